What follows belongs to an exercise in optimizing a design on an open flow for small area; a production flow would make more cautious choices. RTL that was checked went through simulation tests only; none was proved equivalent to the original. Order is by start time. A run may have started before the one above it ended, and the first run may already hold edits. Not every run is shown, and edits may drop behaviour that the tests do not exercise. Function not checked in runs 5 and 13: the RTL went through the layout flow alone. The clock port is modelled as an ideal driver, which makes a skipped or thinned clock tree look cheaper than it is; a real chip needs a root buffer or a tree. Power figures rest on the tool's default switching activity, not on a simulated workload.

==> flow/design.v <==
module vending_machine (
	clk,							 
	reset_n,						 
	i_input_coin,				 
	i_select_item,				 
	i_trigger_return,			 
	o_available_item,			 
	o_output_item,			 
	o_return_coin				 
);
	input clk;
	input reset_n;
	input [3-1:0] i_input_coin;
	input [4-1:0] i_select_item;
	input i_trigger_return;
	output reg [4-1:0] o_available_item;
	output reg [4-1:0] o_output_item;
	output reg [3-1:0] o_return_coin;
	wire [31:0] kkItemPrice [4-1:0];	 
	wire [31:0] kkCoinValue [3-1:0];	 
	assign kkItemPrice[0] = 400;
	assign kkItemPrice[1] = 500;
	assign kkItemPrice[2] = 1000;
	assign kkItemPrice[3] = 2000;
	assign kkCoinValue[0] = 100;
	assign kkCoinValue[1] = 500;
	assign kkCoinValue[2] = 1000;
	reg [31-1:0] current_total;
	reg [3:0] stopwatch;                         
	reg returning;                               
	reg [31-1:0] current_total_nxt;
	reg [4-1:0] withdrawl_items_nxt;
	reg [3:0] stopwatch_nxt;
	reg returning_nxt;
	reg action;                                  
	always @(*) begin
		current_total_nxt = current_total;
		withdrawl_items_nxt = 0;
		stopwatch_nxt = stopwatch;
		returning_nxt = returning;
		action = 0;
		if (returning) begin
			stopwatch_nxt = 10;
			if (current_total >= kkCoinValue[2][31-1:0])
				current_total_nxt = current_total - kkCoinValue[2][31-1:0];
			else if (current_total >= kkCoinValue[1][31-1:0])
				current_total_nxt = current_total - kkCoinValue[1][31-1:0];
			else if (current_total >= kkCoinValue[0][31-1:0])
				current_total_nxt = current_total - kkCoinValue[0][31-1:0];
			else
				returning_nxt = 0;
		end
		else if (i_trigger_return) begin
			returning_nxt = 1;
			stopwatch_nxt = 10;
		end
		else begin
			action = 1;
			if (i_input_coin[0])
				current_total_nxt = current_total + kkCoinValue[0][31-1:0];
			else if (i_input_coin[1])
				current_total_nxt = current_total + kkCoinValue[1][31-1:0];
			else if (i_input_coin[2])
				current_total_nxt = current_total + kkCoinValue[2][31-1:0];
			else if (i_select_item[0]) begin
				if (current_total >= kkItemPrice[0][31-1:0]) begin
					current_total_nxt = current_total - kkItemPrice[0][31-1:0];
					withdrawl_items_nxt[0] = 1;
				end
			end
			else if (i_select_item[1]) begin
				if (current_total >= kkItemPrice[1][31-1:0]) begin
					current_total_nxt = current_total - kkItemPrice[1][31-1:0];
					withdrawl_items_nxt[1] = 1;
				end
			end
			else if (i_select_item[2]) begin
				if (current_total >= kkItemPrice[2][31-1:0]) begin
					current_total_nxt = current_total - kkItemPrice[2][31-1:0];
					withdrawl_items_nxt[2] = 1;
				end
			end
			else if (i_select_item[3]) begin
				if (current_total >= kkItemPrice[3][31-1:0]) begin
					current_total_nxt = current_total - kkItemPrice[3][31-1:0];
					withdrawl_items_nxt[3] = 1;
				end
			end
			else
				action = 0;
			if (action || current_total == 0)
				stopwatch_nxt = 10;
			else if (stopwatch == 0) begin
				returning_nxt = 1;
				stopwatch_nxt = 10;
			end
			else
				stopwatch_nxt = stopwatch - 4'd1;
		end
	end
	always @(*) begin
		o_available_item[0] = current_total >= kkItemPrice[0][31-1:0];
		o_available_item[1] = current_total >= kkItemPrice[1][31-1:0];
		o_available_item[2] = current_total >= kkItemPrice[2][31-1:0];
		o_available_item[3] = current_total >= kkItemPrice[3][31-1:0];
		o_return_coin = 0;
		if (returning) begin
			if (current_total >= kkCoinValue[2][31-1:0]) o_return_coin[2] = 1;
			else if (current_total >= kkCoinValue[1][31-1:0]) o_return_coin[1] = 1;
			else if (current_total >= kkCoinValue[0][31-1:0]) o_return_coin[0] = 1;
		end
	end
	always @(posedge clk) begin
		if (!reset_n) begin
			current_total <= 0;
			o_output_item <= 0;
			stopwatch <= 10;
			returning <= 0;
		end
		else begin
			current_total <= current_total_nxt;
			o_output_item <= withdrawl_items_nxt;
			stopwatch <= stopwatch_nxt;
			returning <= returning_nxt;
		end
	end
endmodule
==> flow/run.sh <==
#!/bin/bash
# synth_recipe.tcl (not shown) runs the flow's synth.tcl, then flattens the netlist and writes it again
# the make line also repeats each setting of config.mk as NAME=value (left out here)
make -C /OpenROAD-flow-scripts/flow DESIGN_CONFIG=/design/flow/config.mk WORK_HOME=/design/flow/orfs CLKGATE_MAP_FILE= SYNTH_SCRIPT=/design/flow/synth_recipe.tcl finish
==> flow/config.mk <==
export PLATFORM = sky130hd
export DESIGN_NAME = vending_machine
export DESIGN_NICKNAME = vending_machine
export VERILOG_FILES = /design/flow/design.v
export SDC_FILE = /design/flow/constraint.sdc
export NUM_CORES = 4
export LEC_CHECK = 0
export CAP_MARGIN = 20
export CORE_MARGIN = 2
export CORE_UTILIZATION = 40
export SLEW_MARGIN = 20
==> flow/constraint.sdc <==
create_clock -name core_clock -period 7.0 [get_ports {clk}]
set_input_delay 1.4000 -clock core_clock [delete_from_list [all_inputs] [get_ports {clk}]]
set_output_delay 1.4000 -clock core_clock [all_outputs]
set_load 0.01 [all_outputs]
==> out/qor.yml, run 1 <==
synth:
  synth_seq_area_share: 0.0997
  synth_ff_type: "dfxtp_1"
  yosysWarnings: 1
  synth_area_sq_mm: 0.00763
  syn_area_per_cell_sq_um: 6.72
  synth_seq_cells: 38
  synth.distinct_cells: 86
  synth_edf_count: 0
  async_flop_share: 0
  synth_cells: 1135
global_routing:
  grt_pass1_vias: 8944
  grt_max_degree: 42
  grt_pass1_wl_um: 56000
  grt_use_total: 0.365
  antenna_found_initial: 1
  overflow: 0
die:
  die_y_um: 142
  die_x_um: 142
  coreArea_sq_mm: 0.0187
  start_util: 0.408
  row_count: 50
  num_io_pins: 21
  dieArea_sq_mm: 0.0202
timing:
  clock_skew_ns: 0.00858
  hold_violations: 0
  rsz0062_at_grt: "no"
  tns_ns: 0
  min_period_over_period: 0.846
  max_freq_mhz: 169
  drv_slew: 0
  setup_viol: 0
  tightestPinTransition_ns: 1.15
  period_needed_ns: 5.92
  relSlewSlack: 0.233
routing:
  vias: 9994
  wl_met1_um: 14600
  drtIter0Drc: 1949
  ant_nets: 0
  routed_wl_um: 37600
  vias_per_cell: 7.59
  drtPass1Iterations: 6
  wl_met3_um: 5210
  drc: 0
  post_drt_wl_per_cell_um: 28.6
  dr_wl_met2_um: 15400
  highest_layer: "met4"
cts:
  cts_root_buffer: "clkbuf_16"
  post_cts_resized: 0
  clk-insertion-delay-late_ns: 0.31
  clock_sinks: 38
  tritoncts: "built"
  clock_path_buffers: 2
  cts_made_buffers: 5
  htree_num_levels: 2
  cts_setup_buffers: 0
  cts_hold_buf: 0
  path_clk_slew_ns: 0.07
pwr:
  max-vdd-ir-drop_v: 0.0000940
  powerDensity_mw_per_mm2: 193
  power_leakage_uw: 0.00252
worst_hold_path:
  holdCritPathClass: "flip-flop to flip-flop"
cells_and_area:
  area_growth_pct: 6.30
  antenna_cells: 0
  nNetsFinal: 1106
  drive_above_1_share: 0.0869
  n_fill_cell: 1949
  finish.utilization: 0.434
placement:
  dp_hpwl_um: 25900
  gp_congestion: 1.05
  numPortBuffers: 20
setup_path:
  r2r_end: "current_total[19]"
  path_max_fanout: 18
  worstSetupStartpoint: "current_total[4]"
  reg2reg_from: "current_total[4]"
  worstPathRequired_ns: 5.60
  r2r_cells: 11
  worst-endpoint-arrival_ns: 4.52
  reg2reg_slack_ns: 2.33
  critical_path_class: "flip-flop to primary output"
  cp-endpoint: "o_return_coin[2]"
  critPathLaunchType: "flip-flop"
  critPathCaptureType: "primary output"
job:
  maxCapViolCount: 0
run_status:
  status: "finished clean"
-- cell usage after synthesis (all sizes together) (8+ instances only) --
cell | count | area (sq um)
o221ai | 10 | 87.6
a21o | 12 | 90.1
nor3 | 56 | 285
buf | 30 | 145
or4 | 18 | 139
or3 | 19 | 119
or2 | 11 | 68.8
a221o | 13 | 130
xor2 | 20 | 175
xnor2 | 54 | 473
and4 | 10 | 87.6
a211o | 13 | 114
nor4 | 28 | 245
nand2 | 78 | 295
nand3 | 38 | 190
dfxtp | 38 | 761
inv | 29 | 109
o21ai | 80 | 400
o31ai | 13 | 103
mux2i | 9 | 90.1
and3 | 10 | 62.6
o22ai | 8 | 50.1
nor2 | 78 | 293
a31oi | 21 | 131
ha | 15 | 188
a21oi | 84 | 420
nor2b | 11 | 68.8
nand4 | 37 | 231
a211oi | 29 | 248
clkbuf | 91 | 342
a2111oi | 12 | 138
a221oi | 13 | 114
o211ai | 29 | 218
-- sequential cells by signal, summed over array words and instances, names as in the netlist --
signal,count
current_total,29
o_output_item,4
returning,1
stopwatch,4
-- where the power goes --
part | switching, uW | leakage [uW] | total (uW) | internal [uW]
logic | 628 | 0.00213 | 947 | 320
registers | 83.7 | 0.000313 | 322 | 238
clock network | 124 | 0.0000760 | 292 | 169
total | 835 | 0.00252 | 1560 | 726
-- cell type report --
class,count,area [sq um],share of cell area
Inverter,33,124,0.0153
Clock inverter,3,45.0,0.00555
Timing Repair Buffer,60,495,0.0611
Clock buffer,5,125,0.0154
Tap cell,234,293,0.0361
Sequential cell,38,761,0.0938
Multi-Input combinational cell,943,6270,0.773
-- worst min path at each step --
stage	start	to	slack, ns	cells after the start
2_1_floorplan	stopwatch[0]	stopwatch[0]	0.41	1
3_3_place_gp	stopwatch[0]	stopwatch[0]	0.43	1
3_5_place_dp	stopwatch[0]	stopwatch[0]	0.44	1
4_1_cts	stopwatch[0]	stopwatch[0]	0.46	1
5_1_grt	stopwatch[0]	stopwatch[0]	0.47	1
6_report	stopwatch[0]	stopwatch[0]	0.44	1
-- placed cells by master, fill, tap and decap left out, types with 7 or more instances in the layout --
cell type        instances
xor2_1                  20
and3_1                  10
nand2_1                 77
or4_1                   17
a221oi_1                13
a2111oi_0                8
o31ai_1                 12
or3_1                   19
nor3_1                  55
o22ai_1                  8
buf_4                   40
o221ai_1                10
a21oi_1                 84
a31oi_1                 21
a221o_1                 13
o211ai_1                29
o32ai_1                  7
nor2b_1                 11
a21o_1                  12
or2_2                   11
nor4_1                  21
nand3_1                 38
a211o_1                 13
and4_1                  10
ha_1                    15
a211oi_1                26
mux2i_1                  9
xnor2_1                 54
dfxtp_1                 38
nor2_1                  78
nand4_1                 37
clkdlybuf4s50_1         19
o21ai_0                 75
inv_1                   27
-- routing by layer --
layer,vias up,global-route usage
li1,4289,-
met1,4680,0.508
met2,833,0.524
met3,192,0.0723
met4,0,0.198
met5,-,0
-- critical path, stage by stage (launching register included) --
cell             delay [ns]
dfxtp_1                0.78
inv_1                  0.30
ha_1                   0.39
nor2b_1                0.55
a211oi_4               0.22
and4_1                 0.41
buf_4                  0.28
inv_2                  0.32
nand2_1                0.22
inv_2                  0.19
clkdlybuf4s50_1        0.55
-- logic make-up after synthesis --
| group | Yosys count | synth area share |
|---|---|---|
| flops | 38 | 0.0997 |
| mux | 13 | 0.0177 |
| xor+xnor | 74 | 0.0849 |
| buf+inv | 154 | 0.0800 |
| simple gates | 419 | 0.299 |
| fa+ha+maj | 15 | 0.0246 |
| compound gates | 422 | 0.394 |
-- through the flow --
step	instance area [sq um]	worst slack [ns]	total power [uW]	hold WS [ns]	std cells
floorplan	7630	3.02	945	0.413	1135
global route	8110	0.963	1620	0.474	1316
detailed placement	7930	1.56	1220	0.439	1308
global placement	7930	1.76	1220	0.432	1308
finish	8110	1.08	1560	0.445	1316
CTS	8100	1.19	1520	0.456	1316
==> run 2, diff against run 1 <==
==> flow/design.v (replaced) <==
module vending_machine (
	clk,
	reset_n,
	i_input_coin,
	i_select_item,
	i_trigger_return,
	o_available_item,
	o_output_item,
	o_return_coin
);
	input clk;
	input reset_n;
	input [3-1:0] i_input_coin;
	input [4-1:0] i_select_item;
	input i_trigger_return;
	output [4-1:0] o_available_item;
	output [4-1:0] o_output_item;
	output [3-1:0] o_return_coin;
	localparam [3:0] S_T0  = 4'd0;
	localparam [3:0] S_T10 = 4'd10;
	localparam [3:0] S_O0  = 4'd11;
	localparam [3:0] S_O1  = 4'd12;
	localparam [3:0] S_O2  = 4'd13;
	localparam [3:0] S_O3  = 4'd14;
	localparam [3:0] S_RET = 4'd15;
	localparam HB = 25 - 6;            
	reg [25-1:0] credit;               
	reg [3:0] state;
	wire [5:0] lo = credit[5:0];
	wire [HB-1:0] hi = credit[25-1:6];
	wire hi_nz = |hi;
	wire ge1  = hi_nz | (|lo);
	wire ge4  = hi_nz | (|lo[5:2]);
	wire ge5  = hi_nz | (|lo[5:3]) | (lo[2] & (lo[1] | lo[0]));
	wire ge10 = hi_nz | (|lo[5:4]) | (lo[3] & (lo[2] | lo[1]));
	wire ge20 = hi_nz | lo[5] | (lo[4] & (lo[3] | lo[2]));
	wire returning = (state == S_RET);
	reg [5:0] delta;
	reg [3:0] state_nxt;
	reg [3:0] s_dec;
	always @(*) begin
		case (state)
			4'd1: s_dec = 4'd0;
			4'd2: s_dec = 4'd1;
			4'd3: s_dec = 4'd2;
			4'd4: s_dec = 4'd3;
			4'd5: s_dec = 4'd4;
			4'd6: s_dec = 4'd5;
			4'd7: s_dec = 4'd6;
			4'd8: s_dec = 4'd7;
			4'd9: s_dec = 4'd8;
			4'd10: s_dec = 4'd9;
			4'd11: s_dec = 4'd9;
			4'd12: s_dec = 4'd9;
			4'd13: s_dec = 4'd9;
			4'd14: s_dec = 4'd9;
			default: s_dec = 4'd9;
		endcase
	end
	always @(*) begin
		delta = 6'd0;
		if (returning) begin
			if (ge10) delta = -6'sd10;
			else if (ge5) delta = -6'sd5;
			else if (ge1) delta = -6'sd1;
			state_nxt = ge1 ? S_RET : S_T10;
		end
		else if (i_trigger_return)
			state_nxt = S_RET;
		else if (i_input_coin[0]) begin
			delta = 6'd1;
			state_nxt = S_T10;
		end
		else if (i_input_coin[1]) begin
			delta = 6'd5;
			state_nxt = S_T10;
		end
		else if (i_input_coin[2]) begin
			delta = 6'd10;
			state_nxt = S_T10;
		end
		else if (i_select_item[0]) begin
			if (ge4) delta = -6'sd4;
			state_nxt = ge4 ? S_O0 : S_T10;
		end
		else if (i_select_item[1]) begin
			if (ge5) delta = -6'sd5;
			state_nxt = ge5 ? S_O1 : S_T10;
		end
		else if (i_select_item[2]) begin
			if (ge10) delta = -6'sd10;
			state_nxt = ge10 ? S_O2 : S_T10;
		end
		else if (i_select_item[3]) begin
			if (ge20) delta = -6'sd20;
			state_nxt = ge20 ? S_O3 : S_T10;
		end
		else if (!ge1)
			state_nxt = S_T10;
		else if (state == S_T0)
			state_nxt = S_RET;
		else
			state_nxt = s_dec;
	end
	wire [6:0] lo_sum = {1'b0, lo} + {1'b0, delta};
	wire neg = delta[5];
	wire up = lo_sum[6] & ~neg;
	wire dn = ~lo_sum[6] & neg;
	wire [HB:0] tog;
	assign tog[0] = up | dn;
	genvar i;
	generate
		for (i = 0; i < HB; i = i + 1) begin : g_cnt
			assign tog[i+1] = tog[i] & (hi[i] ^ dn);
		end
	endgenerate
	wire [HB-1:0] hi_nxt = hi ^ tog[HB-1:0];
	always @(posedge clk) begin
		if (!reset_n) begin
			credit <= 0;
			state <= S_T10;
		end
		else begin
			credit <= {hi_nxt, lo_sum[5:0]};
			state <= state_nxt;
		end
	end
	assign o_available_item = {ge20, ge10, ge5, ge4};
	assign o_output_item = {state == S_O3, state == S_O2, state == S_O1, state == S_O0};
	assign o_return_coin = returning ? {ge10, ~ge10 & ge5, ~ge5 & ge1} : 3'b000;
endmodule
==> out/qor.yml, run 2 <==
routing:
  vias_per_cell: 5.37
  drc: 0
  vias: 1924
  ant_nets: 0
  post_drt_wl_per_cell_um: 13.2
  routed_wl_um: 4720
  drtIter0Drc: 113
  drtPass1Iterations: 4
synth:
  synth_top_area_share: 0.262
  synth.distinct_cells: 54
  synth_area_sq_mm: 0.00222
  synth_simple_gate_area_frac: 0.320
  synth_compound_gate_area_share: 0.175
  synth_cells: 276
  synth_ff_type: "dfxtp_1"
  synth_seq_cells: 29
  async_flop_share: 0
  yosysWarnings: 1
  synthAdderAreaFrac: 0.0711
  synth_xor_area_frac: 0.107
  yosysTopAreaCell: "dfxtp_1"
  synth_edf_count: 0
  synthMuxAreaShare: 0.00451
  syn_area_per_cell_sq_um: 8.04
  synth.most_common_cell: "dfxtp_1"
  synth_area_leaders: "dfxtp_1 26%, and2_1 6.5%, ha_1 6.2%"
  synth_seq_area_share: 0.262
  synthTopCellsByCount: "29 x dfxtp_1, 23 x and2_1, 19 x nor2_1"
  synth_top_family_by_area: "simple AND/OR/NAND/NOR gates"
pwr:
  max-vdd-ir-drop_v: 0.000128
  powerDensity_mw_per_mm2: 186
  power_leakage_uw: 0.00111
cts:
  clock_sinks: 29
  clock_path_buffers: 2
  cts_hold_buf: 0
  path_clk_slew_ns: 0.06
  cts_setup_buffers: 0
  htree_num_levels: 2
  cts_root_buffer: "clkbuf_8"
  clk-insertion-delay-late_ns: 0.28
  cts_made_buffers: 5
  tritoncts: "built"
  post_cts_resized: 0
setup_path:
  critical_path_class: "flip-flop to flip-flop"
  slowest_stage: "or4_1"
  path_max_fanout: 9
  critPathLaunchType: "flip-flop"
  critPathCaptureType: "flip-flop"
  worstPathRequired_ns: 7.21
  worst-endpoint-arrival_ns: 6.00
  slowest_delay_ns: 0.74
  crit_chain: "nor4_1 -> nand4_1 -> or4_1 -> and2_1 -> nand2_1 -> o221ai_1 -> ha_1 -> fa_1 -> a21oi_1 -> o21bai_1 -> a21o_1 -> a21oi_1 -> ha_1 -> or4b_4 -> a221oi_4 -> and3_1 -> nand2_4 -> or3_1 -> a21boi_1"
  cpLargestDelayFamily: "simple AND/OR/NAND/NOR gates"
  cp_num_buf_inv: 0
timing:
  period_needed_ns: 5.79
  tns_ns: 0
  hold_violations: 0
  rsz0062_at_grt: "no"
  max_freq_mhz: 173
  min_period_over_period: 0.828
  drv_slew: 0
  hold-worst-slack_ns: 0.482
  clock_skew_ns: 0.00374
  relSlewSlack: 0.485
  setup_viol: 0
  tightestPinTransition_ns: 0.770
placement:
  dp_hpwl_um: 3490
  numPortBuffers: 20
  gp_congestion: 0.915
global_routing:
  top_usage_layer: "met1"
  overflow: 0
  globalRouteMet3Util: 0.0345
  grt_util_met1: 0.244
  use_met2: 0.242
  grt_use_total: 0.166
  grt_max_degree: 28
  grt_pass1_vias: 1776
  grt_pass1_wl_um: 8290
  antenna_found_initial: 0
cells_and_area:
  nNetsFinal: 308
  layout_commonest_cell: "dfxtp_1"
  final_cell_mix: "29 x dfxtp_1, 23 x and2_1, 20 x clkdlybuf4s50_1, 19 x nor2_1, 17 x nand2_1"
  reg_top3: "credit x25, state x4"
  n_fill_cell: 535
  antenna_cells: 0
  multiInputGateArea_sq_mm: 0.00150
  area_growth_pct: 12.7
  regArea_sq_um: 581
  largest_reg_flops: 25
  regMostFlops: "credit"
  drive_above_1_share: 0.0559
job:
  maxCapViolCount: 0
die:
  die_x_um: 78.5
  start_util: 0.408
  dieArea_sq_mm: 0.00616
  row_count: 27
  num_io_pins: 21
  coreArea_sq_mm: 0.00544
  die_y_um: 78.5
run_status:
  status: "finished clean"
worst_hold_path:
  holdCritPathClass: "flip-flop to flip-flop"
==> run 2: cell count changes in the layout (fill, tap and decap cells not counted), sizes merged, moves of 34 or more <==
cell	change
xnor2	-40
nor3	-47
nand3	-34
buf	-40
o21ai	-66
nand2	-60
nand4	-35
a21oi	-71
nor2	-59
==> run 2: report_power, final <==
part	leakage, uW	total [uW]	internal (uW)	switching (uW)
Combinational	0.000832	144	63.8	80.0
Sequential	0.000235	183	173	10.1
Clock	0.0000443	139	77.8	60.7
==> run 2: final cells by class <==
type / instances / share of cell area
multi-input cells: 220 / 0.601
inverters: 9 / 0.0135
clock buffers: 7 / 0.0345
well taps: 72 / 0.0360
flip-flops and latches: 29 / 0.232
repair buffers: 21 / 0.0830
==> run 2: worst reg2reg max path: stages, from the launching register on <==
cell and delay (ns):
dfxtp_1 0.38, nor4_1 0.37, nand4_1 0.31, or4_1 0.74, and2_1 0.26, nand2_1 0.09
o221ai_1 0.13, ha_1 0.23, fa_1 0.40, a21oi_1 0.19, o21bai_1 0.11, a21o_1 0.19
a21oi_1 0.14, ha_1 0.33, or4b_4 0.53, a221oi_4 0.35, and3_1 0.38, nand2_4 0.11
or3_1 0.35, a21boi_1 0.13
==> run 2: stage by stage <==
step                      std cells  setup slack, ns  area [sq um]  power [uW]   util
final                           358             1.21          2500         465  0.460
after global routing            358            0.727          2500         495  0.460
after CTS                       358             1.15          2500         470  0.460
after detailed placement        351             1.07          2410         328  0.444
after global placement          351             1.08          2410         330  0.444
after floorplan                 276             2.02          2220         292      -
==> run 2: logic make-up (layout without fill, tap and decap cells) <==
family / after synthesis / after routing
simple gates: 123 / 123
compound gates: 57 / 57
flops: 29 / 29
xor+xnor: 27 / 27
buf+inv: 27 / 37
fa+ha+maj: 12 / 12
mux: 1 / 1
==> run 2: per-layer routing <==
| metal | vias up | wire length, um |
|---|---|---|
| li1 | 983 | - |
| met1 | 887 | 2440 |
| met2 | 43 | 1980 |
| met3 | 11 | 202 |
| met4 | 0 | 87 |
| met5 | - | 0 |
==> run 2: final timing paths <==
kind / from / end / slack, ns / cells after the start
setup / recovery: credit[21] / credit[22] / 1.21 / 19
hold reg to reg: credit[24] / credit[24] / 0.48 / 2
setup reg to reg: credit[21] / credit[22] / 1.21 / 19
hold / removal: credit[24] / credit[24] / 0.48 / 2
==> run 3, diff against run 2 <==
==> flow/flow/run.sh (new file) <==
#!/bin/bash
# The standard ORFS layout (standard.sh), with two changes to what it inserts:
# the port buffers are the smallest buffer cell, and the clock tree is built
# from few buffers without dummy loads.
set -euo pipefail
export BUFFER_PORTS_ARGS="-buffer_cell sky130_fd_sc_hd__buf_1"
export CTS_ARGS="-sink_clustering_enable -repair_clock_nets -dont_use_dummy_load -sink_clustering_size 50 -sink_clustering_max_diameter 500 -buf_list sky130_fd_sc_hd__clkbuf_8 -root_buf sky130_fd_sc_hd__clkbuf_8"
bash standard.sh finish > standard.log 2>&1
==> flow/standard.sh (new file) <==
#!/bin/bash
# synth_recipe.tcl (not shown) runs the flow's synth.tcl, then flattens the netlist and writes it again
# the make line also repeats each setting of config.mk as NAME=value (left out here)
make -C /OpenROAD-flow-scripts/flow DESIGN_CONFIG=/design/flow/config.mk WORK_HOME=/design/flow/orfs CLKGATE_MAP_FILE= SYNTH_SCRIPT=/design/flow/synth_recipe.tcl "${@:-finish}"
removed: flow/run.sh
==> out/qor.yml, run 3 <==
synth:
  synth_seq_cells: 29
  synth.most_common_cell: "dfxtp_1"
  synth.distinct_cells: 54
  synth_cells: 276
  synth_seq_area_share: 0.262
  async_flop_share: 0
  synth_edf_count: 0
  yosysTopAreaCell: "dfxtp_1"
  synthTopCellsByCount: "29 x dfxtp_1, 23 x and2_1, 19 x nor2_1"
  synth_area_leaders: "dfxtp_1 26%, and2_1 6.5%, ha_1 6.2%"
  synth_area_sq_mm: 0.00222
  synth_top_area_share: 0.262
  yosysWarnings: 1
  syn_area_per_cell_sq_um: 8.04
  synth_ff_type: "dfxtp_1"
timing:
  clock_skew_ns: 0.0193
  rsz0062_at_grt: "no"
  setup_viol: 0
  relSlewSlack: 0.448
  tns_ns: 0
  hold_violations: 0
  hold-worst-slack_ns: 0.490
  period_needed_ns: 6.02
  max_freq_mhz: 166
  tightestPinTransition_ns: 0.827
  min_period_over_period: 0.860
  layout_setup_ws_ns: 0.982
  drv_slew: 0
global_routing:
  grt_max_degree: 28
  overflow: 0
  grt_pass1_wl_um: 7870
  top_usage_layer: "met2"
  use_met2: 0.253
  antenna_found_initial: 0
  grt_pass1_vias: 1728
  grt_use_total: 0.158
  globalRouteMet3Util: 0.0345
  grt_util_met1: 0.217
setup_path:
  path_max_fanout: 24
  critical_path_class: "flip-flop to flip-flop"
  critPathLaunchType: "flip-flop"
  worstPathRequired_ns: 7.22
  critPathCaptureType: "flip-flop"
  reg2reg_slack_ns: 0.98
  r2r_cells: 19
  worst-endpoint-arrival_ns: 6.24
  r2r_end: "credit[23]"
  reg2reg_from: "credit[21]"
cts:
  post_cts_resized: 0
  clock_sinks: 29
  path_clk_slew_ns: 0.07
  htree_num_levels: 2
  cts_root_buffer: "clkbuf_8"
  cts_hold_buf: 0
  clock_path_buffers: 2
  cts_setup_buffers: 0
  tritoncts: "built"
  cts_made_buffers: 5
  clk-insertion-delay-late_ns: 0.28
die:
  start_util: 0.408
  die_y_um: 78.5
  die_x_um: 78.5
  coreArea_sq_mm: 0.00544
  row_count: 27
  dieArea_sq_mm: 0.00616
  num_io_pins: 21
routing:
  drtIter0Drc: 159
  drtPass1Iterations: 5
  ant_nets: 0
  routed_wl_um: 4600
  vias_per_cell: 5.33
  post_drt_wl_per_cell_um: 12.9
  vias: 1897
  drc: 0
pwr:
  power_leakage_uw: 0.00105
  max-vdd-ir-drop_v: 0.000134
  powerDensity_mw_per_mm2: 182
cells_and_area:
  area_growth_pct: 6.32
  nNetsFinal: 308
  regMostFlops: "credit"
  reg_top3: "credit x25, state x4"
  largest_reg_flops: 25
  drive_above_1_share: 0.0528
  final_cell_mix: "29 x dfxtp_1, 23 x and2_1, 20 x buf_1, 19 x nor2_1, 17 x nand2_1"
  antenna_cells: 0
  finish.utilization: 0.434
  fin_area_sq_mm: 0.00236
  layout_commonest_cell: "dfxtp_1"
worst_hold_path:
  min_delay_path_depth: 2
  hp-start: "credit[24]"
  hold_path_end: "credit[24]"
  holdCritPathClass: "flip-flop to flip-flop"
run_status:
  status: "finished clean"
placement:
  dp_hpwl_um: 3460
  gp_congestion: 0.869
  post_dp_cell_area_sq_mm: 0.00229
  dp_slack_ns: 0.968
  numPortBuffers: 20
job:
  maxCapViolCount: 0
run 3: cell counts after synthesis:
Identical to the previous run, type by type.
run 3: how the worst max path moves through the flow:
| stage | start | end | slack, ns | cells past startpoint |
|---|---|---|---|---|
| 6_report | credit[21] | credit[23] | 0.98 | 19 |
| 3_5_place_dp | credit[21] | credit[22] | 0.97 | 19 |
| 4_1_cts | credit[21] | credit[22] | 0.97 | 19 |
| 5_1_grt | credit[21] | credit[16] | 0.41 | 19 |
| 3_3_place_gp | i_input_coin[0] | credit[23] | 1.01 | 15 |
| 2_1_floorplan | credit[21] | credit[16] | 2.02 | 21 |
run 3: layout make-up:
type,count,area [sq um]
fill,561,3080
multi-input combinational,220,1500
sequential,29,581
tap,72,90.1
timing repair buffer,21,82.6
clock buffer,5,68.8
inverter,9,33.8
run 3: report_power, final:
part,switching [uW],internal [uW],total (uW)
Combinational,78.4,47.6,126
Sequential,10.1,173,183
Clock,55.9,63.7,120
run 3: critical path: stages, from the launching register on:
cell,delay (ns)
dfxtp_1,0.38
nor4_1,0.32
nand4_1,0.27
or4_1,0.71
and2_1,0.25
nand2_1,0.08
o221ai_1,0.12
ha_1,0.23
fa_1,0.40
a21oi_1,0.14
o21bai_1,0.10
a21o_1,0.19
a21oi_1,0.14
ha_1,0.71
or4b_4,0.58
a221oi_4,0.34
and3_1,0.37
nand2_4,0.12
or3_1,0.36
a21boi_1,0.14
run 3: cell families (layout without fill, tap and decap cells):
family	Yosys count	count (layout)	synth area share
compound gates	57	57	0.175
flops	29	29	0.262
simple gates	123	123	0.320
xor+xnor	27	27	0.107
fa+ha+maj	12	12	0.0711
buf+inv	27	35	0.0609
mux	1	1	0.00451
run 3: metal layers:
layer | part of all wire | vias up | wire length (um)
li1 | - | 982 | -
met1 | 0.51 | 862 | 2340
met2 | 0.44 | 47 | 2030
met3 | 0.040 | 6 | 185
met4 | 0.0087 | 0 | 40
met5 | 0 | - | 0
run 3: through the flow:
step | std cells | power, uW
global route | 356 | 457
CTS | 356 | 433
global placement | 351 | 311
detailed placement | 351 | 311
floorplan | 276 | 292
finish | 356 | 428
==> run 4, diff against run 3 <==
==> flow/flow/run.sh (replaced) <==
#!/bin/bash
# Own layout flow: the standard ORFS flow (standard.sh) with three changes.
#  - Synthesis runs the standard flow's synthesis script unchanged, except that ABC maps
#    the logic with flow/area.abc (deep AIG optimisation, then area-oriented
#    mapping) and Yosys's full/half-adder extraction is off
#    (ADDER_MAP_FILE empty). Registers are mapped before ABC, as before.
#  - Every port gets a buffer, of the smallest buffer cell (buf_1).
#  - The clock tree is built from clkbuf_4 cells, without dummy loads.
set -euo pipefail
W=$PWD
cat "$W/flow/abc_override.tcl" "$W/synth_recipe.tcl" > "$W/own_synth.tcl"
export MY_ABC_SCRIPT="$W/flow/area.abc"
export BUFFER_PORTS_ARGS="-buffer_cell sky130_fd_sc_hd__buf_1"
export CTS_ARGS="-sink_clustering_enable -repair_clock_nets -dont_use_dummy_load -buf_list sky130_fd_sc_hd__clkbuf_4 -root_buf sky130_fd_sc_hd__clkbuf_4"
bash standard.sh SYNTH_SCRIPT="$W/own_synth.tcl" ADDER_MAP_FILE= finish > "$W/standard.log" 2>&1
==> flow/flow/abc_override.tcl (new file) <==
# Run ABC with the script named by MY_ABC_SCRIPT instead of ORFS's.
proc abc {args} {
  set i [lsearch -exact $args -script]
  if { $i >= 0 } { lset args [expr {$i + 1}] $::env(MY_ABC_SCRIPT) }
  yosys abc {*}$args
}
==> flow/flow/area.abc (new file) <==
strash
&get -n
&deepsyn -J 100 -T 100
&put
dch -f
amap
==> out/qor.yml, run 4 <==
cts:
  path_clk_slew_ns: 0.09
  clock_sinks: 29
  cts_hold_buf: 0
  tritoncts: "built"
  htree_num_levels: 2
  cts_made_buffers: 5
  clock_path_buffers: 2
  clk-insertion-delay-late_ns: 0.33
  cts_root_buffer: "clkbuf_4"
setup_path:
  r2r_end: "credit[24]"
  reg2reg_from: "credit[14]"
  crit_top_cell: "nor2_1"
  slowest_delay_ns: 0.57
  critPathLaunchType: "flip-flop"
  reg2reg_slack_ns: 0.81
  worstPathRequired_ns: 7.24
  slowest_stage: "or4_1"
  critical_path_class: "flip-flop to flip-flop"
  path_max_fanout: 5
  r2r_cells: 35
  critPathCaptureType: "flip-flop"
  worst-endpoint-arrival_ns: 6.43
die:
  dieArea_sq_mm: 0.00481
  num_io_pins: 21
  die_x_um: 69.3
  die_y_um: 69.3
  row_count: 23
  start_util: 0.421
  coreArea_sq_mm: 0.00406
cells_and_area:
  reg_top3: "credit x25, state x4"
  nNetsFinal: 291
  layout_commonest_cell: "nor2_1"
  drive_above_1_share: 0.0358
  n_fill_cell: 410
  area_growth_pct: 10.1
  largest_reg_flops: 25
  final_cell_mix: "57 x nor2_1, 40 x clkinv_1, 29 x dfxtp_1, 22 x nand2_1, 20 x buf_1"
  regMostFlops: "credit"
  antenna_cells: 0
pwr:
  powerDensity_mw_per_mm2: 261
  max-vdd-ir-drop_v: 0.000115
  total_power_uw: 490
  power_leakage_uw: 0.000624
routing:
  highest_layer: "met4"
  ant_nets: 0
  drtPass1Iterations: 4
  wl_met1_um: 1870
  vias_per_cell: 5.36
  drc: 0
  drtIter0Drc: 69
  wl_met3_um: 233
  dr_wl_met2_um: 1600
  vias: 1764
  post_drt_wl_per_cell_um: 11.6
  routed_wl_um: 3820
timing:
  clock_skew_ns: 0.0113
  tightestPinTransition_ns: 0.676
  period_needed_ns: 6.19
  min_period_over_period: 0.884
  setup_viol: 0
  max_freq_mhz: 162
  hold_violations: 0
  rsz0062_at_grt: "no"
  drv_slew: 0
  tns_ns: 0
  layout_setup_ws_ns: 0.810
  relSlewSlack: 0.547
global_routing:
  grt_pass1_wl_um: 6580
  grt_pass1_vias: 1559
  grt_use_total: 0.167
  grt_max_degree: 25
  overflow: 0
  antenna_found_initial: 0
synth:
  synth_area_sq_mm: 0.00171
  synth.distinct_cells: 30
  synth_ff_type: "dfxtp_1"
  synth.most_common_cell: "nor2_1"
  synth_seq_cells: 29
  synth_seq_area_share: 0.340
  async_flop_share: 0
  synth_area_leaders: "dfxtp_1 34%, nor2_1 13%, clkinv_1 8.8%"
  synth_edf_count: 0
  yosysTopAreaCell: "dfxtp_1"
  syn_area_per_cell_sq_um: 6.62
  synth_cells: 258
  synthTopCellsByCount: "57 x nor2_1, 40 x clkinv_1, 29 x dfxtp_1"
  synth_top_area_share: 0.340
  yosysWarnings: 1
placement:
  dp_hpwl_um: 2860
  numPortBuffers: 20
  gp_congestion: 0.864
  dp_slack_ns: 0.525
job:
  maxCapViolCount: 0
worst_hold_path:
  hold_path_end: "credit[9]"
  holdCritPathClass: "flip-flop to flip-flop"
  hp-start: "credit[9]"
  min_delay_path_depth: 2
run_status:
  status: "finished clean"
-- run 4: cell types whose count changed after synthesis, moves of 8 or more --
cell,change
inv_1,-9
and2_1,-23
clkinv_1,+40
nor2_1,+38
clkbuf_1,-8
a211oi_1,+12
nand2b_1,-8
xnor2_1,-14
xor2_1,-13
ha_1,-11
nor3_1,+12
-- run 4: how the worst max path moves through the flow --
stage,end,slack (ns),startpoint,cells past startpoint
after detailed placement,credit[24],0.52,credit[14],35
after CTS,credit[24],0.48,credit[14],35
final,credit[24],0.81,credit[14],35
after floorplan,credit[24],1.42,credit[14],35
after global placement,credit[24],0.61,credit[14],35
after global routing,credit[24],0.0003,credit[14],35
-- run 4: layout make-up --
class,instances,area (sq um),area share
multi-input cells,185,975,0.518
flip-flops and latches,29,581,0.309
inverters,40,150,0.0798
repair buffers,20,75.1,0.0399
well taps,50,62.6,0.0333
clock buffers,5,37.5,0.0200
-- run 4: what timing repair did --
action / 4_1_cts / 5_1_grt
setup buffers: 0 / 0
endpoints found under the hold margin: 0 / 0
resized for setup: 0 / 7
setup endpoints to repair: 0 / 2
-- run 4: layer usage --
metal	track usage	vias to the layer above
li1	-	955
met1	0.208	739
met2	0.252	56
met3	0.0494	14
met4	0.105	0
met5	0	-
-- run 4: logic make-up (layout without fill, tap and decap cells) --
| family | after synthesis | count (layout) | synth area share |
|---|---|---|---|
| simple gates | 119 | 119 | 0.302 |
| compound gates | 66 | 66 | 0.253 |
| buf+inv | 44 | 65 | 0.105 |
| flops | 29 | 29 | 0.340 |
-- run 4: critical path, delay by kind of cell, from the launching register on --
family	cells	cell delay, ns
flip-flops	1	0.35
AO/OA/AOI/OAI	13	2.06
AND/OR/NAND/NOR	18	3.26
buffers and inverters	4	0.41
-- run 4: power breakdown --
group / switching, uW / internal [uW]
Combinational: 136 / 67.3
Clock: 53.1 / 33.4
Sequential: 17.9 / 183
Total: 207 / 283
-- run 4: per-stage QoR --
| stage | std cells | utilization | cell area (sq um) | hold WS, ns |
|---|---|---|---|---|
| floorplan | 258 | - | 1710 | 0.438 |
| global placement | 324 | 0.447 | 1820 | 0.472 |
| detailed placement | 324 | 0.447 | 1820 | 0.469 |
| CTS | 329 | 0.457 | 1850 | 0.484 |
| global route | 329 | 0.463 | 1880 | 0.518 |
| finish | 329 | 0.463 | 1880 | 0.481 |
==> run 5, diff against run 4 <==
==> flow/design.v (replaced) <==
module vending_machine (
	clk,
	reset_n,
	i_input_coin,
	i_select_item,
	i_trigger_return,
	o_available_item,
	o_output_item,
	o_return_coin
);
	input clk;
	input reset_n;
	input [3-1:0] i_input_coin;
	input [4-1:0] i_select_item;
	input i_trigger_return;
	output [4-1:0] o_available_item;
	output [4-1:0] o_output_item;
	output [3-1:0] o_return_coin;
	localparam [3:0] S_T0  = 4'd4;
	localparam [3:0] S_T10 = 4'd14;
	localparam [3:0] S_O0  = 4'd0;
	localparam [3:0] S_O1  = 4'd1;
	localparam [3:0] S_O2  = 4'd2;
	localparam [3:0] S_O3  = 4'd3;
	localparam [3:0] S_RET = 4'd15;
	localparam LB = 5;                       
	localparam HB = 25 - LB;           
	reg [25-1:0] credit;               
	reg [3:0] state;
	wire [LB-1:0] lo = credit[LB-1:0];
	wire [HB-1:0] hi = credit[25-1:LB];
	wire hi_nz = |hi;
	wire ge1  = hi_nz | (lo >= 1);
	wire ge4  = hi_nz | (lo >= 4);
	wire ge5  = hi_nz | (lo >= 5);
	wire ge10 = hi_nz | (lo >= 10);
	wire ge20 = hi_nz | (lo >= 20);
	wire returning = (state == S_RET);
	reg [LB-1:0] delta;
	reg neg;
	reg [3:0] state_nxt;
	reg [3:0] s_dec;
	always @(*) begin
		case (state)
			4'd5: s_dec = 4'd4;
			4'd6: s_dec = 4'd5;
			4'd7: s_dec = 4'd6;
			4'd8: s_dec = 4'd7;
			4'd9: s_dec = 4'd8;
			4'd10: s_dec = 4'd9;
			4'd11: s_dec = 4'd10;
			4'd12: s_dec = 4'd11;
			4'd13: s_dec = 4'd12;
			4'd14: s_dec = 4'd13;
			4'd0: s_dec = 4'd13;
			4'd1: s_dec = 4'd13;
			4'd2: s_dec = 4'd13;
			4'd3: s_dec = 4'd13;
			default: s_dec = 4'd13;
		endcase
	end
	always @(*) begin
		delta = 0;
		neg = 0;
		if (returning) begin
			if (ge10) begin delta = -10; neg = 1; end
			else if (ge5) begin delta = -5; neg = 1; end
			else if (ge1) begin delta = -1; neg = 1; end
			state_nxt = ge1 ? S_RET : S_T10;
		end
		else if (i_trigger_return)
			state_nxt = S_RET;
		else if (i_input_coin[0]) begin
			delta = 1;
			state_nxt = S_T10;
		end
		else if (i_input_coin[1]) begin
			delta = 5;
			state_nxt = S_T10;
		end
		else if (i_input_coin[2]) begin
			delta = 10;
			state_nxt = S_T10;
		end
		else if (i_select_item[0]) begin
			if (ge4) begin delta = -4; neg = 1; end
			state_nxt = ge4 ? S_O0 : S_T10;
		end
		else if (i_select_item[1]) begin
			if (ge5) begin delta = -5; neg = 1; end
			state_nxt = ge5 ? S_O1 : S_T10;
		end
		else if (i_select_item[2]) begin
			if (ge10) begin delta = -10; neg = 1; end
			state_nxt = ge10 ? S_O2 : S_T10;
		end
		else if (i_select_item[3]) begin
			if (ge20) begin delta = -20; neg = 1; end
			state_nxt = ge20 ? S_O3 : S_T10;
		end
		else if (!ge1)
			state_nxt = S_T10;
		else if (state == S_T0)
			state_nxt = S_RET;
		else
			state_nxt = s_dec;
	end
	wire [LB:0] lo_sum = {1'b0, lo} + {1'b0, delta};
	wire up = lo_sum[LB] & ~neg;
	wire dn = ~lo_sum[LB] & neg;
	wire fwd_in = ~(hi[HB-1] ^ hi[2]);
	wire bwd_in = ~(hi[0] ^ hi[3]);
	wire [HB-1:0] hi_up = {hi[HB-2:0], fwd_in};
	wire [HB-1:0] hi_dn = {bwd_in, hi[HB-1:1]};
	wire [HB-1:0] hi_nxt = up ? hi_up : dn ? hi_dn : hi;
	always @(posedge clk) begin
		if (!reset_n) begin
			credit <= 0;
			state <= S_T10;
		end
		else begin
			credit <= {hi_nxt, lo_sum[LB-1:0]};
			state <= state_nxt;
		end
	end
	assign o_available_item = {ge20, ge10, ge5, ge4};
	assign o_output_item = {state == S_O3, state == S_O2, state == S_O1, state == S_O0};
	assign o_return_coin = returning ? {ge10, ~ge10 & ge5, ~ge5 & ge1} : 3'b000;
endmodule
==> out/qor.yml, run 5 <==
setup_path:
  crit_top_cell: "nor2_1"
  slowest_delay_ns: 0.87
  path_max_fanout: 21
  worst-endpoint-arrival_ns: 5.40
  slowest_stage: "nand3b_1"
  reg2reg_from: "credit[22]"
  r2r_end: "credit[24]"
  reg2reg_slack_ns: 1.99
  crit_cells: 20
  critPathCaptureType: "flip-flop"
  cpLargestDelayFamily: "simple AND/OR/NAND/NOR gates"
  worstPathRequired_ns: 7.17
  cp_num_buf_inv: 3
  critPathLaunchType: "input port"
  critical_path_class: "input port to flip-flop"
  crit_chain: "buf_1 -> clkinv_1 -> nor2_1 -> nor2_1 -> o21ai_0 -> clkinv_1 -> nor2_1 -> nor2_1 -> o21ai_0 -> a21oi_1 -> nand2_1 -> o21ai_0 -> nor2b_1 -> or2_0 -> o22ai_1 -> nor2_1 -> nand4_1 -> nand3b_1 -> o22a_1 -> o21ai_0"
  r2r_cells: 25
cells_and_area:
  reg_top3: "credit x25, state x4"
  area_growth_pct: 9.06
  final_cell_mix: "38 x clkinv_1, 33 x o21ai_0, 29 x nor2_1, 29 x dfxtp_1"
  layout_commonest_cell: "clkinv_1"
  fin_area_sq_mm: 0.00172
  nNetsFinal: 249
  largest_reg_flops: 25
  drive_above_1_share: 0.0211
  antenna_cells: 0
  regMostFlops: "credit"
global_routing:
  antenna_found_initial: 0
  grt_use_total: 0.174
  grt_pass1_wl_um: 5800
  grt_pass1_vias: 1291
  overflow: 0
  grt_max_degree: 22
worst_hold_path:
  hold_path_end: "credit[0]"
  holdCritPathClass: "flip-flop to flip-flop"
  hp-start: "credit[0]"
  min_delay_path_depth: 1
cts:
  clock_sinks: 29
  cts_root_buffer: "clkbuf_4"
  htree_num_levels: 2
  clk-insertion-delay-late_ns: 0.32
  tritoncts: "built"
  cts_hold_buf: 0
  clock_path_buffers: 2
  post_cts_resized: 0
  path_clk_slew_ns: 0.08
  cts_made_buffers: 5
  cts_setup_buffers: 0
synth:
  synthTopCellsByCount: "38 x clkinv_1, 33 x o21ai_0, 29 x dfxtp_1, 29 x nor2_1, 20 x o22a_1"
  synth_area_sq_mm: 0.00157
  async_flop_share: 0
  yosysTopAreaCell: "dfxtp_1"
  synth_cells: 216
  synth_seq_area_share: 0.369
  synth_ff_type: "dfxtp_1"
  syn_area_per_cell_sq_um: 7.29
  synth_top_area_share: 0.369
  synth_area_leaders: "dfxtp_1 37%, o22a_1 11%, o21ai_0 10%"
  synth.distinct_cells: 27
  synth_edf_count: 0
  synth_seq_cells: 29
  synth.most_common_cell: "clkinv_1"
  yosysWarnings: 1
timing:
  min_period_over_period: 0.747
  tightestPinTransition_ns: 0.739
  hold_violations: 0
  period_needed_ns: 5.23
  relSlewSlack: 0.506
  setup_viol: 0
  hold-worst-slack_ns: 0.471
  tns_ns: 0
  max_freq_mhz: 191
  rsz0062_at_grt: "no"
  clock_skew_ns: 0.0257
  drv_slew: 0
die:
  num_io_pins: 21
  row_count: 22
  start_util: 0.424
  die_y_um: 66.7
  coreArea_sq_mm: 0.00372
  dieArea_sq_mm: 0.00445
  die_x_um: 66.7
placement:
  post_dp_cell_area_sq_mm: 0.00168
  numPortBuffers: 20
  gp_congestion: 0.845
  dp_hpwl_um: 2510
routing:
  post_drt_wl_per_cell_um: 11.9
  vias: 1508
  drtPass1Iterations: 4
  ant_nets: 0
  drtIter0Drc: 38
  vias_per_cell: 5.29
  routed_wl_um: 3390
  drc: 0
pwr:
  power_leakage_uw: 0.000562
  powerDensity_mw_per_mm2: 336
  max-vdd-ir-drop_v: 0.000167
run_status:
  status: "finished clean"
job:
  maxCapViolCount: 0
## run 5: changes by cell type in the layout (fill, tap and decap cells not counted), moves of 5 or more
cell      previous run  this run
o21ai_0             15        33
a21oi_1             10         5
nand2_1             22        11
o22a_1               0        20
nor2_1              57        29
a211oi_1            14         3
o22ai_1              6         1
nor3_1              18         8
## run 5: cells by family (layout without fill, tap and decap cells)
kind of cell,Yosys count,in the layout,synth area share
flops,29,29,0.369
compound gates,75,75,0.315
buf+inv,42,63,0.110
simple gates,70,70,0.207
## run 5: metal layers
| layer | GRT usage | up-vias | part of all wire |
|---|---|---|---|
| met5 | 0 | - | 0 |
| met4 | 0.0612 | 0 | 0.014 |
| met3 | 0.0541 | 6 | 0.040 |
| met2 | 0.254 | 29 | 0.41 |
| met1 | 0.241 | 664 | 0.53 |
| li1 | - | 809 | - |
## run 5: through the flow
step                      cells  power [uW]  setup WS, ns  utilization
after floorplan             216         449          2.53            -
after global placement      280         496          1.66        0.452
after detailed placement    280         493          1.54        0.452
after CTS                   285         579          1.83        0.462
after global routing        285         640          1.16        0.462
final                       285         577          1.77        0.462
## run 5: power by group
part	switching, uW	total [uW]	internal [uW]
Clock	50.6	84.1	33.4
Sequential	15.2	198	183
Combinational	195	294	98.8
Total	261	577	315
## run 5: worst max-delay path by stage
stage	start	endpoint
5_1_grt	i_select_item[1]	credit[24]
4_1_cts	i_select_item[1]	credit[24]
3_5_place_dp	i_select_item[1]	credit[24]
3_3_place_gp	i_select_item[1]	credit[16]
2_1_floorplan	i_select_item[1]	credit[24]
6_report	i_select_item[1]	credit[24]
## run 5: cell type report
type	instances	area, sq um
flip-flops and latches	29	581
repair buffers	20	75.1
well taps	48	60.1
clock buffers	5	37.5
fillers	395	2000
inverters	38	143
multi-input cells	145	821
==> run 6, diff against run 5 <==
==> flow/design.v (replaced) <==
module vending_machine (
	clk,
	reset_n,
	i_input_coin,
	i_select_item,
	i_trigger_return,
	o_available_item,
	o_output_item,
	o_return_coin
);
	input clk;
	input reset_n;
	input [3-1:0] i_input_coin;
	input [4-1:0] i_select_item;
	input i_trigger_return;
	output [4-1:0] o_available_item;
	output [4-1:0] o_output_item;
	output [3-1:0] o_return_coin;
	localparam [3:0] S_T0  = 4'd4;
	localparam [3:0] S_T1  = 4'd5;
	localparam [3:0] S_T2  = 4'd6;
	localparam [3:0] S_T3  = 4'd7;
	localparam [3:0] S_T4  = 4'd8;
	localparam [3:0] S_T5  = 4'd9;
	localparam [3:0] S_T6  = 4'd10;
	localparam [3:0] S_T7  = 4'd11;
	localparam [3:0] S_T8  = 4'd12;
	localparam [3:0] S_T9  = 4'd13;
	localparam [3:0] S_T10 = 4'd14;
	localparam [3:0] S_O0  = 4'd0;
	localparam [3:0] S_O1  = 4'd1;
	localparam [3:0] S_O2  = 4'd2;
	localparam [3:0] S_O3  = 4'd3;
	localparam [3:0] S_RET = 4'd15;
	localparam HB = 21;
	localparam [2:0] RC0 = 3'd0;
	localparam [2:0] RC1 = 3'd1;
	localparam [2:0] RC2 = 3'd3;
	localparam [2:0] RC3 = 3'd2;
	localparam [2:0] RC4 = 3'd6;
	reg [HB-1:0] h;
	reg [1:0] m;
	reg [2:0] r;                                 
	reg [3:0] state;
	wire h_nz = |h;
	wire r4 = (r == RC4);
	wire r_nz = (r != RC0);
	wire ge5  = h_nz | (m != 2'd0);
	wire ge1  = ge5 | r_nz;
	wire ge4  = ge5 | r4;
	wire ge10 = h_nz | m[1];
	wire ge20 = h_nz;
	wire returning = (state == S_RET);
	reg op_p1, op_p5, op_p10, op_m1, op_m4, op_m5, op_m10, op_m20;
	reg [3:0] state_nxt;
	reg [3:0] s_dec;
	always @(*) begin
		case (state)
			S_T1: s_dec = S_T0;
			S_T2: s_dec = S_T1;
			S_T3: s_dec = S_T2;
			S_T4: s_dec = S_T3;
			S_T5: s_dec = S_T4;
			S_T6: s_dec = S_T5;
			S_T7: s_dec = S_T6;
			S_T8: s_dec = S_T7;
			S_T9: s_dec = S_T8;
			S_T10: s_dec = S_T9;
			default: s_dec = S_T9;
		endcase
	end
	always @(*) begin
		{op_p1, op_p5, op_p10, op_m1, op_m4, op_m5, op_m10, op_m20} = 8'b0;
		if (returning) begin
			if (ge10) op_m10 = 1'b1;
			else if (ge5) op_m5 = 1'b1;
			else if (ge1) op_m1 = 1'b1;
			state_nxt = ge1 ? S_RET : S_T10;
		end
		else if (i_trigger_return)
			state_nxt = S_RET;
		else if (i_input_coin[0]) begin
			op_p1 = 1'b1;
			state_nxt = S_T10;
		end
		else if (i_input_coin[1]) begin
			op_p5 = 1'b1;
			state_nxt = S_T10;
		end
		else if (i_input_coin[2]) begin
			op_p10 = 1'b1;
			state_nxt = S_T10;
		end
		else if (i_select_item[0]) begin
			op_m4 = ge4;
			state_nxt = ge4 ? S_O0 : S_T10;
		end
		else if (i_select_item[1]) begin
			op_m5 = ge5;
			state_nxt = ge5 ? S_O1 : S_T10;
		end
		else if (i_select_item[2]) begin
			op_m10 = ge10;
			state_nxt = ge10 ? S_O2 : S_T10;
		end
		else if (i_select_item[3]) begin
			op_m20 = ge20;
			state_nxt = ge20 ? S_O3 : S_T10;
		end
		else if (!ge1)
			state_nxt = S_T10;
		else if (state == S_T0)
			state_nxt = S_RET;
		else
			state_nxt = s_dec;
	end
	wire r_inc = op_p1 | op_m4;
	wire r_dec = op_m1;
	reg [2:0] r_nxt;
	always @(*) begin
		r_nxt = r;
		if (r_inc)
			case (r)
				RC0: r_nxt = RC1;
				RC1: r_nxt = RC2;
				RC2: r_nxt = RC3;
				RC3: r_nxt = RC4;
				default: r_nxt = RC0;
			endcase
		else if (r_dec)
			case (r)
				RC1: r_nxt = RC0;
				RC2: r_nxt = RC1;
				RC3: r_nxt = RC2;
				RC4: r_nxt = RC3;
				default: r_nxt = RC4;
			endcase
	end
	wire m_p1 = (op_p1 & r4) | op_p5;
	wire m_m1 = (op_m1 & ~r_nz) | (op_m4 & ~r4) | op_m5;
	wire [3:0] m_sum = {2'b00, m} + (op_p10 ? 4'd2 : m_p1 ? 4'd1 : m_m1 ? 4'b1111 : op_m10 ? 4'b1110 : 4'd0);
	wire up = m_sum[3:2] == 2'b01;
	wire dn = (m_sum[3] == 1'b1) | op_m20;
	wire fwd_in = ~(h[HB-1] ^ h[HB-3]);
	wire bwd_in = ~(h[0] ^ h[HB-2]);
	wire [HB-1:0] h_nxt = up ? {h[HB-2:0], fwd_in} : dn ? {bwd_in, h[HB-1:1]} : h;
	always @(posedge clk) begin
		if (!reset_n) begin
			h <= 0;
			m <= 0;
			r <= RC0;
			state <= S_T10;
		end
		else begin
			h <= h_nxt;
			m <= m_sum[1:0];
			r <= r_nxt;
			state <= state_nxt;
		end
	end
	assign o_available_item = {ge20, ge10, ge5, ge4};
	assign o_output_item = {state == S_O3, state == S_O2, state == S_O1, state == S_O0};
	assign o_return_coin = returning ? {ge10, ~ge10 & ge5, ~ge5 & ge1} : 3'b000;
endmodule
==> out/qor.yml, run 6 <==
run_status:
  status: "finished clean"
die:
  row_count: 22
  die_y_um: 64.8
  dieArea_sq_mm: 0.00420
  num_io_pins: 21
  die_x_um: 64.8
  start_util: 0.410
  coreArea_sq_mm: 0.00361
setup_path:
  r2r_cells: 19
  worstPathRequired_ns: 7.25
  reg2reg_from: "h[18]"
  critPathLaunchType: "flip-flop"
  path_max_fanout: 21
  critPathCaptureType: "flip-flop"
  r2r_end: "h[7]"
  critical_path_class: "flip-flop to flip-flop"
  worst-endpoint-arrival_ns: 4.97
  reg2reg_slack_ns: 2.28
routing:
  routed_wl_um: 3070
  post_drt_wl_per_cell_um: 11.7
  ant_nets: 0
  drc: 0
  vias_per_cell: 5.45
  drtIter0Drc: 145
  drtPass1Iterations: 6
  vias: 1427
global_routing:
  top_usage_layer: "met2"
  overflow: 0
  grt_use_total: 0.159
  grt_max_degree: 22
  grt_util_met1: 0.196
  grt_pass1_wl_um: 5130
  use_met2: 0.256
  antenna_found_initial: 0
  grt_pass1_vias: 1174
  globalRouteMet3Util: 0.0521
cells_and_area:
  layout_commonest_cell: "clkinv_1"
  final_cell_mix: "46 x clkinv_1, 30 x dfxtp_1, 26 x nor2_1, 21 x a222oi_1, 20 x buf_1"
  reg_top3: "h x21, state x4, r x3"
  drive_above_1_share: 0.0374
  regMostFlops: "h"
  antenna_cells: 0
  nNetsFinal: 226
  area_growth_pct: 10.8
  largest_reg_flops: 21
worst_hold_path:
  holdCritPathClass: "flip-flop to flip-flop"
  min_delay_path_depth: 2
  hold_path_end: "r[0]"
  hp-start: "r[0]"
timing:
  period_needed_ns: 4.72
  relSlewSlack: 0.498
  tightestPinTransition_ns: 0.752
  drv_slew: 0
  min_period_over_period: 0.674
  rsz0062_at_grt: "no"
  hold_violations: 0
  tns_ns: 0
  hold-worst-slack_ns: 0.504
  clock_skew_ns: 0.0237
  setup_viol: 0
  max_freq_mhz: 212
job:
  maxCapViolCount: 0
synth:
  synth_edf_count: 0
  synth_seq_cells: 30
  syn_area_per_cell_sq_um: 7.74
  synth_area_sq_mm: 0.00148
  synth_seq_area_share: 0.406
  async_flop_share: 0
  synth.distinct_cells: 25
  synth_top_area_share: 0.406
  synth.most_common_cell: "clkinv_1"
  yosysWarnings: 1
  synth_ff_type: "dfxtp_1"
  synth_cells: 191
  synthTopCellsByCount: "46 x clkinv_1, 30 x dfxtp_1, 27 x nor2_1"
  yosysTopAreaCell: "dfxtp_1"
  synth_area_leaders: "dfxtp_1 41%, a222oi_1 14%, clkinv_1 12%"
cts:
  cts_setup_buffers: 0
  clk-insertion-delay-late_ns: 0.33
  tritoncts: "built"
  htree_num_levels: 2
  cts_made_buffers: 5
  clock_sinks: 30
  cts_root_buffer: "clkbuf_4"
  path_clk_slew_ns: 0.09
  cts_hold_buf: 0
  post_cts_resized: 0
  clock_path_buffers: 2
placement:
  numPortBuffers: 20
  dp_hpwl_um: 2250
  gp_congestion: 0.804
pwr:
  max-vdd-ir-drop_v: 0.000110
  powerDensity_mw_per_mm2: 233
  power_leakage_uw: 0.000560
  total_power_uw: 381
## run 6: routing by layer
metal	vias to the layer above	wire, um
li1	737	-
met1	651	1490
met2	33	1370
met3	6	155
met4	0	53
met5	-	0
## run 6: critical path, stage by stage, from the launching register on
cell	delay [ns]
dfxtp_1	0.36
or4_1	0.53
nor3_1	0.24
nand4_1	0.19
nor2_1	0.22
clkinv_1	0.18
nor2_1	0.16
clkinv_1	0.14
nor2_1	0.18
nor3b_1	0.10
a211oi_1	0.31
o221ai_1	0.19
and2_0	0.24
o21ai_0	0.23
nor2_1	0.08
a21oi_1	0.22
clkinv_1	0.14
nor2_2	0.62
a222oi_1	0.25
clkinv_1	0.07
## run 6: report_power, final
group / total (uW) / switching, uW / internal, uW
Combinational: 110 / 76.9 / 32.9
Clock: 84.7 / 51.3 / 33.4
Sequential: 187 / 7.54 / 179
## run 6: worst max path at each step
| stage | start | end | slack [ns] | cells past startpoint |
|---|---|---|---|---|
| finish | h[18] | h[7] | 2.28 | 19 |
| global route | h[18] | h[7] | 1.73 | 19 |
| CTS | h[18] | h[7] | 2.28 | 19 |
| detailed placement | i_trigger_return | h[15] | 2.08 | 19 |
| global placement | i_trigger_return | h[15] | 1.77 | 19 |
| floorplan | i_trigger_return | h[0] | 2.31 | 18 |
## run 6: area by class of cell
class / count / area (sq um)
Inverter: 46 / 173
Fill cell: 377 / 1970
Clock buffer: 5 / 37.5
Timing Repair Buffer: 22 / 90.1
Tap cell: 48 / 60.1
Sequential cell: 30 / 601
Multi-Input combinational cell: 111 / 677
## run 6: logic make-up after synthesis
| kind of cell | Yosys count | share of synthesized area |
|---|---|---|
| AOI/OAI and AO/OA | 46 | 0.251 |
| DFF | 30 | 0.406 |
| buffers and inverters | 50 | 0.137 |
| and+or+nand+nor | 65 | 0.206 |
## run 6: metrics by stage
stage          instance area, sq um  utilization  setup slack [ns]  instances
3_3_place_gp                   1600        0.443              1.77        257
2_1_floorplan                  1480            -              2.31        191
3_5_place_dp                   1600        0.444              2.08        257
6_report                       1640        0.454              2.28        262
5_1_grt                        1640        0.454              1.73        262
4_1_cts                        1640        0.454              2.28        262
==> run 7, diff against run 6 <==
--- a/flow/flow/run.sh
+++ b/flow/flow/run.sh
@@ -6,10 +6,14 @@
 #    (ADDER_MAP_FILE empty). Registers are mapped before ABC, as before.
 #  - Every port gets a buffer, of the smallest buffer cell (buf_1).
 #  - The clock tree is built from clkbuf_4 cells, without dummy loads.
+#  - Global placement is not timing-driven (the design meets timing with
+#    room to spare), and the buffers synthesis puts on ports are removed at
+#    floorplan instead.
 set -euo pipefail
 W=$PWD
 cat "$W/flow/abc_override.tcl" "$W/synth_recipe.tcl" > "$W/own_synth.tcl"
 export MY_ABC_SCRIPT="$W/flow/area.abc"
 export BUFFER_PORTS_ARGS="-buffer_cell sky130_fd_sc_hd__buf_1"
+export REMOVE_ABC_BUFFERS=1
 export CTS_ARGS="-sink_clustering_enable -repair_clock_nets -dont_use_dummy_load -buf_list sky130_fd_sc_hd__clkbuf_4 -root_buf sky130_fd_sc_hd__clkbuf_4"
 bash standard.sh SYNTH_SCRIPT="$W/own_synth.tcl" ADDER_MAP_FILE= finish > "$W/standard.log" 2>&1
--- a/flow/config.mk
+++ b/flow/config.mk
@@ -8,4 +8,5 @@
 export CAP_MARGIN = 20
 export CORE_MARGIN = 2
 export CORE_UTILIZATION = 40
+export GPL_TIMING_DRIVEN = 0
 export SLEW_MARGIN = 20
==> out/qor.yml, run 7 <==
synth:
  synth_simple_gate_area_frac: 0.206
  synth.most_common_cell: "clkinv_1"
  synth_area_sq_mm: 0.00148
  synth.distinct_cells: 25
  synthTopCellsByCount: "46 x clkinv_1, 30 x dfxtp_1, 27 x nor2_1"
  yosysWarnings: 1
  synth_xor_area_frac: 0
  syn_area_per_cell_sq_um: 7.74
  synth_seq_cells: 30
  synth_ff_type: "dfxtp_1"
  synth_cells: 191
  synth_top_area_share: 0.406
  synth_compound_gate_area_share: 0.251
  synth_top_family_by_area: "compound AO/OA/AOI/OAI gates"
  synth_area_leaders: "dfxtp_1 41%, a222oi_1 14%, clkinv_1 12%"
  synthMuxAreaShare: 0
  async_flop_share: 0
  synth_edf_count: 0
  synth_seq_area_share: 0.406
  synthAdderAreaFrac: 0
  yosysTopAreaCell: "dfxtp_1"
cells_and_area:
  n_fill_cell: 371
  area_growth_pct: 11.2
  drive_above_1_share: 0.0423
  antenna_cells: 0
  nNetsFinal: 225
  layoutNonFillerInstCount: 261
  final_cell_mix: "46 x clkinv_1, 30 x dfxtp_1, 25 x nor2_1, 21 x a222oi_1, 20 x buf_1"
  largest_reg_flops: 21
  reg_top3: "h x21, state x4, r x3"
  regMostFlops: "h"
  layout_commonest_cell: "clkinv_1"
cts:
  cts_hold_buf: 0
  htree_num_levels: 2
  post_cts_resized: 0
  path_clk_slew_ns: 0.10
  cts_made_buffers: 5
  cts_setup_buffers: 0
  clock_path_buffers: 2
  clk-insertion-delay-late_ns: 0.33
  tritoncts: "built"
  cts_root_buffer: "clkbuf_4"
  clock_sinks: 30
setup_path:
  worstPathRequired_ns: 7.26
  critical_path_class: "flip-flop to flip-flop"
  critPathLaunchType: "flip-flop"
  path_max_fanout: 21
  critPathCaptureType: "flip-flop"
  worst-endpoint-arrival_ns: 5.12
routing:
  drtIter0Drc: 168
  post_drt_wl_per_cell_um: 12.2
  vias: 1433
  drtPass1Iterations: 5
  ant_nets: 0
  vias_per_cell: 5.49
  drc: 0
  routed_wl_um: 3180
timing:
  clock_skew_ns: 0.0237
  tns_ns: 0
  tightestPinTransition_ns: 0.809
  setup_viol: 0
  relSlewSlack: 0.460
  period_needed_ns: 4.86
  max_freq_mhz: 206
  hold_violations: 0
  drv_slew: 0
  layout_setup_ws_ns: 2.14
  min_period_over_period: 0.694
  rsz0062_at_grt: "no"
die:
  start_util: 0.410
  die_x_um: 64.8
  num_io_pins: 21
  coreArea_sq_mm: 0.00361
  row_count: 22
  dieArea_sq_mm: 0.00420
  die_y_um: 64.8
pwr:
  max-vdd-ir-drop_v: 0.0000873
  total_power_uw: 383
  powerDensity_mw_per_mm2: 233
  power_frac_comb: 0.291
  swShare: 0.357
  pwr-share-clk: 0.222
  intPower_uw: 246
  power_leakage_uw: 0.000557
  power.share.sequential: 0.487
  power.switching_uw: 137
job:
  maxCapViolCount: 0
global_routing:
  overflow: 0
  grt_use_total: 0.174
  grt_pass1_vias: 1302
  grt_max_degree: 22
  antenna_found_initial: 0
  grt_pass1_wl_um: 5680
run_status:
  status: "finished clean"
placement:
  dp_hpwl_um: 2340
  gp_congestion: 0.787
  dp_cells: 256
  dp_slack_ns: 1.87
  numPortBuffers: 20
worst_hold_path:
  holdCritPathClass: "flip-flop to flip-flop"
## run 7: cell counts after synthesis
Identical to the previous run, type by type.
## run 7: layout make-up
| type | count | area, sq um | share of cell area |
|---|---|---|---|
| tap | 48 | 60.1 | 0.0366 |
| timing repair buffer | 21 | 86.3 | 0.0526 |
| clock buffer | 5 | 37.5 | 0.0228 |
| multi-input combinational | 111 | 686 | 0.417 |
| sequential | 30 | 601 | 0.366 |
| inverter | 46 | 173 | 0.105 |
## run 7: kinds of logic after synthesis
family	after synthesis
compound gates	46
flops	30
buf+inv	50
simple gates	65
## run 7: metrics by stage
stage | cell area (sq um) | hold WS [ns] | util
after detailed placement | 1610 | 0.486 | 0.445
after floorplan | 1450 | 0.462 | -
after CTS | 1640 | 0.498 | 0.456
final | 1640 | 0.496 | 0.456
after global placement | 1580 | 0.483 | 0.439
after global routing | 1640 | 0.533 | 0.456
## run 7: final timing paths
| check | from | to | slack, ns | depth (start not counted) |
|---|---|---|---|---|
| setup / recovery | h[18] | h[7] | 2.14 | 19 |
| hold / removal | r[0] | r[0] | 0.50 | 2 |
| setup reg to reg | h[18] | h[7] | 2.14 | 19 |
| hold reg to reg | r[0] | r[0] | 0.50 | 2 |
## run 7: critical path: stages (launching register included)
cell      delay, ns
dfxtp_1        0.38
or4_1          0.53
nor3_1         0.22
nand4_1        0.21
nor2_1         0.19
clkinv_1       0.17
nor2_1         0.17
clkinv_1       0.15
nor2_1         0.17
nor3b_1        0.10
a211oi_1       0.33
o221ai_1       0.20
and2_0         0.24
o21ai_0        0.22
nor2_1         0.08
a21oi_1        0.28
clkinv_1       0.19
nor2_2         0.65
a222oi_1       0.25
clkinv_1       0.07
## run 7: power by group through the flow
| stage | sequential [uW] | combinational [uW] | clock (uW) |
|---|---|---|---|
| 4_1_cts | 186 | 111 | 89.6 |
| 3_5_place_dp | 190 | 111 | 0 |
| 5_1_grt | 188 | 128 | 97.3 |
| 3_3_place_gp | 190 | 107 | 0 |
| 6_report | 187 | 112 | 85.2 |
| 2_1_floorplan | 189 | 77.4 | 0 |
## run 7: per-layer routing
metal,share of wire,global-route usage,routed length [um]
met1,0.49,0.230,1540
met2,0.45,0.268,1430
met3,0.056,0.0538,177
met4,0.0085,0.0559,27
met5,0,0,0
==> run 8, diff against run 7 <==
--- a/flow/design.v
+++ b/flow/design.v
@@ -16,22 +16,22 @@
 	output [4-1:0] o_available_item;
 	output [4-1:0] o_output_item;
 	output [3-1:0] o_return_coin;
-	localparam [3:0] S_T0  = 4'd4;
-	localparam [3:0] S_T1  = 4'd5;
-	localparam [3:0] S_T2  = 4'd6;
-	localparam [3:0] S_T3  = 4'd7;
-	localparam [3:0] S_T4  = 4'd8;
-	localparam [3:0] S_T5  = 4'd9;
-	localparam [3:0] S_T6  = 4'd10;
-	localparam [3:0] S_T7  = 4'd11;
-	localparam [3:0] S_T8  = 4'd12;
-	localparam [3:0] S_T9  = 4'd13;
-	localparam [3:0] S_T10 = 4'd14;
+	localparam [3:0] S_T0  = 4'd12;
+	localparam [3:0] S_T1  = 4'd6;
+	localparam [3:0] S_T2  = 4'd11;
+	localparam [3:0] S_T3  = 4'd5;
+	localparam [3:0] S_T4  = 4'd10;
+	localparam [3:0] S_T5  = 4'd13;
+	localparam [3:0] S_T6  = 4'd14;
+	localparam [3:0] S_T7  = 4'd15;
+	localparam [3:0] S_T8  = 4'd7;
+	localparam [3:0] S_T9  = 4'd3;
+	localparam [3:0] S_T10 = 4'd1;
 	localparam [3:0] S_O0  = 4'd0;
-	localparam [3:0] S_O1  = 4'd1;
-	localparam [3:0] S_O2  = 4'd2;
-	localparam [3:0] S_O3  = 4'd3;
-	localparam [3:0] S_RET = 4'd15;
+	localparam [3:0] S_O1  = 4'd2;
+	localparam [3:0] S_O2  = 4'd9;
+	localparam [3:0] S_O3  = 4'd8;
+	localparam [3:0] S_RET = 4'd4;
 	localparam HB = 21;
 	localparam [2:0] RC0 = 3'd0;
 	localparam [2:0] RC1 = 3'd1;
--- a/flow/config.mk
+++ b/flow/config.mk
@@ -5,8 +5,8 @@
 export SDC_FILE = /design/flow/constraint.sdc
 export NUM_CORES = 4
 export LEC_CHECK = 0
-export CAP_MARGIN = 20
+export CAP_MARGIN = 0
 export CORE_MARGIN = 2
 export CORE_UTILIZATION = 40
 export GPL_TIMING_DRIVEN = 0
-export SLEW_MARGIN = 20
+export SLEW_MARGIN = 0
==> out/qor.yml, run 8 <==
routing:
  ant_nets: 0
  wl_met3_um: 174
  drtPass1Iterations: 5
  routed_wl_um: 3290
  drc: 0
  vias: 1481
  dr_wl_met2_um: 1580
  highest_layer: "met4"
  post_drt_wl_per_cell_um: 12.9
  drtIter0Drc: 245
  wl_met1_um: 1440
  vias_per_cell: 5.83
cells_and_area:
  antenna_cells: 0
  final_cell_mix: "37 x clkinv_1, 30 x dfxtp_1, 24 x nor2_1, 20 x buf_1, 18 x a222oi_1"
  fin_area_sq_mm: 0.00163
  regMostFlops: "h"
  drive_above_1_share: 0.0433
  finish.utilization: 0.478
  area_growth_pct: 11.8
  regArea_sq_um: 601
  largest_reg_flops: 21
  layout_commonest_cell: "clkinv_1"
  multiInputGateArea_sq_um: 699
  n_fill_cell: 363
  nNetsFinal: 220
  reg_top3: "h x21, state x4, r x3"
setup_path:
  worstSetupStartpoint: "h[5]"
  critical_path_class: "flip-flop to flip-flop"
  path_max_fanout: 18
  worst-endpoint-arrival_ns: 5.70
  worstPathRequired_ns: 7.20
  critPathLaunchType: "flip-flop"
  reg2reg_from: "h[5]"
  critPathCaptureType: "flip-flop"
cts:
  cts_root_buffer: "clkbuf_4"
  cts_made_buffers: 5
  post_cts_resized: 0
  htree_num_levels: 2
  tritoncts: "built"
  cts_setup_buffers: 0
  clock_path_buffers: 2
  clk-insertion-delay-late_ns: 0.32
  path_clk_slew_ns: 0.09
  cts_hold_buf: 0
  clock_sinks: 30
timing:
  clock_skew_ns: 0.00789
  rsz0062_at_grt: "no"
  hold_violations: 0
  period_needed_ns: 5.50
  max_freq_mhz: 182
  tightestPinTransition_ns: 0.709
  layout_setup_ws_ns: 1.50
  tns_ns: 0
  min_period_over_period: 0.786
  drv_slew: 0
  relSlewSlack: 0.525
  setup_viol: 0
die:
  dieArea_sq_mm: 0.00415
  start_util: 0.427
  die_x_um: 64.4
  row_count: 21
  num_io_pins: 21
  die_y_um: 64.4
  coreArea_sq_mm: 0.00342
synth:
  synth_area_leaders: "dfxtp_1 41%, a222oi_1 12%, clkinv_1 9.5%"
  synth_top_family_by_area: "compound AO/OA/AOI/OAI gates"
  synthAdderAreaFrac: 0
  synth_compound_gate_area_share: 0.272
  synth_seq_cells: 30
  synth_simple_gate_area_frac: 0.201
  syn_area_per_cell_sq_um: 7.89
  async_flop_share: 0
  synth_top_area_share: 0.412
  yosysWarnings: 1
  synth.distinct_cells: 26
  synth_cells: 185
  synth.most_common_cell: "clkinv_1"
  synthMuxAreaShare: 0
  synth_area_sq_mm: 0.00146
  synth_edf_count: 0
  yosysTopAreaCell: "dfxtp_1"
  synthTopCellsByCount: "37 x clkinv_1, 30 x dfxtp_1, 24 x nor2_1"
  synth_ff_type: "dfxtp_1"
  synth_xor_area_frac: 0
  synth_seq_area_share: 0.412
global_routing:
  grt_use_total: 0.175
  antenna_found_initial: 0
  grt_pass1_vias: 1424
  grt_pass1_wl_um: 5690
  overflow: 0
  grt_max_degree: 19
pwr:
  pwr-share-clk: 0.271
  intPower_uw: 225
  power.share.sequential: 0.570
  power_frac_comb: 0.159
  swShare: 0.288
  max-vdd-ir-drop_v: 0.0000996
  powerDensity_mw_per_mm2: 194
  power_leakage_uw: 0.000550
  power.switching_uw: 91.3
placement:
  gp_congestion: 0.882
  dp_slack_ns: 1.56
  numPortBuffers: 20
  dp_hpwl_um: 2460
  post_dp_cell_area_sq_mm: 0.00159
worst_hold_path:
  hp-start: "m[0]"
  holdCritPathClass: "flip-flop to flip-flop"
job:
  maxCapViolCount: 0
run_status:
  status: "finished clean"
## run 8: cell count changes after synthesis, sizes merged, moves of 3 or more
| cell | before | now |
|---|---|---|
| or2 | 0 | 3 |
| nor2 | 27 | 24 |
| clkinv | 46 | 37 |
| a22oi | 0 | 3 |
| a222oi | 21 | 18 |
| a31oi | 5 | 2 |
| a21oi | 2 | 6 |
## run 8: metal layers
layer / vias up / GRT usage
met4: 0 / 0.0851
met2: 59 / 0.305
li1: 730 / -
met3: 13 / 0.0546
met5: - / 0
met1: 679 / 0.190
## run 8: path summary, 6_finish.rpt
check,endpoint,slack (ns),cells past startpoint
setup / recovery,h[10],1.50,21
hold / removal,m[0],0.50,1
setup reg to reg,h[10],1.50,21
hold reg to reg,m[0],0.50,1
## run 8: final cells by class
cell class              count  share of cell area
clock buffers               5              0.0230
inverters                  37              0.0851
multi-input cells         114               0.429
flip-flops and latches     30               0.368
well taps                  46              0.0353
repair buffers             22              0.0598
## run 8: kinds of logic (layout without fill, tap and decap cells)
family,after synthesis,after routing
AND/OR/NAND/NOR,62,62
buffers and inverters,41,64
AO/OA/AOI/OAI,52,52
flip-flops,30,30
## run 8: power groups by stage
stage | Sequential [uW] | Combinational [uW] | Clock (uW)
2_1_floorplan | 183 | 34.7 | 0
3_3_place_gp | 184 | 47.8 | 0
3_5_place_dp | 184 | 50.0 | 0
4_1_cts | 180 | 50.2 | 91.8
5_1_grt | 181 | 56.3 | 101
6_report | 181 | 50.4 | 85.8
## run 8: worst max-delay path, stage by stage, from the launching register on
cell and delay [ns]:
dfxtp_1 0.34, or4_1 0.53, nor3_1 0.25, nand4_1 0.24
nor2_1 0.27, clkinv_1 0.16, or3_1 0.39, nand3_1 0.15
nor3_1 0.06, nor3_1 0.18, o21ai_0 0.16, a31o_1 0.23
o21ai_0 0.22, nor2_1 0.08, a21oi_1 0.21, clkinv_1 0.16
nor3_2 0.56, nor2_1 0.12, nand2_1 0.15, clkinv_1 0.39
a222oi_1 0.42, clkinv_1 0.10
## run 8: per-stage QoR
stage          cells  power (uW)  hold WS [ns]
2_1_floorplan    181         218         0.455
3_3_place_gp     247         232         0.480
3_5_place_dp     249         234         0.485
4_1_cts          254         322         0.506
5_1_grt          254         338         0.527
6_report         254         317         0.503
==> run 9, diff against run 8 <==
--- a/flow/flow/run.sh
+++ b/flow/flow/run.sh
@@ -6,14 +6,10 @@
 #    (ADDER_MAP_FILE empty). Registers are mapped before ABC, as before.
 #  - Every port gets a buffer, of the smallest buffer cell (buf_1).
 #  - The clock tree is built from clkbuf_4 cells, without dummy loads.
-#  - Global placement is not timing-driven (the design meets timing with
-#    room to spare), and the buffers synthesis puts on ports are removed at
-#    floorplan instead.
 set -euo pipefail
 W=$PWD
 cat "$W/flow/abc_override.tcl" "$W/synth_recipe.tcl" > "$W/own_synth.tcl"
 export MY_ABC_SCRIPT="$W/flow/area.abc"
 export BUFFER_PORTS_ARGS="-buffer_cell sky130_fd_sc_hd__buf_1"
-export REMOVE_ABC_BUFFERS=1
 export CTS_ARGS="-sink_clustering_enable -repair_clock_nets -dont_use_dummy_load -buf_list sky130_fd_sc_hd__clkbuf_4 -root_buf sky130_fd_sc_hd__clkbuf_4"
 bash standard.sh SYNTH_SCRIPT="$W/own_synth.tcl" ADDER_MAP_FILE= finish > "$W/standard.log" 2>&1
==> flow/config.mk (replaced) <==
export PLATFORM = sky130hd
export DESIGN_NAME = vending_machine
export DESIGN_NICKNAME = vending_machine
export VERILOG_FILES = /design/flow/design.v
export SDC_FILE = /design/flow/constraint.sdc
export NUM_CORES = 4
export LEC_CHECK = 0
export CAP_MARGIN = 20
export CORE_MARGIN = 2
export CORE_UTILIZATION = 65
export SLEW_MARGIN = 20
==> out/qor.yml, run 9 <==
synth:
  async_flop_share: 0
  synth_cells: 185
  synth.most_common_cell: "clkinv_1"
  synth_area_leaders: "dfxtp_1 41%, a222oi_1 12%, clkinv_1 9.5%"
  yosysTopAreaCell: "dfxtp_1"
  synth_ff_type: "dfxtp_1"
  synth_top_area_share: 0.412
  synth_seq_area_share: 0.412
  synth.distinct_cells: 26
  synth_edf_count: 0
  synthTopCellsByCount: "37 x clkinv_1, 30 x dfxtp_1, 24 x nor2_1"
  syn_area_per_cell_sq_um: 7.89
  synth_seq_cells: 30
  synth_area_sq_mm: 0.00146
  yosysWarnings: 1
routing:
  ant_nets: 0
  drtPass1Iterations: 5
  vias_per_cell: 6.05
  vias: 1427
  drc: 0
  drtIter0Drc: 119
  post_drt_wl_per_cell_um: 13.3
  routed_wl_um: 3140
setup_path:
  critPathCaptureType: "flip-flop"
  worstPathRequired_ns: 7.19
  reg2reg_slack_ns: 1.82
  slowest_stage: "or4_1"
  critical_path_class: "flip-flop to flip-flop"
  r2r_cells: 22
  reg2reg_from: "h[5]"
  crit_top_cell: "clkinv_1"
  crit_chain: "or4_1 -> nor3_1 -> nand4_1 -> nor2_1 -> clkinv_1 -> or3_1 -> nand3_1 -> nor3_1 -> nor3_1 -> o21ai_0 -> a31o_1 -> o21ai_0 -> nor2_1 -> a21oi_1 -> clkinv_1 -> nor3_2 -> buf_4 -> nor2_1 -> nand2_1 -> clkinv_1 -> a222oi_1 -> clkinv_1"
  slowest_delay_ns: 0.53
  r2r_end: "h[5]"
  critPathLaunchType: "flip-flop"
  worst-endpoint-arrival_ns: 5.37
  path_max_fanout: 21
timing:
  period_needed_ns: 5.18
  rsz0062_at_grt: "no"
  hold_violations: 0
  max_freq_mhz: 193
  drv_slew: 0
  relSlewSlack: 0.698
  clock_skew_ns: 0.00712
  min_period_over_period: 0.740
  setup_viol: 0
  tightestPinTransition_ns: 0.451
  tns_ns: 0
cts:
  clock_sinks: 30
  clk-insertion-delay-late_ns: 0.31
  path_clk_slew_ns: 0.08
  cts_root_buffer: "clkbuf_4"
  clock_path_buffers: 2
  post_cts_resized: 0
  tritoncts: "built"
  htree_num_levels: 2
  cts_setup_buffers: 0
  cts_hold_buf: 0
  cts_made_buffers: 5
job:
  maxCapViolCount: 0
run_status:
  status: "finished clean"
cells_and_area:
  regMostFlops: "h"
  finish.utilization: 0.738
  antenna_cells: 0
  nNetsFinal: 220
  largest_reg_flops: 21
  area_growth_pct: 9.78
  reg_top3: "h x21, state x4, r x3"
  final_cell_mix: "37 x clkinv_1, 30 x dfxtp_1, 24 x nor2_1, 20 x buf_1, 18 x a222oi_1"
  drive_above_1_share: 0.0433
  layout_commonest_cell: "clkinv_1"
  n_fill_cell: 191
global_routing:
  grt_max_degree: 22
  antenna_found_initial: 0
  overflow: 0
  grt_pass1_vias: 1322
  grt_use_total: 0.267
  grt_pass1_wl_um: 5260
worst_hold_path:
  min_delay_path_depth: 1
  hold_path_end: "m[0]"
  hp-start: "m[0]"
  holdCritPathClass: "flip-flop to flip-flop"
die:
  dieArea_sq_mm: 0.00264
  row_count: 17
  die_x_um: 51.4
  start_util: 0.672
  num_io_pins: 21
  die_y_um: 51.4
  coreArea_sq_mm: 0.00217
pwr:
  powerDensity_mw_per_mm2: 196
  max-vdd-ir-drop_v: 0.000171
  power_leakage_uw: 0.000548
placement:
  gp_congestion: 0.909
  dp_hpwl_um: 2320
  numPortBuffers: 20
==> run 9: cell count changes in the layout (fill, tap and decap cells not counted) <==
| cell | delta |
|---|---|
| buf_6 | -2 |
| buf_4 | +2 |
==> run 9: metrics by stage <==
stage | total power (uW) | worst slack [ns] | area [sq um] | std cells | hold slack (ns)
2_1_floorplan | 225 | 1.66 | 1460 | 185 | 0.455
3_3_place_gp | 232 | 2.04 | 1560 | 231 | 0.478
3_5_place_dp | 234 | 1.87 | 1560 | 231 | 0.500
4_1_cts | 316 | 1.85 | 1600 | 236 | 0.519
5_1_grt | 329 | 1.32 | 1600 | 236 | 0.547
6_report | 313 | 1.82 | 1600 | 236 | 0.512
==> run 9: final cells by class <==
type,count,area [sq um],share of cell area
Clock buffer,5,37.5,0.0234
Inverter,37,139,0.0867
Multi-Input combinational cell,114,699,0.437
Sequential cell,30,601,0.375
Tap cell,28,35.0,0.0219
Timing Repair Buffer,22,90.1,0.0562
==> run 9: kinds of logic after synthesis <==
kind of cell	Yosys count	share of synthesized area
buf+inv	41	0.116
flops	30	0.412
compound gates	52	0.272
simple gates	62	0.201
==> run 9: worst max-delay path by stage <==
stage | cells after the start | start | endpoint | slack, ns
3_5_place_dp | 22 | i_input_coin[0] | h[5] | 1.87
6_report | 22 | h[5] | h[5] | 1.82
4_1_cts | 22 | h[5] | h[5] | 1.85
2_1_floorplan | 20 | i_input_coin[1] | h[0] | 1.66
5_1_grt | 22 | h[5] | h[16] | 1.32
3_3_place_gp | 22 | i_input_coin[0] | h[7] | 2.04
==> run 9: critical path, delay by kind of cell (launching register included) <==
kind | cells | cell delay [ns]
buf+inv | 5 | 1.09
flops | 1 | 0.33
compound gates | 5 | 1.22
simple gates | 12 | 2.40
==> run 9: where the power goes <==
group	leakage (uW)	switching (uW)	internal (uW)
registers	0.000243	5.34	175
clock network	0.0000230	48.6	33.4
logic	0.000282	33.9	16.6
==> run 9: per-layer routing <==
metal	vias to the layer above	global-route usage	wire length, um	part of all wire
met3	6	0.0877	164	0.052
met5	-	0	0	0
met4	0	0.132	53	0.017
met2	49	0.442	1530	0.49
li1	728	-	-	-
met1	644	0.308	1390	0.44
==> run 10, diff against run 9 <==
--- a/flow/config.mk
+++ b/flow/config.mk
@@ -7,5 +7,6 @@
 export LEC_CHECK = 0
 export CAP_MARGIN = 20
 export CORE_MARGIN = 2
-export CORE_UTILIZATION = 65
+export CORE_UTILIZATION = 55
+export PLACE_DENSITY = 0.75
 export SLEW_MARGIN = 20
==> out/qor.yml, run 10 <==
setup_path:
  path_max_fanout: 21
  reg2reg_from: "h[5]"
  r2r_end: "h[3]"
  cp-endpoint: "h[3]"
  r2r_cells: 22
  crit_top_cell: "clkinv_1"
  worstSetupStartpoint: "h[5]"
  worstPathRequired_ns: 7.19
  critical_path_class: "flip-flop to flip-flop"
  worst-endpoint-arrival_ns: 5.32
  slowest_stage: "or4_1"
  critPathLaunchType: "flip-flop"
  reg2reg_slack_ns: 1.86
  slowest_delay_ns: 0.53
  crit_chain: "or4_1 -> nor3_1 -> nand4_1 -> nor2_1 -> clkinv_1 -> or3_1 -> nand3_1 -> nor3_1 -> nor3_1 -> o21ai_0 -> a31o_1 -> o21ai_0 -> nor2_1 -> a21oi_1 -> clkinv_1 -> nor3_2 -> buf_4 -> nor2_1 -> nand2_1 -> clkinv_1 -> a222oi_1 -> clkinv_1"
  critPathCaptureType: "flip-flop"
die:
  coreArea_sq_mm: 0.00250
  row_count: 18
  num_io_pins: 21
  start_util: 0.584
  dieArea_sq_mm: 0.00308
  die_y_um: 55.5
  die_x_um: 55.5
placement:
  numPortBuffers: 20
  gp_congestion: 0.983
  dp_hpwl_um: 2310
cells_and_area:
  reg_top3: "h x21, state x4, r x3"
  drive_above_1_share: 0.0433
  layout_commonest_cell: "clkinv_1"
  regMostFlops: "h"
  final_cell_mix: "37 x clkinv_1, 30 x dfxtp_1, 24 x nor2_1, 20 x buf_1, 18 x a222oi_1"
  n_fill_cell: 219
  largest_reg_flops: 21
  nNetsFinal: 220
  multiInputGateArea_sq_um: 699
  area_growth_pct: 9.95
  regArea_sq_um: 601
  antenna_cells: 0
pwr:
  powerDensity_mw_per_mm2: 195
  power_leakage_uw: 0.000548
  max-vdd-ir-drop_v: 0.000128
  total_power_uw: 313
cts:
  post_cts_resized: 0
  cts_hold_buf: 0
  cts_root_buffer: "clkbuf_4"
  clock_path_buffers: 2
  cts_made_buffers: 5
  clock_sinks: 30
  clk-insertion-delay-late_ns: 0.31
  path_clk_slew_ns: 0.08
  htree_num_levels: 2
  cts_setup_buffers: 0
  tritoncts: "built"
routing:
  vias: 1442
  vias_per_cell: 6.06
  drtIter0Drc: 136
  ant_nets: 0
  post_drt_wl_per_cell_um: 12.9
  drc: 0
  drtPass1Iterations: 7
  routed_wl_um: 3060
run_status:
  status: "finished clean"
synth:
  synth.distinct_cells: 26
  synth_area_sq_mm: 0.00146
  synth_area_leaders: "dfxtp_1 41%, a222oi_1 12%, clkinv_1 9.5%"
  synth_ff_type: "dfxtp_1"
  synth_edf_count: 0
  async_flop_share: 0
  synth.most_common_cell: "clkinv_1"
  synth_cells: 185
  yosysWarnings: 1
  synthTopCellsByCount: "37 x clkinv_1, 30 x dfxtp_1, 24 x nor2_1"
  synth_seq_area_share: 0.412
  yosysTopAreaCell: "dfxtp_1"
  syn_area_per_cell_sq_um: 7.89
  synth_seq_cells: 30
  synth_top_area_share: 0.412
job:
  maxCapViolCount: 0
worst_hold_path:
  holdCritPathClass: "flip-flop to flip-flop"
global_routing:
  grt_max_degree: 22
  grt_use_total: 0.212
  use_met2: 0.345
  overflow: 0
  grt_pass1_vias: 1260
  grt_util_met1: 0.254
  globalRouteMet3Util: 0.0749
  antenna_found_initial: 0
  grt_pass1_wl_um: 5240
  top_usage_layer: "met2"
timing:
  drv_slew: 0
  max_freq_mhz: 195
  clock_skew_ns: 0.0105
  setup_viol: 0
  hold-worst-slack_ns: 0.517
  relSlewSlack: 0.701
  tns_ns: 0
  min_period_over_period: 0.734
  period_needed_ns: 5.14
  hold_violations: 0
  rsz0062_at_grt: "no"
  tightestPinTransition_ns: 0.445
==> run 10: worst min-delay path by stage <==
stage               from   end  slack, ns  cells past startpoint
floorplan           m[0]  m[0]       0.45                      1
global placement    m[0]  m[0]       0.48                      1
detailed placement  m[0]  m[0]       0.48                      1
CTS                 m[0]  m[0]       0.51                      1
global route        m[0]  m[0]       0.55                      1
finish              m[0]  m[0]       0.52                      1
==> run 10: per-stage QoR <==
stage,utilization,setup slack (ns),instances,instance area [sq um]
3_5_place_dp,0.627,1.86,233,1570
2_1_floorplan,-,1.66,185,1460
5_1_grt,0.642,1.23,238,1600
3_3_place_gp,0.627,2.04,233,1570
4_1_cts,0.642,1.83,238,1600
6_report,0.642,1.86,238,1600
==> run 10: layout make-up <==
type	instances	area share
timing repair buffer	22	0.0562
tap	30	0.0234
multi-input combinational	114	0.436
clock buffer	5	0.0234
sequential	30	0.374
inverter	37	0.0866
==> run 10: cells by family after synthesis <==
logic type,Yosys count,share of synthesized area
AOI/OAI and AO/OA,52,0.272
buffers and inverters,41,0.116
DFF,30,0.412
and+or+nand+nor,62,0.201
==> run 10: report_power, final <==
part / internal [uW] / leakage, uW / switching, uW
Combinational: 16.6 / 0.000282 / 33.7
Clock: 33.5 / 0.0000230 / 49.3
Sequential: 175 / 0.000243 / 5.07
==> run 10: critical path, delay by kind of cell (launching register included) <==
family          cells  cell delay [ns]
flops               1             0.34
buf+inv             5             1.06
simple gates       12             2.38
compound gates      5             1.23
==> run 10: metal layers <==
layer  up-vias  wire [um]
met3         4        197
met1       648       1310
met5         -          0
met2        61       1510
met4         0         38
li1        729          -
==> run 11, diff against run 10 <==
--- a/flow/config.mk
+++ b/flow/config.mk
@@ -7,6 +7,5 @@
 export LEC_CHECK = 0
 export CAP_MARGIN = 20
 export CORE_MARGIN = 2
-export CORE_UTILIZATION = 55
-export PLACE_DENSITY = 0.75
+export CORE_UTILIZATION = 40
 export SLEW_MARGIN = 20
==> out/qor.yml, run 11 <==
run_status:
  status: "finished clean"
synth:
  synth.most_common_cell: "clkinv_1"
  yosysWarnings: 1
  synth_seq_area_share: 0.412
  syn_area_per_cell_sq_um: 7.89
  async_flop_share: 0
  synth_top_area_share: 0.412
  synth_area_leaders: "dfxtp_1 41%, a222oi_1 12%, clkinv_1 9.5%"
  synth_edf_count: 0
  synth_ff_type: "dfxtp_1"
  synth_area_sq_mm: 0.00146
  synth_seq_cells: 30
  synthTopCellsByCount: "37 x clkinv_1, 30 x dfxtp_1, 24 x nor2_1"
  yosysTopAreaCell: "dfxtp_1"
  synth.distinct_cells: 26
  synth_cells: 185
global_routing:
  grt_use_total: 0.173
  grt_pass1_wl_um: 5710
  overflow: 0
  grt_pass1_vias: 1379
  antenna_found_initial: 0
  grt_max_degree: 22
setup_path:
  path_max_fanout: 21
  crit_top_cell: "clkinv_1"
  slowest_stage: "or4_1"
  crit_chain: "or4_1 -> nor3_1 -> nand4_1 -> nor2_1 -> clkinv_1 -> or3_1 -> nand3_1 -> nor3_1 -> nor3_1 -> o21ai_0 -> a31o_1 -> o21ai_0 -> nor2_1 -> a21oi_1 -> clkinv_1 -> nor3_2 -> buf_4 -> nor2_1 -> nand2_1 -> clkinv_1 -> a222oi_1 -> clkinv_1"
  slowest_delay_ns: 0.52
  critPathLaunchType: "flip-flop"
  critical_path_class: "flip-flop to flip-flop"
  critPathCaptureType: "flip-flop"
  r2r_cells: 22
  worstPathRequired_ns: 7.21
  worst-endpoint-arrival_ns: 5.35
pwr:
  power_leakage_uw: 0.000548
  powerDensity_mw_per_mm2: 194
  total_power_uw: 315
  max-vdd-ir-drop_v: 0.0000973
worst_hold_path:
  min_delay_path_depth: 1
  holdCritPathClass: "flip-flop to flip-flop"
die:
  dieArea_sq_mm: 0.00415
  die_x_um: 64.4
  num_io_pins: 21
  start_util: 0.427
  die_y_um: 64.4
  row_count: 21
  coreArea_sq_mm: 0.00342
cells_and_area:
  n_fill_cell: 364
  drive_above_1_share: 0.0433
  area_growth_pct: 11.3
  fin_area_sq_mm: 0.00162
  regMostFlops: "h"
  largest_reg_flops: 21
  antenna_cells: 0
  regArea_sq_um: 601
  final_cell_mix: "37 x clkinv_1, 30 x dfxtp_1, 24 x nor2_1, 20 x buf_1, 18 x a222oi_1"
  reg_top3: "h x21, state x4, r x3"
  nNetsFinal: 220
  layout_commonest_cell: "clkinv_1"
  multiInputGateArea_sq_um: 699
placement:
  post_dp_cell_area_sq_mm: 0.00159
  dp_hpwl_um: 2460
  gp_congestion: 0.816
  numPortBuffers: 20
cts:
  cts_made_buffers: 5
  clock_path_buffers: 2
  clock_sinks: 30
  cts_root_buffer: "clkbuf_4"
  tritoncts: "built"
  cts_hold_buf: 0
  post_cts_resized: 0
  cts_setup_buffers: 0
  clk-insertion-delay-late_ns: 0.32
  htree_num_levels: 2
  path_clk_slew_ns: 0.09
routing:
  drc: 0
  vias_per_cell: 5.67
  routed_wl_um: 3220
  vias: 1440
  drtPass1Iterations: 5
  drtIter0Drc: 150
  ant_nets: 0
  post_drt_wl_per_cell_um: 12.7
timing:
  tns_ns: 0
  min_period_over_period: 0.735
  relSlewSlack: 0.714
  clock_skew_ns: 0.0198
  max_freq_mhz: 194
  drv_slew: 0
  setup_viol: 0
  hold_violations: 0
  rsz0062_at_grt: "no"
  period_needed_ns: 5.14
  tightestPinTransition_ns: 0.427
job:
  maxCapViolCount: 0
## run 11: cell counts after synthesis
No cell type changed its count.
## run 11: power breakdown
part	switching, uW	internal [uW]
logic	34.0	16.6
clock network	50.1	33.4
registers	5.17	175
total	89.3	225
## run 11: worst max-delay path: cells and delay by family (launching register included)
family          cells  cell delay, ns
simple gates       12            2.39
compound gates      5            1.24
buf+inv             5            1.04
flops               1            0.34
## run 11: logic make-up (layout without fill, tap and decap cells)
group           Yosys count  after routing  synth area share
flops                    30             30             0.412
buf+inv                  41             64             0.116
compound gates           52             52             0.272
simple gates             62             62             0.201
## run 11: final cells by class
| type | count | share of cell area |
|---|---|---|
| multi-input cells | 114 | 0.431 |
| flip-flops and latches | 30 | 0.370 |
| inverters | 37 | 0.0855 |
| repair buffers | 22 | 0.0555 |
| well taps | 46 | 0.0354 |
| clock buffers | 5 | 0.0231 |
## run 11: routing by layer
metal | vias up | share of wire | GRT usage
li1 | 726 | - | -
met1 | 671 | 0.46 | 0.207
met2 | 41 | 0.47 | 0.296
met3 | 2 | 0.057 | 0.0546
met4 | 0 | 0.0075 | 0.0532
met5 | - | 0 | 0
## run 11: final timing paths
check,from,end,slack [ns]
worst max-delay path,h[5],h[11],1.86
worst min register to register,m[0],m[0],0.50
worst max register to register,h[5],h[11],1.86
worst min-delay path,m[0],m[0],0.50
## run 11: metrics by stage
| step | hold slack [ns] | worst slack (ns) | util | instances |
|---|---|---|---|---|
| final | 0.496 | 1.86 | 0.475 | 254 |
| after global routing | 0.539 | 1.19 | 0.475 | 254 |
| after CTS | 0.501 | 1.80 | 0.475 | 254 |
| after detailed placement | 0.484 | 1.73 | 0.464 | 249 |
| after global placement | 0.473 | 1.94 | 0.464 | 249 |
| after floorplan | 0.455 | 1.66 | - | 185 |
==> run 12, diff against run 11 <==
==> flow/flow/run.sh (replaced) <==
#!/bin/bash
# Own layout flow: the standard ORFS flow (standard.sh) with these changes.
#  - Synthesis runs the standard flow's synthesis script unchanged, except that ABC maps
#    the logic with flow/area.abc (deep AIG optimisation, then area-oriented
#    mapping) and Yosys's full/half-adder extraction is off
#    (ADDER_MAP_FILE empty). Registers are mapped before ABC, as before.
#  - Every port gets a buffer, of the smallest buffer cell (buf_1).
#  - The clock tree is a single clkbuf_16: CTS builds a tree of clkbuf_4
#    cells without dummy loads, and flow/post_cts.tcl (run at the end of the
#    CTS step) moves every flip-flop onto the root buffer, upsized.
set -euo pipefail
W=$PWD
cat "$W/flow/abc_override.tcl" "$W/synth_recipe.tcl" > "$W/own_synth.tcl"
export MY_ABC_SCRIPT="$W/flow/area.abc"
export BUFFER_PORTS_ARGS="-buffer_cell sky130_fd_sc_hd__buf_1"
export POST_CTS_TCL="$W/flow/post_cts.tcl"
export CTS_ARGS="-sink_clustering_enable -repair_clock_nets -dont_use_dummy_load -buf_list sky130_fd_sc_hd__clkbuf_4 -root_buf sky130_fd_sc_hd__clkbuf_4"
bash standard.sh SYNTH_SCRIPT="$W/own_synth.tcl" ADDER_MAP_FILE= finish > "$W/standard.log" 2>&1
==> flow/flow/post_cts.tcl (new file) <==
# Runs at the end of the CTS step (POST_CTS_TCL). The clock tree CTS built
# (a root buffer driving four leaf buffers) is replaced by its root buffer
# alone, upsized to clkbuf_16 and moved to the middle of the flip-flops:
# every flip-flop clock pin is moved from its leaf buffer's net onto the root
# buffer's net and the leaf buffers are removed. The clock port still drives
# only the root buffer.
set block [ord::get_db_block]
set root ""
foreach it [[$block findNet clk] getITerms] {
  if {[$it isInputSignal]} { set root [$it getInst] }
}
set root_net [[$root findITerm X] getNet]
set leaves {}
foreach it [$root_net getITerms] {
  set inst [$it getInst]
  if {$inst != $root && [string match "*clkbuf*" [[$inst getMaster] getName]]} {
    lappend leaves $inst
  }
}
foreach inst $leaves {
  set net [[$inst findITerm X] getNet]
  foreach it [$net getITerms] {
    if {[$it getInst] == $inst} { continue }
    $it disconnect
    $it connect $root_net
  }
  odb::dbInst_destroy $inst
  odb::dbNet_destroy $net
}
$root swapMaster [[ord::get_db] findMaster sky130_fd_sc_hd__clkbuf_16]
set sx 0
set sy 0
set n 0
foreach it [$root_net getITerms] {
  set inst [$it getInst]
  if {$inst == $root} { continue }
  set b [$inst getBBox]
  set sx [expr {$sx + ([$b xMin] + [$b xMax]) / 2}]
  set sy [expr {$sy + ([$b yMin] + [$b yMax]) / 2}]
  incr n
}
$root setLocation [expr {$sx / $n}] [expr {$sy / $n}]
$root setPlacementStatus PLACED
puts "post_cts: removed [llength $leaves] leaf clock buffers, root drives $n pins"
detailed_placement
check_placement -verbose
estimate_parasitics -placement
==> out/qor.yml, run 12 <==
routing:
  routed_wl_um: 3190
  ant_nets: 0
  vias_per_cell: 5.85
  drtIter0Drc: 140
  post_drt_wl_per_cell_um: 12.8
  drtPass1Iterations: 6
  drc: 0
  vias: 1463
placement:
  dp_cells: 249
  dp_slack_ns: 1.73
  numPortBuffers: 20
  dp_hpwl_um: 2460
  gp_congestion: 0.816
setup_path:
  worstPathRequired_ns: 7.05
  critPathLaunchType: "flip-flop"
  path_max_fanout: 21
  critical_path_class: "flip-flop to flip-flop"
  worst-endpoint-arrival_ns: 5.20
  r2r_cells: 22
  critPathCaptureType: "flip-flop"
die:
  row_count: 21
  die_y_um: 64.4
  dieArea_sq_mm: 0.00415
  num_io_pins: 21
  coreArea_sq_mm: 0.00342
  start_util: 0.427
  die_x_um: 64.4
pwr:
  max-vdd-ir-drop_v: 0.000118
  total_power_uw: 299
  powerDensity_mw_per_mm2: 185
  power_leakage_uw: 0.000538
synth:
  synth_seq_cells: 30
  synthTopCellsByCount: "37 x clkinv_1, 30 x dfxtp_1, 24 x nor2_1"
  synth_seq_area_share: 0.412
  synth_top_family_by_area: "compound AO/OA/AOI/OAI gates"
  synthMuxAreaShare: 0
  synth_simple_gate_area_frac: 0.201
  yosysTopAreaCell: "dfxtp_1"
  synth.distinct_cells: 26
  synth_cells: 185
  synthAdderAreaFrac: 0
  syn_area_per_cell_sq_um: 7.89
  synth_compound_gate_area_share: 0.272
  synth_edf_count: 0
  synth_area_sq_mm: 0.00146
  synth_ff_type: "dfxtp_1"
  synth.most_common_cell: "clkinv_1"
  async_flop_share: 0
  synth_area_leaders: "dfxtp_1 41%, a222oi_1 12%, clkinv_1 9.5%"
  yosysWarnings: 1
  synth_xor_area_frac: 0
  synth_top_area_share: 0.412
cts:
  path_clk_slew_ns: 0.11
  clk-insertion-delay-late_ns: 0.17
  clock_sinks: 30
cells_and_area:
  layoutNonFillerInstCount: 250
  largest_reg_flops: 21
  reg_top3: "h x21, state x4, r x3"
  nNetsFinal: 216
  regMostFlops: "h"
  multiInputGateArea_sq_um: 699
  finish.utilization: 0.472
  drive_above_1_share: 0.0245
  layout_commonest_cell: "clkinv_1"
  regArea_sq_um: 601
  final_cell_mix: "37 x clkinv_1, 30 x dfxtp_1, 24 x nor2_1, 20 x buf_1, 18 x a222oi_1"
  antenna_cells: 0
  n_fill_cell: 360
  area_growth_pct: 10.5
job:
  maxCapViolCount: 0
timing:
  layout_setup_ws_ns: 1.85
  min_period_over_period: 0.736
  tns_ns: 0
  clock_skew_ns: 0.00411
  relSlewSlack: 0.713
  drv_slew: 0
  period_needed_ns: 5.15
  rsz0062_at_grt: "no"
  max_freq_mhz: 194
  setup_viol: 0
  tightestPinTransition_ns: 0.428
  hold_violations: 0
global_routing:
  overflow: 0
  grt_use_total: 0.184
  grt_pass1_vias: 1326
  grt_pass1_wl_um: 5590
  antenna_found_initial: 0
  grt_max_degree: 31
worst_hold_path:
  holdCritPathClass: "flip-flop to flip-flop"
  min_delay_path_depth: 1
run_status:
  status: "finished clean"
==> run 12: kinds of logic after synthesis <==
kind of cell	Yosys count
AND/OR/NAND/NOR	62
AO/OA/AOI/OAI	52
buffers and inverters	41
flip-flops	30
==> run 12: stage by stage <==
| stage | instance area (sq um) | hold slack (ns) |
|---|---|---|
| floorplan | 1460 | 0.455 |
| global placement | 1590 | 0.473 |
| detailed placement | 1590 | 0.484 |
| global route | 1610 | 0.547 |
| finish | 1610 | 0.518 |
==> run 12: routing by layer <==
layer  wire (um)  vias up  GRT usage
met2        1540       58      0.327
met1        1410      685      0.248
met4          14        0     0.0213
met5           0        -          0
li1            -      718          -
met3         231        2     0.0176
==> run 12: power by group <==
group	total (uW)	switching, uW	internal [uW]
Clock	67.7	41.1	26.5
Combinational	50.6	34.0	16.6
Sequential	181	5.26	175
Total	299	80.4	219
==> run 12: cell type report <==
class,count,share of cell area
multi-input cells,114,0.434
inverters,37,0.0862
well taps,46,0.0357
repair buffers,22,0.0559
flip-flops and latches,30,0.373
clock buffers,1,0.0155
==> run 12: path summary, 6_finish.rpt <==
check,startpoint,end,slack (ns)
min reg2reg,m[0],m[0],0.52
min,m[0],m[0],0.52
max reg2reg,h[5],h[11],1.85
max,h[5],h[11],1.85
==> run 12: critical path: stages, from the launching register on <==
cell	delay (ns)
dfxtp_1	0.35
or4_1	0.52
nor3_1	0.21
nand4_1	0.24
nor2_1	0.28
clkinv_1	0.14
or3_1	0.38
nand3_1	0.14
nor3_1	0.06
nor3_1	0.16
o21ai_0	0.15
a31o_1	0.23
o21ai_0	0.21
nor2_1	0.08
a21oi_1	0.21
clkinv_1	0.16
nor3_2	0.12
buf_4	0.25
nor2_1	0.08
nand2_1	0.12
clkinv_1	0.37
a222oi_1	0.44
clkinv_1	0.11
==> run 13, diff against run 12 <==
--- a/flow/design.v
+++ b/flow/design.v
@@ -143,7 +143,13 @@
 	wire dn = (m_sum[3] == 1'b1) | op_m20;
 	wire fwd_in = ~(h[HB-1] ^ h[HB-3]);
 	wire bwd_in = ~(h[0] ^ h[HB-2]);
-	wire [HB-1:0] h_nxt = up ? {h[HB-2:0], fwd_in} : dn ? {bwd_in, h[HB-1:1]} : h;
+	wire up2 = up & ge5;
+	wire dn2 = dn & h_nz;
+	localparam HL = HB / 2;
+	wire [HB-1:0] h_up = {h[HB-2:0], fwd_in};
+	wire [HB-1:0] h_dn = {bwd_in, h[HB-1:1]};
+	wire [HB-1:0] h_nxt = {up2 ? h_up[HB-1:HL] : dn2 ? h_dn[HB-1:HL] : h[HB-1:HL],
+	                       up ? h_up[HL-1:0] : dn ? h_dn[HL-1:0] : h[HL-1:0]};
 	always @(posedge clk) begin
 		if (!reset_n) begin
 			h <= 0;
--- a/flow/flow/run.sh
+++ b/flow/flow/run.sh
@@ -5,7 +5,7 @@
 #    mapping) and Yosys's full/half-adder extraction is off
 #    (ADDER_MAP_FILE empty). Registers are mapped before ABC, as before.
 #  - Every port gets a buffer, of the smallest buffer cell (buf_1).
-#  - The clock tree is a single clkbuf_16: CTS builds a tree of clkbuf_4
+#  - The clock tree is a single buf_12: CTS builds a tree of clkbuf_4
 #    cells without dummy loads, and flow/post_cts.tcl (run at the end of the
 #    CTS step) moves every flip-flop onto the root buffer, upsized.
 set -euo pipefail
--- a/flow/flow/post_cts.tcl
+++ b/flow/flow/post_cts.tcl
@@ -1,6 +1,6 @@
 # Runs at the end of the CTS step (POST_CTS_TCL). The clock tree CTS built
 # (a root buffer driving four leaf buffers) is replaced by its root buffer
-# alone, upsized to clkbuf_16 and moved to the middle of the flip-flops:
+# alone, resized to buf_12 and moved to the middle of the flip-flops:
 # every flip-flop clock pin is moved from its leaf buffer's net onto the root
 # buffer's net and the leaf buffers are removed. The clock port still drives
 # only the root buffer.
@@ -27,7 +27,7 @@
   odb::dbInst_destroy $inst
   odb::dbNet_destroy $net
 }
-$root swapMaster [[ord::get_db] findMaster sky130_fd_sc_hd__clkbuf_16]
+$root swapMaster [[ord::get_db] findMaster sky130_fd_sc_hd__buf_12]
 set sx 0
 set sy 0
 set n 0
==> out/qor.yml, run 13 <==
cells_and_area:
  layout_commonest_cell: "clkinv_1"
  layoutNonFillerInstCount: 257
  reg_top3: "h x21, state x4, r x3"
  antenna_cells: 0
  largest_reg_flops: 21
  drive_above_1_share: 0.0191
  area_growth_pct: 9.65
  regMostFlops: "h"
  final_cell_mix: "41 x clkinv_1, 30 x dfxtp_1, 27 x nor2_1, 21 x a222oi_1, 20 x buf_1"
  finish.utilization: 0.449
  n_fill_cell: 382
  nNetsFinal: 221
global_routing:
  antenna_found_initial: 0
  grt_pass1_vias: 1202
  grt_pass1_wl_um: 5370
  use_met2: 0.267
  grt_max_degree: 31
  grt_use_total: 0.181
  top_usage_layer: "met1"
  grt_util_met1: 0.288
  overflow: 0
  globalRouteMet3Util: 0.0208
cts:
  clk-insertion-delay-late_ns: 0.14
  path_clk_slew_ns: 0.11
  clock_sinks: 30
synth:
  synth_cells: 190
  synth_edf_count: 0
  synth.distinct_cells: 26
  syn_area_per_cell_sq_um: 7.78
  async_flop_share: 0
  yosysWarnings: 1
  synth.most_common_cell: "clkinv_1"
  synth_seq_cells: 30
  synth_area_sq_mm: 0.00148
  synth_area_leaders: "dfxtp_1 41%, a222oi_1 14%, clkinv_1 10%"
  yosysTopAreaCell: "dfxtp_1"
  synth_seq_area_share: 0.406
  synthTopCellsByCount: "41 x clkinv_1, 30 x dfxtp_1, 28 x nor2_1"
  synth_top_area_share: 0.406
  synth_ff_type: "dfxtp_1"
timing:
  max_freq_mhz: 231
  clock_skew_ns: 0.00725
  setup_viol: 0
  period_needed_ns: 4.33
  tightestPinTransition_ns: 0.773
  hold_violations: 0
  drv_slew: 0
  tns_ns: 0
  min_period_over_period: 0.619
  rsz0062_at_grt: "no"
  relSlewSlack: 0.484
die:
  start_util: 0.410
  num_io_pins: 21
  row_count: 22
  die_y_um: 64.8
  dieArea_sq_mm: 0.00420
  coreArea_sq_mm: 0.00361
  die_x_um: 64.8
setup_path:
  critPathCaptureType: "flip-flop"
  critical_path_class: "input port to flip-flop"
  reg2reg_slack_ns: 2.77
  worstSetupStartpoint: "i_trigger_return"
  worst-endpoint-arrival_ns: 4.43
  reg2reg_from: "h[18]"
  slowest_delay_ns: 0.66
  r2r_cells: 18
  path_max_fanout: 21
  slowest_stage: "nor2_2"
  critPathLaunchType: "input port"
  worstPathRequired_ns: 7.10
  crit_chain: "buf_1 -> nor2_1 -> clkinv_1 -> or2_0 -> or3_1 -> or2_0 -> o211ai_1 -> a31oi_1 -> nor2_1 -> a21oi_1 -> nand2_1 -> o21ai_0 -> nor2_2 -> a222oi_1 -> clkinv_1"
worst_hold_path:
  holdCritPathClass: "flip-flop to flip-flop"
  hp-start: "r[2]"
  min_delay_path_depth: 1
run_status:
  status: "finished clean"
pwr:
  swShare: 0.294
  powerDensity_mw_per_mm2: 192
  power_frac_comb: 0.210
  power_leakage_uw: 0.000549
  power.share.sequential: 0.581
  pwr-share-clk: 0.209
  power.switching_uw: 91.4
  intPower_uw: 220
  max-vdd-ir-drop_v: 0.000104
routing:
  vias_per_cell: 5.56
  drtIter0Drc: 259
  drc: 0
  ant_nets: 0
  routed_wl_um: 3070
  vias: 1428
  post_drt_wl_per_cell_um: 11.9
  drtPass1Iterations: 7
placement:
  numPortBuffers: 20
  dp_hpwl_um: 2280
  dp_cells: 256
  gp_congestion: 0.817
job:
  maxCapViolCount: 0
run 13: cell count changes after synthesis, moves of 2 or more:
cell	change
nor2_1	+4
nor3_1	-4
or2_0	+5
a222oi_1	+3
o211ai_1	+2
a31o_1	-2
a22oi_1	-3
clkinv_1	+4
or3_1	+3
run 13: logic make-up (layout without fill, tap and decap cells):
logic type | Yosys count | after routing | share of synthesized area
simple gates | 68 | 68 | 0.216
compound gates | 47 | 47 | 0.253
buf+inv | 45 | 64 | 0.124
flops | 30 | 30 | 0.406
run 13: cell type report:
class,count,area [sq um],share of cell area
Inverter,41,154,0.0950
Timing Repair Buffer,22,90.1,0.0556
Sequential cell,30,601,0.371
Tap cell,48,60.1,0.0371
Clock buffer,1,20.0,0.0124
Multi-Input combinational cell,115,696,0.429
run 13: final timing paths:
check / to
min: r[0]
min reg2reg: r[0]
max: h[6]
max reg2reg: h[6]
run 13: per-layer routing:
layer,vias up,part of all wire
li1,730,-
met2,51,0.44
met4,0,0
met1,647,0.49
met3,0,0.069
met5,-,0
run 13: worst max-delay path, delay by kind of cell:
kind                   cells  cell delay [ns]
and+or+nand+nor            7             2.00
AOI/OAI and AO/OA          5             0.73
buffers and inverters      3             0.27
run 13: power groups by stage:
stage          sequential (uW)  clock [uW]  combinational (uW)
2_1_floorplan              184           0                53.7
3_3_place_gp               185           0                65.4
3_5_place_dp               185           0                65.3
5_1_grt                    182        74.7                74.5
6_report                   181        65.1                65.6
run 13: metrics by stage:
step	area (sq um)	hold slack [ns]	worst slack [ns]	total power [uW]
after floorplan	1480	0.428	2.54	237
after global placement	1600	0.452	2.26	250
after detailed placement	1600	0.449	2.54	250
after global routing	1620	0.471	2.25	331
final	1620	0.458	2.67	312
==> run 14, diff against run 13 <==
--- a/flow/design.v
+++ b/flow/design.v
@@ -143,13 +143,7 @@
 	wire dn = (m_sum[3] == 1'b1) | op_m20;
 	wire fwd_in = ~(h[HB-1] ^ h[HB-3]);
 	wire bwd_in = ~(h[0] ^ h[HB-2]);
-	wire up2 = up & ge5;
-	wire dn2 = dn & h_nz;
-	localparam HL = HB / 2;
-	wire [HB-1:0] h_up = {h[HB-2:0], fwd_in};
-	wire [HB-1:0] h_dn = {bwd_in, h[HB-1:1]};
-	wire [HB-1:0] h_nxt = {up2 ? h_up[HB-1:HL] : dn2 ? h_dn[HB-1:HL] : h[HB-1:HL],
-	                       up ? h_up[HL-1:0] : dn ? h_dn[HL-1:0] : h[HL-1:0]};
+	wire [HB-1:0] h_nxt = up ? {h[HB-2:0], fwd_in} : dn ? {bwd_in, h[HB-1:1]} : h;
 	always @(posedge clk) begin
 		if (!reset_n) begin
 			h <= 0;
==> out/qor.yml, run 14 <==
setup_path:
  critPathCaptureType: "flip-flop"
  worst-endpoint-arrival_ns: 5.19
  critPathLaunchType: "flip-flop"
  r2r_cells: 22
  path_max_fanout: 21
  worstPathRequired_ns: 7.03
  critical_path_class: "flip-flop to flip-flop"
cells_and_area:
  antenna_cells: 0
  regArea_sq_um: 601
  drive_above_1_share: 0.0245
  area_growth_pct: 10.1
  n_fill_cell: 361
  multiInputGateArea_sq_um: 699
  final_cell_mix: "37 x clkinv_1, 30 x dfxtp_1, 24 x nor2_1, 20 x buf_1, 18 x a222oi_1"
  layoutNonFillerInstCount: 250
  layout_commonest_cell: "clkinv_1"
  nNetsFinal: 216
  reg_top3: "h x21, state x4, r x3"
  regMostFlops: "h"
  largest_reg_flops: 21
worst_hold_path:
  holdCritPathClass: "flip-flop to flip-flop"
  min_delay_path_depth: 1
placement:
  dp_cells: 249
  numPortBuffers: 20
  dp_hpwl_um: 2460
  gp_congestion: 0.816
timing:
  clock_skew_ns: 0.00402
  hold_violations: 0
  setup_viol: 0
  drv_slew: 0
  hold-worst-slack_ns: 0.507
  rsz0062_at_grt: "no"
  tightestPinTransition_ns: 0.425
  max_freq_mhz: 194
  tns_ns: 0
  min_period_over_period: 0.737
  period_needed_ns: 5.16
  relSlewSlack: 0.715
synth:
  async_flop_share: 0
  synth_top_area_share: 0.412
  yosysTopAreaCell: "dfxtp_1"
  synth_ff_type: "dfxtp_1"
  synth_seq_cells: 30
  synthTopCellsByCount: "37 x clkinv_1, 30 x dfxtp_1, 24 x nor2_1"
  synth_seq_area_share: 0.412
  synth_cells: 185
  yosysWarnings: 1
  syn_area_per_cell_sq_um: 7.89
  synth.distinct_cells: 26
  synth.most_common_cell: "clkinv_1"
  synth_edf_count: 0
  synth_area_sq_mm: 0.00146
  synth_area_leaders: "dfxtp_1 41%, a222oi_1 12%, clkinv_1 9.5%"
die:
  die_y_um: 64.4
  row_count: 21
  coreArea_sq_mm: 0.00342
  die_x_um: 64.4
  dieArea_sq_mm: 0.00415
  start_util: 0.427
  num_io_pins: 21
routing:
  routed_wl_um: 3190
  ant_nets: 0
  vias: 1460
  drc: 0
  drtPass1Iterations: 6
  drtIter0Drc: 163
  vias_per_cell: 5.84
  post_drt_wl_per_cell_um: 12.8
cts:
  clock_sinks: 30
  path_clk_slew_ns: 0.11
  clk-insertion-delay-late_ns: 0.14
global_routing:
  grt_use_total: 0.185
  grt_max_degree: 31
  grt_pass1_wl_um: 5580
  grt_pass1_vias: 1325
  antenna_found_initial: 0
  overflow: 0
pwr:
  max-vdd-ir-drop_v: 0.000118
  pwr-share-clk: 0.218
  power_leakage_uw: 0.000535
  power.share.sequential: 0.611
  power_frac_comb: 0.171
  power.switching_uw: 80.4
  intPower_uw: 215
  swShare: 0.272
  powerDensity_mw_per_mm2: 184
job:
  maxCapViolCount: 0
run_status:
  status: "finished clean"
run 14: final cells by class:
| class | instances | area share |
|---|---|---|
| inverters | 37 | 0.0864 |
| flip-flops and latches | 30 | 0.374 |
| multi-input cells | 114 | 0.435 |
| well taps | 46 | 0.0358 |
| repair buffers | 22 | 0.0561 |
| clock buffers | 1 | 0.0125 |
run 14: through the flow:
step           total power (uW)  instance area [sq um]  setup slack (ns)  utilization
3_3_place_gp                233                   1590              1.94        0.464
2_1_floorplan               225                   1460              1.66            -
5_1_grt                     313                   1610              1.23        0.470
6_report                    296                   1610              1.84        0.470
3_5_place_dp                235                   1590              1.73        0.464
run 14: logic make-up (layout without fill, tap and decap cells):
group | after synthesis | count (layout) | share of synthesized area
simple gates | 62 | 62 | 0.201
compound gates | 52 | 52 | 0.272
buf+inv | 41 | 60 | 0.116
flops | 30 | 30 | 0.412
run 14: path summary, 6_finish.rpt:
path                            from     to  slack [ns]
worst min register to register  m[0]   m[0]        0.51
worst min-delay path            m[0]   m[0]        0.51
worst max register to register  h[5]  h[11]        1.84
worst max-delay path            h[5]  h[11]        1.84
run 14: worst max-delay path, cell delays in order, from the launching register on:
cell      delay (ns)
dfxtp_1         0.35
or4_1           0.52
nor3_1          0.21
nand4_1         0.25
nor2_1          0.28
clkinv_1        0.14
or3_1           0.38
nand3_1         0.14
nor3_1          0.06
nor3_1          0.16
o21ai_0         0.15
a31o_1          0.23
o21ai_0         0.21
nor2_1          0.08
a21oi_1         0.21
clkinv_1        0.16
nor3_2          0.13
buf_4           0.25
nor2_1          0.08
nand2_1         0.12
clkinv_1        0.37
a222oi_1        0.44
clkinv_1        0.11
run 14: power groups by stage:
stage / sequential (uW) / combinational (uW) / clock (uW)
finish: 181 / 50.6 / 64.5
global placement: 184 / 49.4 / 0
detailed placement: 184 / 50.7 / 0
floorplan: 183 / 41.6 / 0
global route: 182 / 57.1 / 74.7
run 14: routing by layer:
metal | wire [um] | up-vias | global-route usage
li1 | - | 719 | -
met1 | 1400 | 685 | 0.253
met2 | 1560 | 56 | 0.323
met3 | 223 | 0 | 0.0176
met4 | 0 | 0 | 0.0213
met5 | 0 | - | 0
==> run 15, diff against run 14 <==
--- a/flow/flow/run.sh
+++ b/flow/flow/run.sh
@@ -7,7 +7,9 @@
 #  - Every port gets a buffer, of the smallest buffer cell (buf_1).
 #  - The clock tree is a single buf_12: CTS builds a tree of clkbuf_4
 #    cells without dummy loads, and flow/post_cts.tcl (run at the end of the
-#    CTS step) moves every flip-flop onto the root buffer, upsized.
+#    CTS step) moves every flip-flop onto the root buffer, resized.
+#  - flow/post_cts.tcl also removes the buffers that timing-driven global
+#    placement put on signal nets.
 set -euo pipefail
 W=$PWD
 cat "$W/flow/abc_override.tcl" "$W/synth_recipe.tcl" > "$W/own_synth.tcl"
--- a/flow/flow/post_cts.tcl
+++ b/flow/flow/post_cts.tcl
@@ -1,10 +1,29 @@
-# Runs at the end of the CTS step (POST_CTS_TCL). The clock tree CTS built
+# Runs at the end of the CTS step (POST_CTS_TCL).
+#
+# The clock tree CTS built
 # (a root buffer driving four leaf buffers) is replaced by its root buffer
 # alone, resized to buf_12 and moved to the middle of the flip-flops:
 # every flip-flop clock pin is moved from its leaf buffer's net onto the root
 # buffer's net and the leaf buffers are removed. The clock port still drives
 # only the root buffer.
 set block [ord::get_db_block]
+
+# Buffers that timing-driven placement put on high-fanout signal nets are
+# removed again: with the placement done, their drivers meet the slew and
+# capacitance limits without them.
+set extra {}
+foreach inst [$block getInsts] {
+  set name [$inst getName]
+  if {[string match "sky130_fd_sc_hd__buf_*" [[$inst getMaster] getName]] &&
+      ![string match "input*" $name] && ![string match "output*" $name]} {
+    lappend extra $name
+  }
+}
+if {[llength $extra] > 0} {
+  puts "post_cts: removing buffers $extra"
+  remove_buffers $extra
+}
+
 set root ""
 foreach it [[$block findNet clk] getITerms] {
   if {[$it isInputSignal]} { set root [$it getInst] }
==> out/qor.yml, run 15 <==
synth:
  synth_compound_gate_area_share: 0.272
  async_flop_share: 0
  synth_cells: 185
  synth_xor_area_frac: 0
  synth.most_common_cell: "clkinv_1"
  synth_seq_area_share: 0.412
  synth_area_sq_mm: 0.00146
  synth_top_area_share: 0.412
  yosysWarnings: 1
  syn_area_per_cell_sq_um: 7.89
  synth_edf_count: 0
  synthAdderAreaFrac: 0
  synth_ff_type: "dfxtp_1"
  yosysTopAreaCell: "dfxtp_1"
  synth_top_family_by_area: "compound AO/OA/AOI/OAI gates"
  synthTopCellsByCount: "37 x clkinv_1, 30 x dfxtp_1, 24 x nor2_1"
  synthMuxAreaShare: 0
  synth_simple_gate_area_frac: 0.201
  synth.distinct_cells: 26
  synth_seq_cells: 30
  synth_area_leaders: "dfxtp_1 41%, a222oi_1 12%, clkinv_1 9.5%"
run_status:
  stop_error: "Error: cts.tcl, 90 invalid command name \"NULL\""
  status: "aborted with a tool error"
  failing_step: "4_1_cts"
die:
  start_util: 0.427
  row_count: 21
  num_io_pins: 21
  die_y_um: 64.4
  die_x_um: 64.4
placement:
  dp_hpwl_um: 2460
  gp_congestion: 0.816
  numPortBuffers: 20
cts:
  clock_sinks: 30
[run 15: cell families after synthesis]
logic type,after synthesis
buf+inv,41
flops,30
simple gates,62
compound gates,52
[run 15: power groups by stage]
stage	Clock [uW]	Combinational, uW	Sequential (uW)
after global placement	0	49.4	184
after detailed placement	0	50.7	184
after floorplan	0	41.6	183
[run 15: stage by stage]
step | area [sq um] | cells | setup WS [ns] | utilization | power, uW
3_5_place_dp | 1590 | 249 | 1.73 | 0.464 | 235
3_3_place_gp | 1590 | 249 | 1.94 | 0.464 | 233
2_1_floorplan | 1460 | 185 | 1.66 | - | 225
[run 15: worst min path at each step]
| stage | startpoint | endpoint | slack [ns] | cells past startpoint |
|---|---|---|---|---|
| after detailed placement | m[0] | m[0] | 0.48 | 1 |
| after global placement | m[0] | m[0] | 0.47 | 1 |
| after floorplan | m[0] | m[0] | 0.45 | 1 |
==> run 16, diff against run 15 <==
--- a/flow/flow/post_cts.tcl
+++ b/flow/flow/post_cts.tcl
@@ -1,8 +1,7 @@
 # Runs at the end of the CTS step (POST_CTS_TCL).
 #
-# The clock tree CTS built
-# (a root buffer driving four leaf buffers) is replaced by its root buffer
-# alone, resized to buf_12 and moved to the middle of the flip-flops:
+# The clock tree CTS built (a root buffer driving four leaf buffers) is
+# replaced by its root buffer alone, resized to buf_12 and moved to the middle of the flip-flops:
 # every flip-flop clock pin is moved from its leaf buffer's net onto the root
 # buffer's net and the leaf buffers are removed. The clock port still drives
 # only the root buffer.
@@ -19,9 +18,9 @@
     lappend extra $name
   }
 }
-if {[llength $extra] > 0} {
-  puts "post_cts: removing buffers $extra"
-  remove_buffers $extra
+foreach name $extra {
+  puts "post_cts: removing buffer $name"
+  remove_buffers [list $name]
 }
 
 set root ""
==> out/qor.yml, run 16 <==
synth:
  synth_top_area_share: 0.412
  synth_area_sq_mm: 0.00146
  synthTopCellsByCount: "37 x clkinv_1, 30 x dfxtp_1, 24 x nor2_1"
  synth_ff_type: "dfxtp_1"
  async_flop_share: 0
  yosysTopAreaCell: "dfxtp_1"
  synth_seq_area_share: 0.412
  synth_seq_cells: 30
  synth_area_leaders: "dfxtp_1 41%, a222oi_1 12%, clkinv_1 9.5%"
  synth.distinct_cells: 26
  synth_cells: 185
  synth.most_common_cell: "clkinv_1"
  synth_edf_count: 0
  yosysWarnings: 1
  syn_area_per_cell_sq_um: 7.89
cts:
  path_clk_slew_ns: 0.11
  clock_sinks: 30
  clk-insertion-delay-late_ns: 0.14
setup_path:
  crit_cells: 21
  cpLargestDelayFamily: "simple AND/OR/NAND/NOR gates"
  worst-endpoint-arrival_ns: 5.60
  slowest_stage: "nor3_4"
  crit_chain: "or4_1 -> nor3_1 -> nand4_1 -> nor2_1 -> clkinv_1 -> or3_1 -> nand3_1 -> nor3_1 -> nor3_1 -> o21ai_0 -> a31o_1 -> o21ai_0 -> nor2_1 -> a21oi_1 -> clkinv_1 -> nor3_4 -> nor2_1 -> nand2_1 -> clkinv_1 -> a222oi_1 -> clkinv_1"
  slowest_delay_ns: 0.60
  cp_num_buf_inv: 4
  worstPathRequired_ns: 7.03
  crit_top_cell: "clkinv_1"
  path_max_fanout: 21
  critPathCaptureType: "flip-flop"
  critical_path_class: "flip-flop to flip-flop"
  r2r_cells: 21
  critPathLaunchType: "flip-flop"
timing:
  relSlewSlack: 0.515
  rsz0062_at_grt: "no"
  drv_slew: 0
  min_period_over_period: 0.795
  tightestPinTransition_ns: 0.725
  clock_skew_ns: 0.00566
  hold-worst-slack_ns: 0.510
  hold_violations: 0
  max_freq_mhz: 180
  tns_ns: 0
  period_needed_ns: 5.56
  setup_viol: 0
routing:
  ant_nets: 0
  routed_wl_um: 3150
  vias_per_cell: 5.87
  vias: 1456
  drc: 0
  drtPass1Iterations: 6
  post_drt_wl_per_cell_um: 12.7
  drtIter0Drc: 166
cells_and_area:
  n_fill_cell: 364
  nNetsFinal: 214
  largest_reg_flops: 21
  reg_top3: "h x21, state x4, r x3"
  area_growth_pct: 9.95
  drive_above_1_share: 0.0149
  antenna_cells: 0
  final_cell_mix: "37 x clkinv_1, 30 x dfxtp_1, 24 x nor2_1, 20 x buf_1, 18 x a222oi_1"
  layout_commonest_cell: "clkinv_1"
  regMostFlops: "h"
global_routing:
  grt_max_degree: 31
  antenna_found_initial: 0
  grt_pass1_wl_um: 5590
  overflow: 0
  grt_use_total: 0.185
  grt_pass1_vias: 1322
placement:
  dp_hpwl_um: 2460
  numPortBuffers: 20
  gp_congestion: 0.816
die:
  row_count: 21
  num_io_pins: 21
  coreArea_sq_mm: 0.00342
  start_util: 0.427
  die_y_um: 64.4
  dieArea_sq_mm: 0.00415
  die_x_um: 64.4
pwr:
  max-vdd-ir-drop_v: 0.000119
  power_leakage_uw: 0.000523
  powerDensity_mw_per_mm2: 185
worst_hold_path:
  min_delay_path_depth: 1
  holdCritPathClass: "flip-flop to flip-flop"
job:
  maxCapViolCount: 0
run_status:
  status: "finished clean"
[run 16: cell counts after synthesis]
Identical to the previous run, type by type.
[run 16: worst paths after layout]
check	start	end	slack (ns)
min reg2reg	m[0]	m[0]	0.51
max	h[5]	h[11]	1.44
max reg2reg	h[5]	h[11]	1.44
min	m[0]	m[0]	0.51
[run 16: kinds of logic after synthesis]
kind of cell,count (synthesis),synth area share
AO/OA/AOI/OAI,52,0.272
buffers and inverters,41,0.116
AND/OR/NAND/NOR,62,0.201
flip-flops,30,0.412
[run 16: layer usage]
metal,up-vias,global-route usage,part of all wire
li1,715,-,-
met1,677,0.252,0.44
met2,60,0.326,0.48
met3,4,0.0176,0.077
met4,0,0.0213,0.0079
met5,-,0,0
[run 16: layout make-up]
class	instances	area (sq um)	share of cell area
well taps	46	57.6	0.0359
multi-input cells	114	712	0.444
repair buffers	20	75.1	0.0468
inverters	37	139	0.0866
clock buffers	1	20.0	0.0125
flip-flops and latches	30	601	0.374
[run 16: worst register-to-register path, cell delays in order (launching register included)]
cell	delay, ns
dfxtp_1	0.35
or4_1	0.52
nor3_1	0.21
nand4_1	0.24
nor2_1	0.28
clkinv_1	0.14
or3_1	0.38
nand3_1	0.14
nor3_1	0.06
nor3_1	0.17
o21ai_0	0.15
a31o_1	0.23
o21ai_0	0.21
nor2_1	0.08
a21oi_1	0.28
clkinv_1	0.22
nor3_4	0.60
nor2_1	0.12
nand2_1	0.16
clkinv_1	0.37
a222oi_1	0.44
clkinv_1	0.11
[run 16: report_power, final]
part           switching [uW]  internal, uW  leakage [uW]
sequential               5.20           175      0.000243
combinational            34.3          16.4      0.000271
clock                    41.4          23.4    0.00000940
[run 16: metrics by stage]
| stage | cell area [sq um] | worst slack (ns) | cells | total power [uW] | utilization |
|---|---|---|---|---|---|
| 6_report | 1600 | 1.44 | 248 | 296 | 0.470 |
| 5_1_grt | 1600 | 0.713 | 248 | 314 | 0.470 |
| 3_5_place_dp | 1590 | 1.73 | 249 | 235 | 0.464 |
| 3_3_place_gp | 1590 | 1.94 | 249 | 233 | 0.464 |
| 2_1_floorplan | 1460 | 1.66 | 185 | 225 | - |
==> run 17, diff against run 16 <==
--- a/flow/config.mk
+++ b/flow/config.mk
@@ -5,7 +5,7 @@
 export SDC_FILE = /design/flow/constraint.sdc
 export NUM_CORES = 4
 export LEC_CHECK = 0
-export CAP_MARGIN = 20
+export CAP_MARGIN = 0
 export CORE_MARGIN = 2
 export CORE_UTILIZATION = 40
-export SLEW_MARGIN = 20
+export SLEW_MARGIN = 0
==> out/qor.yml, run 17 <==
die:
  dieArea_sq_mm: 0.00415
  coreArea_sq_mm: 0.00342
  num_io_pins: 21
  row_count: 21
  die_y_um: 64.4
  die_x_um: 64.4
  start_util: 0.427
cells_and_area:
  regMostFlops: "h"
  area_growth_pct: 9.09
  n_fill_cell: 363
  antenna_cells: 0
  largest_reg_flops: 21
  reg_top3: "h x21, state x4, r x3"
  nNetsFinal: 214
  final_cell_mix: "37 x clkinv_1, 30 x dfxtp_1, 24 x nor2_1, 20 x buf_1, 18 x a222oi_1"
  layout_commonest_cell: "clkinv_1"
  drive_above_1_share: 0.0149
routing:
  vias: 1456
  routed_wl_um: 3200
  vias_per_cell: 5.87
  drtPass1Iterations: 5
  ant_nets: 0
  drtIter0Drc: 170
  post_drt_wl_per_cell_um: 12.9
  drc: 0
timing:
  period_needed_ns: 5.77
  min_period_over_period: 0.824
  relSlewSlack: 0.219
  layout_setup_ws_ns: 1.23
  hold_violations: 0
  tightestPinTransition_ns: 1.17
  max_freq_mhz: 173
  drv_slew: 0
  tns_ns: 0
  setup_viol: 0
  clock_skew_ns: 0.00390
  rsz0062_at_grt: "no"
setup_path:
  slowest_stage: "nor3_2"
  path_max_fanout: 21
  critPathCaptureType: "flip-flop"
  worst-endpoint-arrival_ns: 5.80
  critical_path_class: "flip-flop to flip-flop"
  crit_top_cell: "clkinv_1"
  worstPathRequired_ns: 7.03
  cpLargestDelayFamily: "simple AND/OR/NAND/NOR gates"
  critPathLaunchType: "flip-flop"
  crit_chain: "or4_1 -> nor3_1 -> nand4_1 -> nor2_1 -> clkinv_1 -> or3_1 -> nand3_1 -> nor3_1 -> nor3_1 -> o21ai_0 -> a31o_1 -> o21ai_0 -> nor2_1 -> a21oi_1 -> clkinv_1 -> nor3_2 -> nor2_1 -> nand2_1 -> clkinv_1 -> a222oi_1 -> clkinv_1"
  slowest_delay_ns: 0.90
  cp_num_buf_inv: 4
synth:
  synth_top_area_share: 0.412
  async_flop_share: 0
  synth_area_leaders: "dfxtp_1 41%, a222oi_1 12%, clkinv_1 9.5%"
  synth.most_common_cell: "clkinv_1"
  synth_seq_area_share: 0.412
  synth_ff_type: "dfxtp_1"
  synth_seq_cells: 30
  synth_area_sq_mm: 0.00146
  yosysTopAreaCell: "dfxtp_1"
  synth_cells: 185
  synth_edf_count: 0
  synthTopCellsByCount: "37 x clkinv_1, 30 x dfxtp_1, 24 x nor2_1"
  synth.distinct_cells: 26
  yosysWarnings: 1
  syn_area_per_cell_sq_um: 7.89
placement:
  dp_hpwl_um: 2460
  dp_slack_ns: 1.73
  numPortBuffers: 20
  gp_congestion: 0.816
cts:
  path_clk_slew_ns: 0.11
  clock_sinks: 30
  clk-insertion-delay-late_ns: 0.14
global_routing:
  grt_max_degree: 31
  grt_pass1_wl_um: 5590
  grt_pass1_vias: 1322
  overflow: 0
  grt_use_total: 0.185
  antenna_found_initial: 0
pwr:
  power_leakage_uw: 0.000524
  powerDensity_mw_per_mm2: 185
  total_power_uw: 295
  max-vdd-ir-drop_v: 0.000118
worst_hold_path:
  holdCritPathClass: "flip-flop to flip-flop"
job:
  maxCapViolCount: 0
run_status:
  status: "finished clean"
==> run 17: cell count changes in the layout (fill, tap and decap cells not counted) <==
cell / previous run / this run
nor3_2: 0 / 2
nor3_4: 2 / 0
==> run 17: area by class of cell <==
cell class              instances  area [sq um]  share of cell area
well taps                      46          57.6              0.0362
repair buffers                 20          75.1              0.0472
flip-flops and latches         30           601               0.377
clock buffers                   1          20.0              0.0126
multi-input cells             114           699               0.439
inverters                      37           139              0.0873
==> run 17: through the flow <==
stage	util	instance area [sq um]	hold slack, ns	std cells
6_report	0.466	1590	0.513	248
3_3_place_gp	0.464	1590	0.473	249
5_1_grt	0.466	1590	0.549	248
2_1_floorplan	-	1460	0.455	185
3_5_place_dp	0.464	1590	0.484	249
==> run 17: cell families after synthesis <==
logic type	Yosys count	share of synthesized area
AO/OA/AOI/OAI	52	0.272
AND/OR/NAND/NOR	62	0.201
buffers and inverters	41	0.116
flip-flops	30	0.412
==> run 17: worst paths after layout <==
kind         startpoint  endpoint  slack, ns  depth (start not counted)
max                h[5]     h[11]       1.23                         21
min                m[0]      m[0]       0.51                          1
max reg2reg        h[5]     h[11]       1.23                         21
min reg2reg        m[0]      m[0]       0.51                          1
==> run 17: metal layers <==
layer / part of all wire / track usage / vias to the layer above
met1: 0.42 / 0.252 / 683
met5: 0 / 0 / -
met4: 0.0044 / 0.0213 / 0
li1: - / - / 712
met3: 0.084 / 0.0176 / 2
met2: 0.49 / 0.326 / 59
==> run 17: report_power, final <==
part           internal, uW  switching, uW  leakage, uW
clock                  23.4           41.1   0.00000940
sequential              175           5.22     0.000243
combinational          16.3           33.9     0.000272
==> run 17: worst reg2reg max path: cells and delay by family, from the launching register on <==
| kind | cells | cell delay, ns |
|---|---|---|
| AND/OR/NAND/NOR | 12 | 3.28 |
| AO/OA/AOI/OAI | 5 | 1.24 |
| buffers and inverters | 4 | 0.78 |
| flip-flops | 1 | 0.35 |

-- what the ideal ports hide --
Ports are ideal in the flow. The routed layouts listed here were re-timed in OpenROAD.
Step 1, drivers: a clkbuf_16 drives clk and a buf_2 each remaining input, both assumed.
Step 2 adds t to the input delays and takes it off the output delays; t is the mean of the earliest and latest rising clock arrival at the registers after step 1. Input paths then give back, and output paths get back, about the clock's delay inside the block.
Three values: ideal, step 1, step 2; two values: the first two.
| run | shift t [ns] | setup WS [ns] | latest minus earliest clock arrival (ns) |
|---|---|---|---|
| run 1 | 0.346 | 1.078 / 1.035 / 1.381 | 0.008 / 0.009 |
| run 2 | 0.302 | 1.205 / 1.205 / 1.055 | 0.004 / 0.004 |
| run 3 | 0.300 | 0.982 / 0.982 / 0.954 | 0.019 / 0.019 |
| run 4 | 0.348 | 0.810 / 0.810 / 0.810 | 0.012 / 0.011 |
| run 5 | 0.333 | 1.769 / 1.760 / 1.427 | 0.025 / 0.026 |
| run 6 | 0.340 | 2.281 / 2.281 / 2.030 | 0.023 / 0.024 |
| run 7 | 0.335 | 2.143 / 2.143 / 1.829 | 0.024 / 0.023 |
| run 8 | 0.340 | 1.499 / 1.499 / 1.499 | 0.008 / 0.008 |
| run 9 | 0.330 | 1.820 / 1.820 / 1.780 | 0.007 / 0.007 |
| run 10 | 0.323 | 1.863 / 1.863 / 1.816 | 0.010 / 0.011 |
| run 11 | 0.333 | 1.857 / 1.857 / 1.735 | 0.020 / 0.020 |
| run 12 | 0.192 | 1.851 / 1.851 / 1.733 | 0.004 / 0.004 |
| run 13 | 0.170 | 2.667 / 2.677 / 2.507 | 0.007 / 0.008 |
| run 14 | 0.169 | 1.841 / 1.841 / 1.740 | 0.004 / 0.004 |
| run 16 | 0.170 | 1.437 / 1.437 / 1.337 | 0.006 / 0.006 |
| run 17 | 0.170 | 1.234 / 1.234 / 1.110 | 0.004 / 0.004 |
After both steps every run listed still meets setup and hold. For run 5, which loses most, drivers alone change the setup slack by -0.009 ns; drivers and shift together by -0.342 ns.
